This is an optimization exercise on Yosys and OpenROAD, whose aim is a short achievable clock period, few clock cycles and low power, not a production implementation.
Only simulation tests tie the RTL to the original design; equivalence was not proved.
Runs are listed by start time; runs that overlapped did not see each other's results, and the first one shown may already differ from the original design.
The series may have gaps, and a smaller design here may also do less where the tests do not look.
Power and IR drop assume default switching activity.

==> flow/config.mk <==
export PLATFORM = sky130hd
export DESIGN_NAME = mips_multi_cycle
export DESIGN_NICKNAME = mips_multi_cycle
export VERILOG_FILES = /design/flow/design.v
export SDC_FILE = /design/flow/constraint.sdc
export NUM_CORES = 4
export LEC_CHECK = 0
export CAP_MARGIN = 20
export CORE_MARGIN = 2
export CORE_UTILIZATION = 40
export PLACE_DENSITY = 0.6
export SLEW_MARGIN = 20
==> flow/constraint.sdc <==
create_clock -name core_clock -period 7.5 [get_ports {clk}]
set_input_delay 1.5000 -clock core_clock [delete_from_list [all_inputs] [get_ports {clk}]]
set_output_delay 1.5000 -clock core_clock [all_outputs]
set_load 0.01 [all_outputs]
==> flow/design.v <==
module reg_file (clk, rst, we, wa, wd, ra1, ra2, rd1, rd2);
  input clk, rst, we;
  input [4:0] wa, ra1, ra2;
  input [31:0] wd;
  output [31:0] rd1, rd2;
  wire [32*32-1:0] q;
  reg  [31:1] v;
  wire [31:0] val = {v, 1'b0};
  assign q[31:0] = 32'd0;
  genvar g;
  generate
    for (g = 1; g < 32; g = g + 1) begin : R
      reg [31:0] d;
      always @(posedge clk)
        if (we && wa == g) d <= wd;
      assign q[g*32 +: 32] = d;
    end
  endgenerate
  always @(posedge clk) begin
    if (rst) v <= 31'd0;
    else if (we && wa != 5'd0) v[wa] <= 1'b1;
  end
  assign rd1 = q[ra1*32 +: 32] & {32{val[ra1]}};
  assign rd2 = q[ra2*32 +: 32] & {32{val[ra2]}};
endmodule
module mips_multi_cycle (rst, clk, memwrite, memread, adr, inst, writedata);
  input rst, clk;
  output [31:0] adr, writedata;
  input [31:0] inst;
  output memread, memwrite;
  reg        xv;                  
  reg [11:0] pcn;                 
  reg [31:0] A;                   
  reg [31:0] B;                   
  reg [12:0] imm;                 
  reg        x_sub, x_and, x_or, x_slt;
  reg        x_lw, x_sw, x_beq, x_j, x_jal, x_jr, x_we;
  reg [4:0]  x_wa;
  wire [32:0] s  = {1'b0, A} + {1'b0, B ^ {32{x_sub}}} + {32'd0, x_sub};
  wire [31:0] y  = x_and ? (A & B) :
                   x_or  ? (A | B) :
                   x_slt ? {31'd0, ~s[32]} : s[31:0];
  wire [31:0] wd = x_lw ? inst : (x_jal ? {18'd0, pcn, 2'b00} : y);
  wire        we = xv & x_we;
  wire [12:0] ea  = A[12:0] + imm;                
  wire        eq  = (A == B);
  wire [10:0] tgt = x_jr ? A[12:2] :
                    x_j ? imm[10:0] :
                    (x_beq & eq) ? (pcn[10:0] + imm[10:0]) : pcn[10:0];
  wire [10:0] fa  = xv ? tgt : pcn[10:0];         
  wire        fetch = ~(xv & (x_lw | x_sw));
  wire [5:0] op = inst[31:26];
  wire [4:0] rs = inst[25:21];
  wire [4:0] rt = inst[20:16];
  wire [4:0] rd = inst[15:11];
  wire [5:0] fn = inst[5:0];
  wire is_r    = (op == 6'h00);
  wire is_addi = (op == 6'h09);
  wire is_slti = (op == 6'h0A);
  wire is_lw   = (op == 6'h23);
  wire is_sw   = (op == 6'h2B);
  wire is_beq  = (op == 6'h04);
  wire is_j    = (op == 6'h02);
  wire is_jal  = (op == 6'h03);
  wire is_jr   = (op == 6'h06);
  wire f_add = (fn == 6'h20);
  wire f_sub = (fn == 6'h23);
  wire f_or  = (fn == 6'h25);
  wire f_slt = (fn == 6'h2A);
  wire use_imm = is_addi | is_slti;
  wire [4:0] nwa = is_r ? rd : (is_jal ? 5'd31 : rt);
  wire nwe = (is_r | is_addi | is_slti | is_jal | is_lw) & (nwa != 5'd0);
  wire [31:0] rd1, rd2;
  reg_file RF(.clk(clk), .rst(rst), .we(we), .wa(x_wa), .wd(wd),
              .ra1(rs), .ra2(rt), .rd1(rd1), .rd2(rd2));
  wire [31:0] na = (we & (x_wa == rs)) ? wd : rd1;
  wire [31:0] nb = use_imm ? {{16{inst[15]}}, inst[15:0]} :
                   (we & (x_wa == rt)) ? wd : rd2;
  always @(posedge clk) begin
    if (fetch) begin
      A     <= na;
      B     <= nb;
      imm   <= inst[12:0];
      x_sub <= (is_r & (f_sub | f_slt)) | is_slti;
      x_and <= is_r & ~(f_add | f_sub | f_or | f_slt);
      x_or  <= is_r & f_or;
      x_slt <= (is_r & f_slt) | is_slti;
      x_lw  <= is_lw;
      x_sw  <= is_sw;
      x_beq <= is_beq;
      x_j   <= is_j | is_jal;
      x_jal <= is_jal;
      x_jr  <= is_jr;
      x_we  <= nwe;
      x_wa  <= nwa;
    end
    if (rst) begin
      xv  <= 1'b0;
      pcn <= 12'd0;
    end else if (fetch) begin
      xv  <= 1'b1;
      pcn <= {1'b0, fa} + 12'd1;
    end else begin
      xv  <= 1'b0;
    end
  end
  assign memwrite  = xv & x_sw;
  assign memread   = ~memwrite;
  assign adr       = {19'd0, fetch ? fa : ea[12:2], 2'b00};
  assign writedata = B;
endmodule
==> flow/run.sh <==
#!/bin/bash
# synth_recipe.tcl (not shown) runs the flow's synth.tcl, then flattens the netlist and writes it again
# the make line also repeats each setting of config.mk as NAME=value (left out here)
make -C /OpenROAD-flow-scripts/flow DESIGN_CONFIG=/design/flow/config.mk WORK_HOME=/design/flow/orfs CLKGATE_MAP_FILE= SYNTH_SCRIPT=/design/flow/synth_recipe.tcl finish
==> results of run 1 <==
[registers in the layout (all words and copies together), names as in the netlist]
| register | count |
|---|---|
| x_wa | 5 |
| x_we | 1 |
| x_j | 1 |
| x_lw | 1 |
| x_and | 1 |
| x_jal | 1 |
| RF.R.d | 992 |
| B | 32 |
| x_or | 1 |
| pcn | 12 |
| x_beq | 1 |
| x_sw | 1 |
| x_sub | 1 |
| x_jr | 1 |
| A | 32 |
| imm | 13 |
| RF.v | 31 |
| xv | 1 |
| x_slt | 1 |
[synthesized netlist by cell type (9+ instances only)]
library cell / count / area share, %
sky130_fd_sc_hd__dfxtp_1: 44 / 1.5
sky130_fd_sc_hd__o211ai_1: 19 / 0.24
sky130_fd_sc_hd__xnor2_1: 34 / 0.51
sky130_fd_sc_hd__o21a_1: 24 / 0.31
sky130_fd_sc_hd__mux2i_1: 78 / 1.3
sky130_fd_sc_hd__a21oi_1: 164 / 1.4
sky130_fd_sc_hd__o2bb2ai_1: 11 / 0.16
sky130_fd_sc_hd__nor3b_1: 12 / 0.15
sky130_fd_sc_hd__nand2b_1: 25 / 0.27
sky130_fd_sc_hd__a22o_1: 45 / 0.67
sky130_fd_sc_hd__o21bai_1: 10 / 0.13
sky130_fd_sc_hd__edfxtp_1: 1085 / 56
sky130_fd_sc_hd__buf_2: 46 / 0.39
sky130_fd_sc_hd__or2_2: 9 / 0.096
sky130_fd_sc_hd__inv_1: 125 / 0.80
sky130_fd_sc_hd__o21ai_0: 88 / 0.75
sky130_fd_sc_hd__clkbuf_1: 158 / 1.0
sky130_fd_sc_hd__buf_4: 24 / 0.31
sky130_fd_sc_hd__nand2_1: 112 / 0.72
sky130_fd_sc_hd__a31oi_1: 20 / 0.21
sky130_fd_sc_hd__o22ai_1: 34 / 0.36
sky130_fd_sc_hd__mux4_2: 594 / 23
sky130_fd_sc_hd__o31ai_1: 13 / 0.17
sky130_fd_sc_hd__nand4_1: 19 / 0.20
sky130_fd_sc_hd__a21o_1: 24 / 0.31
sky130_fd_sc_hd__mux2_2: 64 / 1.2
sky130_fd_sc_hd__nor2_1: 171 / 1.1
sky130_fd_sc_hd__a211oi_1: 11 / 0.14
sky130_fd_sc_hd__nor3_1: 30 / 0.26
sky130_fd_sc_hd__nor2b_1: 19 / 0.20
sky130_fd_sc_hd__ha_1: 129 / 2.8
sky130_fd_sc_hd__nor4_1: 19 / 0.20
sky130_fd_sc_hd__nand3_1: 31 / 0.26
sky130_fd_sc_hd__a221oi_1: 10 / 0.15
sky130_fd_sc_hd__a22oi_1: 9 / 0.12
sky130_fd_sc_hd__and3_1: 13 / 0.14
sky130_fd_sc_hd__xor2_1: 52 / 0.78
sky130_fd_sc_hd__buf_1: 39 / 0.25
sky130_fd_sc_hd__or3_1: 10 / 0.11
[cell type report]
class | count | share of cell area [%]
Antenna cell | 5 | 0.0190
Clock inverter | 79 | 1.42
Timing Repair Buffer | 167 | 2.39
Sequential cell | 1129 | 50.9
Multi-Input combinational cell | 2031 | 36.2
Tap cell | 1917 | 3.65
Inverter | 127 | 0.729
Clock buffer | 142 | 4.69
[worst paths after layout]
check	slack (ps)	depth (start not counted)	to	startpoint
setup / recovery	1180	11	adr[11]	A[2]$_DFFE_PN_
hold / removal	490	2	RF.v[15]$_SDFFE_PP0P_	RF.v[15]$_SDFFE_PP0P_
setup reg to reg	2250	11	RF.R[20].d[24]$_DFFE_PP_	x_sub$_DFFE_PN_
hold reg to reg	490	2	RF.v[15]$_SDFFE_PP0P_	RF.v[15]$_SDFFE_PP0P_
[routing by layer]
metal  global-route usage (%)  wire (um)
met5                        0         40
met3                     5.21      17400
met1                     33.5      73800
met2                     39.7      88900
met4                     10.3       7940
[cell families (layout without fill, tap and decap cells)]
logic type / after synthesis / after routing / share of synthesized area (%)
and+or+nand+nor: 507 / 507 / 4.25
buffers and inverters: 395 / 515 / 2.80
xor gates and xnor gates: 86 / 86 / 1.29
adders and majority gates: 131 / 131 / 2.83
muxes: 737 / 737 / 25.4
DFF: 1129 / 1129 / 57.2
AOI/OAI and AO/OA: 549 / 549 / 6.24
other: 1 / 26 / 0.00640
[report_power, final]
group	total [mW]	switching (mW)	internal (mW)
Combinational	2.90	1.95	0.942
Clock	6.14	2.55	3.58
Sequential	7.87	0.136	7.73
Total	16.9	4.64	12.3
[metrics by stage]
step | hold slack [ps] | utilization (%) | instance area [sq um] | setup WS (ps)
after floorplan | 447 | - | 58600 | 1540
final | 486 | 45.2 | 65800 | 1180
after detailed placement | 473 | 42.4 | 61700 | 2030
after global placement | 461 | 42.4 | 61700 | 1740
after global routing | 517 | 45.2 | 65700 | 969
after CTS | 489 | 45.1 | 65700 | 1220
[critical path: cells and delay by family, from the launching register on]
kind                     cells  cell delay [ps]
AO/OA/AOI/OAI                1              180
adder cells (fa/ha/maj)      1              360
buffers and inverters        2              580
flip-flops                   1              450
AND/OR/NAND/NOR              7             2470
[placed cells by master (no fill, tap or decap), drive strengths merged, types with 22 or more instances in the layout]
cell,synthesis,routed
a21o,24,24
a21oi,165,165
a22o,45,45
buf,110,99
clkbuf,158,142
clkdlybuf4s50,0,68
clkinv,2,52
dfxtp,44,44
edfxtp,1085,1085
ha,129,129
inv,125,130
mux2,64,64
mux2i,79,79
mux4,594,594
nand2,112,112
nand2b,25,25
nand3,31,31
nor2,171,171
nor3,32,32
nor4,22,22
o21a,24,24
o21ai,91,91
o22ai,34,34
xnor2,34,34
xor2,52,52
==> summary.md, run 1 <==
Cell seen most often among critical-path stages: sky130_fd_sc_hd__nand2_1. The routed wire length is 188,000 um, and the floorplan die height is 387 um. At the worst endpoint, the required time is 6000 ps. The tools report the first-pass GRT wire length as 266,000 um.

The post-cts repair resize count is 0, and the delay of the slowest cell on the worst path is 840 ps. Setup repair after global routing left no endpoint under its margin. The share of cells above drive strength 1 was 27.5%; the number of distinct library cells after synthesis was 90. The number of nets with antenna violations after detailed routing came out at 0. For the pin with the worst max-slew slack, the measured transition is 1230 ps. The core footprint is 146,000 sq um. Along the worst path, the maximum fanout reaches 11. The clock passes through at most 3 buffers. Setup total negative slack on the finished layout was measured at 0 ps. The number of synthesized flops with an enable pin is 1,085. Walking the worst path, the cells encountered are inv_1 -> ha_1 -> nor4_1 -> nand4_1 -> nor3_2 -> nand2_1 -> or4_1 -> nand2_1 -> nor2_1 -> a21o_1 -> clkdlybuf4s50_1.

In the routed design, unresolved DRC markers number 0. Registers take 33,500 sq um. CTS buffer count: 117. Entering global routing, the biggest net connects 98 pins. Of the synthesized area, sequential elements account for 57.2%. Derived from the worst setup path, the maximum achievable clock frequency is 0.158 GHz. The combined global-route utilization of all metal layers was 25.0%. In the final routed layout, each cell accounts on average for 33.6 um. During synthesis, Yosys emitted a total of 2 warnings.

The congestion estimate from routability-driven global placement came to 0.965. STA classifies the critical path startpoint as a register. In this run the mean area of a mapped cell was 16.6 sq um. The clock skew after layout is 42.9 ps. The max-cap check violation count was 0. For this design, the sink count on the clock tree is 1,129. For this design, the slowest cell found on the critical path is sky130_fd_sc_hd__nor3_2. Among all flip-flop cells after synthesis, the most frequent one is sky130_fd_sc_hd__edfxtp_1. The violation count after the first detailed-route iteration is 4,358.

Once the floorplan was initialized, standard cells occupied 40.2% of the core. The first detailed-routing pass took 7 iterations. The run gives 12,500 as the number of fill cells in the layout. The final layout contains 3,738 nets. The setup path with the least slack is of type register to output pin. Setup violations remaining at the end of the flow were counted as 0. STA puts the critical path data arrival time at 4820 ps.

TritonCTS built the clock tree. The total standard cell area after synthesis was 58,500 sq um; the area overhead of the layout relative to synthesis was 12.3%. The async set-or-reset flop fraction in the synthesized netlist works out to 0%.

Number of port buffers: 78. The worst min-delay path class is register to register. The logs give 5,370 for the cell count after placement and 36,000 for the number of vias after detailed routing.

The post-cts hold buffer count is 0. The later pin in the worst-skew pair is clocked with a latency of 780 ps. The multi-input combinational cells in the finished layout cover a total of 23,800 sq um. The flow ran to the end and the layout has no timing, DRC or antenna violations. For this run the aggregate overflow at the end of global routing stands at 0. Leaving out filler cells and counting taps, the final layout contains 5,597.

The cell count after synthesis came out at 3,535. After floorplanning, the core was divided into 140 placement rows. IR analysis of the VDD net gives a maximum drop of 0.000202 V. The worst path in the final design needs a cycle of 6320 ps, including I/O delays and setup.

Initial antenna violation count: 6. Final count of pins violating max slew: 0. The tools report the clock root buffer as sky130_fd_sc_hd__clkbuf_16.

The clock edge transition at the registers on the reported setup and hold paths is 60 ps. For this design the ratio of total power to cell area is 257 nW/um^2. The die is 387 um wide.

Post-synthesis sequential element count: 1,129. The critical path endpoint category was an output pin. Once the clock tree was built, the setup fixing pass inserted 0 buffers. After layout, the design draws a total of 16.9 mW. The top-level I/O count was 100. The via count of the first global-routing pass was 35,400. The die outline area came out at 149,000 sq um. Share of the clock period used by the worst path after layout: 84.2%.

The average vias per placed instance was 6.42; the total count of hold-check failures in the final report was 0. The run gives 110,000 um as the detailed-placement wirelength estimate. Measured against its own limit, the worst slew margin works out to 17.5%. The tools report the leakage power figure as 21.9 nW.

The number of H-tree levels was 3.
Testbench counts, summed over its fixed seeds: cycles 64,912.
==> run 2: changes to the inputs <==
==> flow/design.v (replaced) <==
module reg_file (clk, rst, we, wa, wd, ra1, ra2, rd1, rd2);
  input clk, rst, we;
  input [4:0] wa, ra1, ra2;
  input [31:0] wd;
  output [31:0] rd1, rd2;
  wire [32*32-1:0] q;
  reg  [31:1] v;
  wire [31:0] val = {v, 1'b0};
  assign q[31:0] = 32'd0;
  genvar g;
  generate
    for (g = 1; g < 32; g = g + 1) begin : R
      reg [31:0] d;
      always @(posedge clk)
        if (we && wa == g) d <= wd;
      assign q[g*32 +: 32] = d;
    end
  endgenerate
  always @(posedge clk) begin
    if (rst) v <= 31'd0;
    else if (we && wa != 5'd0) v[wa] <= 1'b1;
  end
  assign rd1 = q[ra1*32 +: 32] & {32{val[ra1]}};
  assign rd2 = q[ra2*32 +: 32] & {32{val[ra2]}};
endmodule
module mips_multi_cycle (rst, clk, memwrite, memread, adr, inst, writedata);
  input rst, clk;
  output [31:0] adr, writedata;
  input [31:0] inst;
  output memread, memwrite;
  reg [10:0] adr_r;               
  reg        mc;                  
  reg        mw;                  
  reg [10:0] pcs;                 
  reg        xv;                  
  reg        x_lw;                
  reg [31:0] A;                   
  reg [31:0] B;                   
  reg        x_sub, x_and, x_or, x_slt;
  reg [4:0]  x_wa;                
  wire [32:0] s  = {1'b0, A} + {1'b0, B ^ {32{x_sub}}} + {32'd0, x_sub};
  wire [31:0] y  = x_and ? (A & B) :
                   x_or  ? (A | B) :
                   x_slt ? {31'd0, ~s[32]} : s[31:0];
  wire        we = xv | (mc & x_lw);
  wire [31:0] wd = mc ? inst : y;
  wire [5:0] op = inst[31:26];
  wire [4:0] rs = inst[25:21];
  wire [4:0] rt = inst[20:16];
  wire [4:0] rd = inst[15:11];
  wire [5:0] fn = inst[5:0];
  wire [15:0] imm = inst[15:0];
  wire is_r    = (op == 6'h00);
  wire is_addi = (op == 6'h09);
  wire is_slti = (op == 6'h0A);
  wire is_lw   = (op == 6'h23);
  wire is_sw   = (op == 6'h2B);
  wire is_beq  = (op == 6'h04);
  wire is_j    = (op == 6'h02);
  wire is_jal  = (op == 6'h03);
  wire is_jr   = (op == 6'h06);
  wire f_add = (fn == 6'h20);
  wire f_sub = (fn == 6'h23);
  wire f_or  = (fn == 6'h25);
  wire f_slt = (fn == 6'h2A);
  wire use_imm = is_addi | is_slti;
  wire [4:0] nwa = is_r ? rd : (is_jal ? 5'd31 : rt);
  wire alu_we = (is_r | is_addi | is_slti | is_jal) & (nwa != 5'd0);
  wire [31:0] rv1, rv2;
  reg_file RF(.clk(clk), .rst(rst), .we(we), .wa(x_wa), .wd(wd),
              .ra1(rs), .ra2(rt), .rd1(rv1), .rd2(rv2));
  wire hz_rs = xv & (x_wa == rs);
  wire hz_rt = xv & (x_wa == rt);
  wire [31:0] a = hz_rs ? y : rv1;
  wire [31:0] b = hz_rt ? y : rv2;
  wire [11:0] pc4 = {1'b0, adr_r} + 12'd1;
  wire [12:0] ea  = a[12:0] + imm[12:0];
  wire        eq  = (a == b);
  wire [10:0] nfa = (is_lw | is_sw) ? ea[12:2] :
                    is_jr ? a[12:2] :
                    (is_j | is_jal) ? inst[10:0] :
                    (is_beq & eq) ? (pc4[10:0] + imm[10:0]) : pc4[10:0];
  wire [31:0] na = is_jal ? 32'd0 : a;
  wire [31:0] nb = use_imm ? {{16{imm[15]}}, imm} :
                   is_jal  ? {18'd0, pc4, 2'b00} : b;
  wire go = ~mc;                  
  always @(posedge clk) begin
    if (go) begin
      A     <= na;
      B     <= nb;
      x_sub <= (is_r & (f_sub | f_slt)) | is_slti;
      x_and <= is_r & ~(f_add | f_sub | f_or | f_slt);
      x_or  <= is_r & f_or;
      x_slt <= (is_r & f_slt) | is_slti;
      x_wa  <= nwa;
      x_lw  <= is_lw & (rt != 5'd0);
      pcs   <= pc4[10:0];
    end
    if (rst) begin
      adr_r <= 11'd0;
      mc    <= 1'b0;
      mw    <= 1'b0;
      xv    <= 1'b0;
    end else if (mc) begin
      adr_r <= pcs;
      mc    <= 1'b0;
      mw    <= 1'b0;
      xv    <= 1'b0;
    end else begin
      adr_r <= nfa;
      mc    <= go & (is_lw | is_sw);
      mw    <= go & is_sw;
      xv    <= go & alu_we;
    end
  end
  assign memwrite  = mw;
  assign memread   = ~mw;
  assign adr       = {19'd0, adr_r, 2'b00};
  assign writedata = B;
endmodule
--- a/flow/config.mk
+++ b/flow/config.mk
@@ -9,4 +9,5 @@
 export CORE_MARGIN = 2
 export CORE_UTILIZATION = 40
 export PLACE_DENSITY = 0.6
+export SETUP_SLACK_MARGIN = 3
 export SLEW_MARGIN = 20
==> run 2 against run 1 <==
Net effect:
- sequential power is 7.0% lower
- clock skew is 3.5 ps lower
- fmax is 23% higher
- synthesized cell count is 12% higher
- first-iteration DRC count is 25% higher
- combinational power is 18% lower
- utilization is 1.6 points higher
- hold slack better by 14 ps
- via count is 13% higher
- total power is 9.3% lower
- critical path depth is 6 higher
==> summary.md, run 2 <==
The clock skew after layout came out at 39.4 ps (-3.46 ps). For the total global routing overflow, the log shows 0 (unchanged). For the worst path arrival time, the log shows 5790 ps (+970 ps). The maximum fanout count along the critical path is 32 (+21).

For the detailed-placement wirelength estimate, the log shows 129,000 um (+17%). The run finished with no timing, DRC or antenna violations. The relative slew slack is 26.7% (+9.1 points). The register containing the most flip-flops in the final layout was RF.R.d. The logs give 6 (-1) for the length of the first detailed-routing pass in iterations and 22.9 nW (+4.8%) for the leakage power figure. Path depth of the worst reg2reg path: 18 (+7). The worst register-to-register path ends at adr_r[6]$_SDFF_PP0_. Setup repair after global routing could not meet its margin everywhere. The critical path starts at inst[18].

The run gives 7 (+1) as the initial antenna violation count. The global routing usage on met1 was 36.6% (+3.0 points); the share of cells above drive strength 1 was 28.2% (+0.70 points). The post-route total power is 15.3 mW (-9.3%), and the pin count of the biggest net entering global routing is 61 (-38%). The most common cell after layout, fill and taps aside is sky130_fd_sc_hd__edfxtp_1. Met2 routing resource usage after global routing: 44.0% (+4.3 points).

For the number of warnings reported in the yosys synthesis log, the log shows 2 (unchanged). The cell sitting at the root of the clock tree is a sky130_fd_sc_hd__clkbuf_16. The share of the clock period used by the worst path after layout is 68.4% (-16 points), and the async set-or-reset flop fraction in the synthesized netlist is 0% (unchanged). Worst min-delay path class: register to register. The register-to-register setup slack is 2480 ps (+230 ps). Counting instances in the post-synthesis netlist gives the leading cell types as sky130_fd_sc_hd__edfxtp_1 (1,077), sky130_fd_sc_hd__mux4_2 (457), sky130_fd_sc_hd__nor2_1 (287). The tools report the synthesized instance count as 3,951 (+12%). The clock period minus worst slack was 5130 ps (-1190 ps); the violation count after the first detailed-route iteration was 5,427 (+25%). The logs give 1,122 (-0.62%) for the number of sinks driven by the clock tree and 40,800 (+13%) for the number of vias after detailed routing. The run gives 0.928 (-3.9%) as the final RePlAce weighted congestion. The number of synthesized flops with an enable pin works out to 1,077 (-0.74%).

The kind of critical path was primary input to register. The actual transition at the worst max-transition pin was 1100 ps (-138 ps). The average cell area after synthesis came out at 14.9 sq um (-10%). The run gives 4,211 (+13%) as the number of nets in the layout.

Endpoint of the worst hold path: RF.v[12]$_SDFFE_PP0P_. The post-cts hold buffer count was 0 (unchanged). The worst slack on hold paths is 500 ps (+13.9 ps). The run gives 0 (unchanged) as the residual DRC count. Initial core utilization: 40.4% (+0.14 points). sky130_fd_sc_hd__edfxtp_1 takes more of the synthesized area than any other cell. The worst hold path depth was 2 (unchanged); the average vias per placed instance was 6.66 (+3.7%). TritonCTS built the clock tree.

The tools report the number of core rows as 140 (unchanged). The worst setup path is captured at a register. The worst register-to-register path begins at x_sub$_DFFE_PN_.

The clock edge transition at the registers on the reported setup and hold paths was 70 ps (about the same); the later-pin clock latency in the skew report was 750 ps (-30 ps). The run gives 27.6% (+2.6 points) as the combined global-route utilization of all metal layers. The run gives 100 (unchanged) as the top-level I/O count. The number of port buffers is 78 (unchanged), and the final routed wire length divided by cell count is 34.8 um (+3.6%). The routed wire length is 213,000 um (+13%).

The global routing stage identified its most utilized layer as met2. The die outline area was 150,000 sq um (+0.58%). The first-pass GRT wire length was 298,000 um (+12%). The area growth from synthesis to layout is 15.8%. The number of buffers between clock root and the deepest sink came out at 3 (unchanged). The most common cell in the synthesized netlist is sky130_fd_sc_hd__edfxtp_1. The total standard cell area after synthesis was 58,900 sq um (+0.59%).

The number of setup violations in the final report was 0 (unchanged). The run gives 0 (unchanged) as the final count of pins violating max slew. The via count of the first global-routing pass came out at 39,200 (+11%).

The number of nets with antenna violations after detailed routing came out at 0 (unchanged). By area the synthesized netlist is led by sky130_fd_sc_hd__edfxtp_1 (55%), sky130_fd_sc_hd__mux4_2 (17%), sky130_fd_sc_hd__mux2i_1 (2.7%). The total power divided by cell area works out to 225 nW/um^2 (-13%).

Data required time at the worst endpoint: 8160 ps (+2160 ps). Post-synthesis sequential area ratio: 56.4% (-0.71 points). For the final core utilization, the log shows 46.7% (+1.6 points). For the cell count after placement, the log shows 5,840 (+8.8%). The tools report the final instance count without filler cells as 6,125 (+9.4%). The setup TNS is 0 ps (unchanged), and the post-synthesis sequential element count is 1,122 (-0.62%). For the max-cap check violation count, the log shows 0 (unchanged).

The largest registers in the layout are RF.R.d (992), A (32), B (32). The number of fill cells in the layout came out at 12,500 (-0.21%). The core footprint is 146,000 sq um (+0.24%). In the layout the commonest cells are sky130_fd_sc_hd__edfxtp_1 (1,077), sky130_fd_sc_hd__mux4_2 (457), sky130_fd_sc_hd__nor2_1 (263), sky130_fd_sc_hd__nand2_1 (221), sky130_fd_sc_hd__a21oi_1 (177). The met3 global-route usage was 5.67% (+0.46 points). The timing-limited maximum frequency is 0.195 GHz (+23%), and the total count of hold-check failures in the final report is 0 (unchanged).

The maximum resistive drop on vdd came out at 0.000166 V (-18%). Floorplan die height: 388 um (+0.29%). For the number of H-tree levels, the log shows 3 (unchanged). The startpoint of the most critical hold path was RF.v[12]$_SDFFE_PP0P_.

The number of distinct library cells after synthesis is 99 (+10%). The run gives 111 (-5.1%) as the CTS buffer count. Among all flip-flop cells after synthesis, the most frequent one is sky130_fd_sc_hd__edfxtp_1.

The area share of the largest cell type after synthesis was 54.9% (-0.73 points). Number of flip-flops under the largest register name: 992 (unchanged). The width of the die came out at 388 um (+0.29%). The worst setup path is launched from a primary input.
run 2: stage by stage:
stage                     area, sq um  setup WS [ps]
final                           68200           2370
after global routing            68200           2360
after CTS                       67500           2550
after detailed placement        62400            938
after global placement          62300            810
after floorplan                 59600           2490
run 2: cells by family after synthesis:
| kind of cell | after synthesis | share of synthesized area, % |
|---|---|---|
| buf+inv | 338 | 3.09 |
| mux | 708 | 21.9 |
| flops | 1122 | 56.4 |
| compound gates | 770 | 8.85 |
| xor+xnor | 106 | 1.58 |
| other cells | 1 | 0.00637 |
| fa+ha+maj | 67 | 1.45 |
| simple gates | 839 | 6.65 |
run 2: area by class of cell:
type                    count  area [sq um]  area share, %
flip-flops and latches   1122         33200           48.7
multi-input cells        2511         25200           36.9
repair buffers            317          3580           5.26
clock buffers             134          2910           4.26
well taps                1917          2400           3.52
clock inverters            74           694           1.02
inverters                  47           188          0.275
diodes                      3          7.51         0.0110
run 2: metal layers:
layer / vias to the layer above / wire [um]
met1: 21100 / 79100
met4: 6 / 11200
met5: - / 29
met2: 2757 / 99100
met3: 547 / 23700
li1: 16400 / -
run 2: worst max-delay path, stage by stage:
cell,delay [ps]
sky130_fd_sc_hd__buf_12,250
sky130_fd_sc_hd__buf_6,320
sky130_fd_sc_hd__nand2b_1,240
sky130_fd_sc_hd__o221ai_1,310
sky130_fd_sc_hd__a21oi_1,100
sky130_fd_sc_hd__a311oi_2,380
sky130_fd_sc_hd__buf_4,170
sky130_fd_sc_hd__o211ai_1,290
sky130_fd_sc_hd__o21ba_2,350
sky130_fd_sc_hd__o21ai_0,70
sky130_fd_sc_hd__o211a_1,170
sky130_fd_sc_hd__nor4_1,290
sky130_fd_sc_hd__buf_4,210
sky130_fd_sc_hd__and4_4,280
sky130_fd_sc_hd__a211oi_1,90
sky130_fd_sc_hd__or4_1,510
sky130_fd_sc_hd__a311oi_2,220
run 2: worst max-delay path by stage:
stage | endpoint | slack [ps] | cells after the start
detailed placement | adr_r[6]$_SDFF_PP0_ | 940 | 15
global route | adr_r[6]$_SDFF_PP0_ | 2360 | 17
CTS | adr_r[6]$_SDFF_PP0_ | 2550 | 18
floorplan | adr_r[6]$_SDFF_PP0_ | 2490 | 17
global placement | adr_r[6]$_SDFF_PP0_ | 810 | 12
finish | adr_r[6]$_SDFF_PP0_ | 2370 | 17
run 2: what timing repair did:
action / 4_1_cts / 5_1_grt
buffers inserted: 33 / 23
setup endpoints to repair: 224 / 11
resized for setup: 188 / 68
pin swaps: 24 / 34
gates cloned: 11 / 6
run 2: where the power goes:
part	leakage (nW)	internal, mW	switching [mW]
Clock	1.76	3.14	2.50
Combinational	10.7	0.843	1.54
Sequential	10.4	7.25	0.0683
Total	22.9	11.2	4.10
Testbench counts for the RTL of run 2, summed over its fixed seeds: cycles 64,912.
==> run 3: changes to the inputs <==
--- a/flow/design.v
+++ b/flow/design.v
@@ -1,3 +1,30 @@
+module pfx_add #(parameter N = 32, parameter L = 5) (a, b, ci, s, co);
+  input  [N-1:0] a, b;
+  input          ci;
+  output [N-1:0] s;
+  output         co;
+  wire [N-1:0] g [0:L];
+  wire [N-1:0] p [0:L];
+  wire [N-1:0] x = a ^ b;
+  assign g[0] = (a & b) | {{(N-1){1'b0}}, x[0] & ci};
+  assign p[0] = x;
+  genvar k, i;
+  generate
+    for (k = 0; k < L; k = k + 1) begin : lvl
+      for (i = 0; i < N; i = i + 1) begin : col
+        if (i >= (1 << k)) begin : op
+          assign g[k+1][i] = g[k][i] | (p[k][i] & g[k][i - (1 << k)]);
+          assign p[k+1][i] = p[k][i] & p[k][i - (1 << k)];
+        end else begin : pass
+          assign g[k+1][i] = g[k][i];
+          assign p[k+1][i] = p[k][i];
+        end
+      end
+    end
+  endgenerate
+  assign s  = x ^ {g[L][N-2:0], ci};
+  assign co = g[L][N-1];
+endmodule
 module reg_file (clk, rst, we, wa, wd, ra1, ra2, rd1, rd2);
   input clk, rst, we;
   input [4:0] wa, ra1, ra2;
@@ -28,20 +55,25 @@
   output [31:0] adr, writedata;
   input [31:0] inst;
   output memread, memwrite;
-  reg [10:0] adr_r;               
+  reg [10:0] seq_r;               
+  reg [10:0] tgt_r;               
+  reg [10:0] ea_r;                
+  reg        s_seq, s_tgt, s_ea;
   reg        mc;                  
   reg        mw;                  
-  reg [10:0] pcs;                 
+  wire [10:0] cur = ({11{s_seq}} & seq_r) | ({11{s_tgt}} & tgt_r) | ({11{s_ea}} & ea_r);
   reg        xv;                  
   reg        x_lw;                
   reg [31:0] A;                   
   reg [31:0] B;                   
   reg        x_sub, x_and, x_or, x_slt;
   reg [4:0]  x_wa;                
-  wire [32:0] s  = {1'b0, A} + {1'b0, B ^ {32{x_sub}}} + {32'd0, x_sub};
+  wire [31:0] s;
+  wire        co;
+  pfx_add #(32, 5) ADD(.a(A), .b(B), .ci(x_sub), .s(s), .co(co));
   wire [31:0] y  = x_and ? (A & B) :
                    x_or  ? (A | B) :
-                   x_slt ? {31'd0, ~s[32]} : s[31:0];
+                   x_slt ? {31'd0, ~co} : s;
   wire        we = xv | (mc & x_lw);
   wire [31:0] wd = mc ? inst : y;
   wire [5:0] op = inst[31:26];
@@ -73,48 +105,59 @@
   wire hz_rt = xv & (x_wa == rt);
   wire [31:0] a = hz_rs ? y : rv1;
   wire [31:0] b = hz_rt ? y : rv2;
-  wire [11:0] pc4 = {1'b0, adr_r} + 12'd1;
-  wire [12:0] ea  = a[12:0] + imm[12:0];
+  wire [11:0] pc4 = {1'b0, cur} + 12'd1;
+  wire [12:0] ea;
+  wire [10:0] btgt;
+  pfx_add #(13, 4) EA(.a(a[12:0]), .b(imm[12:0] & {13{~is_jr}}), .ci(1'b0), .s(ea), .co());
+  pfx_add #(11, 4) BT(.a(pc4[10:0]), .b(imm[10:0]), .ci(1'b0), .s(btgt), .co());
   wire        eq  = (a == b);
-  wire [10:0] nfa = (is_lw | is_sw) ? ea[12:2] :
-                    is_jr ? a[12:2] :
-                    (is_j | is_jal) ? inst[10:0] :
-                    (is_beq & eq) ? (pc4[10:0] + imm[10:0]) : pc4[10:0];
+  wire        n_ea  = is_lw | is_sw | is_jr;
+  wire        n_tgt = is_j | is_jal | (is_beq & eq);
   wire [31:0] na = is_jal ? 32'd0 : a;
   wire [31:0] nb = use_imm ? {{16{imm[15]}}, imm} :
                    is_jal  ? {18'd0, pc4, 2'b00} : b;
+  wire        nsub = (is_r & (f_sub | f_slt)) | is_slti;
   wire go = ~mc;                  
   always @(posedge clk) begin
     if (go) begin
       A     <= na;
-      B     <= nb;
-      x_sub <= (is_r & (f_sub | f_slt)) | is_slti;
+      B     <= nb ^ {32{nsub}};
+      x_sub <= nsub;
       x_and <= is_r & ~(f_add | f_sub | f_or | f_slt);
       x_or  <= is_r & f_or;
       x_slt <= (is_r & f_slt) | is_slti;
       x_wa  <= nwa;
       x_lw  <= is_lw & (rt != 5'd0);
-      pcs   <= pc4[10:0];
+      tgt_r <= (is_j | is_jal) ? inst[10:0] : btgt;
+      ea_r  <= ea[12:2];
     end
     if (rst) begin
-      adr_r <= 11'd0;
+      seq_r <= 11'd0;
+      s_seq <= 1'b1;
+      s_tgt <= 1'b0;
+      s_ea  <= 1'b0;
       mc    <= 1'b0;
       mw    <= 1'b0;
       xv    <= 1'b0;
     end else if (mc) begin
-      adr_r <= pcs;
+      s_seq <= 1'b1;
+      s_tgt <= 1'b0;
+      s_ea  <= 1'b0;
       mc    <= 1'b0;
       mw    <= 1'b0;
       xv    <= 1'b0;
     end else begin
-      adr_r <= nfa;
-      mc    <= go & (is_lw | is_sw);
-      mw    <= go & is_sw;
-      xv    <= go & alu_we;
+      seq_r <= pc4[10:0];
+      s_seq <= ~(n_ea | n_tgt);
+      s_tgt <= n_tgt;
+      s_ea  <= n_ea;
+      mc    <= is_lw | is_sw;
+      mw    <= is_sw;
+      xv    <= alu_we;
     end
   end
   assign memwrite  = mw;
   assign memread   = ~mw;
-  assign adr       = {19'd0, adr_r, 2'b00};
-  assign writedata = B;
+  assign adr       = {19'd0, cur, 2'b00};
+  assign writedata = B;             
 endmodule
--- a/flow/config.mk
+++ b/flow/config.mk
@@ -9,5 +9,5 @@
 export CORE_MARGIN = 2
 export CORE_UTILIZATION = 40
 export PLACE_DENSITY = 0.6
-export SETUP_SLACK_MARGIN = 3
+export SETUP_SLACK_MARGIN = 4
 export SLEW_MARGIN = 20
==> run 3 against run 2 <==
Net effect:
- highest routed layer unchanged
- fmax up 14%
- critical endpoint is now ea_r[10]$_DFFE_PN_
- first-iteration DRC count up 8.6%
- clock power up 8.9%
- critical path depth down 3
- sequential cell count up 14
- register-to-register slack better by 590 ps
- design area up 6.2%
- still clean
- sequential share of layout area down 2.3 points
- clock skew up 3.0 ps
- area after synthesis up 0.87%
==> summary.md, run 3 <==
Summed over all instances, the cell type with the most area after synthesis is sky130_fd_sc_hd__edfxtp_1. The run gives 1,136 (+1.2%) as the number of sinks driven by the clock tree. The cell sitting at the root of the clock tree is a sky130_fd_sc_hd__clkbuf_16. The xor and xnor area share after synthesis was 1.53% (-0.043 points); the synthesized instance count was 3,953 (+0.051%).

The die outline area is 152,000 sq um (+0.86%). The later-pin clock latency in the skew report is 770 ps (+20 ps). The post-synthesis sequential element count came out at 1,136 (+1.2%). The first-pass GRT wire length is 304,000 um (+2.1%), and the actual transition at the worst max-transition pin is 1160 ps (+65.0 ps). The average cell area after synthesis is 15.0 sq um (+0.82%). Worst setup slack before clock tree synthesis: 1090 ps (+148 ps).

In the layout the commonest cells are sky130_fd_sc_hd__edfxtp_1 (1,088), sky130_fd_sc_hd__mux4_2 (461), sky130_fd_sc_hd__buf_4 (250), sky130_fd_sc_hd__nand2_1 (193), sky130_fd_sc_hd__nor2_1 (188). The run gives 0 (unchanged) as the total global routing overflow. The clock edge transition at the registers on the reported setup and hold paths is 60 ps (about the same), and the data required time at the worst endpoint is 8000 ps (-160 ps). The tools report the critical path endpoint category as a register. The total standard cell area after synthesis is 59,400 sq um (+0.87%).

For the number of core rows, the log shows 141 (+0.71%). The initial core utilization is 40.2% (-0.13 points), and the leakage power figure is 24.9 nW (+8.7%). Sorting the synthesized cells by how often they occur yields sky130_fd_sc_hd__edfxtp_1 (1,088), sky130_fd_sc_hd__mux4_2 (461), sky130_fd_sc_hd__nor2_1 (243).

The run gives 4,403 (+4.6%) as the number of nets in the layout. The run gives 16.7% (+1.2 points) as the share of power burned in combinational logic. The share of cells above drive strength 1 is 34.8% (+6.6 points), and the number of port buffers is 78 (unchanged). The floorplan die height was 389 um (+0.43%); the residual DRC count was 0 (unchanged). The logs give 45.4% (-2.3 points) for the power share of the sequential group and 22.6% (-4.1 points) for the relative slew slack. In the post-synthesis netlist, the biggest area contributors are sky130_fd_sc_hd__edfxtp_1 (55%), sky130_fd_sc_hd__mux4_2 (17%), sky130_fd_sc_hd__mux2i_1 (2.2%).

Most used flip-flop cell after synthesis: sky130_fd_sc_hd__edfxtp_1. The kind of launch point of the worst setup path is a primary input. The detailed-placement wirelength estimate is 125,000 um (-3.1%). The kind of critical path was primary input to register.

The tools report the final RePlAce weighted congestion as 0.924 (-0.38%). The area overhead of the layout relative to synthesis is 21.9%, and the share of synthesized cell area in full adder, half adder and majority cells is 2.19% (+0.74 points). The routed wire length was 224,000 um (+4.9%); the CTS buffer count was 115 (+3.6%).

By area, the combinational part of the netlist is dominated by multiplexers. The flow ran to the end and the layout has no timing, DRC or antenna violations. The combined global-route utilization of all metal layers was 28.4% (+0.77 points); the post-cts hold buffer count was 0 (unchanged). The average vias per placed instance was 6.64 (-0.32%); the clock period minus worst slack was 4490 ps (-640 ps).

Switching share of power: 26.3% (-0.50 points). Area share of the largest cell type after synthesis: 55.0% (+0.082 points). The run gives 0 (unchanged) as the final count of pins violating max slew.

The share of the clock period used by the worst path after layout was 59.9% (-8.5 points). The number of nets with antenna violations after detailed routing was 0 (unchanged). TritonCTS built the clock tree. The post-route total power was 16.2 mW (+5.9%).

The register with the most flip-flops in the final layout is RF.R.d. Max-cap check violation count: 0 (unchanged). The number of synthesized flops with an enable pin is 1,088 (+1.0%).

The run gives 100 (unchanged) as the top-level I/O count. Diode insertion count for antenna repair: 0 (-3). The final standard cell area without fillers was 72,400 sq um (+6.2%); the width of the die was 389 um (+0.43%). The initial antenna violation count is 6 (-1), and the clock power share is 37.9% (+1.1 points).

The number of buffers between clock root and the deepest sink was 3 (unchanged). The violation count after the first detailed-route iteration came out at 5,892 (+8.6%). The largest registers in the layout are RF.R.d (992), A (32), B (32).

The cell-internal power came out at 12.0 mW (+6.6%). The post-synthesis sequential area ratio is 56.6% (+0.17 points), and the post-synthesis mux area share is 21.6% (-0.38 points). The number of flip-flops under the largest register name is 992 (unchanged), and the setup TNS is 0 ps (unchanged).

The total power divided by cell area is 224 nW/um^2 (-0.28%). The pin count of the biggest net entering global routing is 82 (+34%). The total count of hold-check failures in the final report was 0 (unchanged). The number of vias after detailed routing came out at 41,800 (+2.4%). The worst min-delay path class is register to register.

The final instance count without filler cells was 6,291 (+2.7%); the post-synthesis share of cell area spent on and, or, nand and nor gates was 6.03% (-0.62 points). The logs give 39,400 (+0.44%) for the via count of the first global-routing pass and 89 (-10%) for the number of distinct library cells after synthesis. The maximum resistive drop on vdd is 0.000182 V (+9.8%).

The switching component of the power came out at 4.26 mW (+3.9%). The async set-or-reset flop fraction in the synthesized netlist was 0% (unchanged); the core footprint was 148,000 sq um (+1.2%). The tools report the number of warnings reported in the yosys synthesis log as 5 (+3).

Clock skew after layout: 42.5 ps (+3.04 ps). The worst setup margin came out at 3010 ps (+640 ps). The tools report the cell count after placement as 5,832 (-0.14%).

The tools report the number of H-tree levels as 3 (unchanged). The maximum fanout count along the critical path was 19 (-41%). In the post-synthesis netlist, the cell with the most instances is sky130_fd_sc_hd__edfxtp_1. Worst path arrival time: 4990 ps (-800 ps). The logs give 0.223 GHz (+14%) for the timing-limited maximum frequency and 62,900 sq um (+0.73%) for the placed instance area.

The library cell used most frequently in the layout, excluding fill and tap cells, is sky130_fd_sc_hd__edfxtp_1. The tools report the length of the first detailed-routing pass in iterations as 8 (+2). The run gives 0 (unchanged) as the number of setup violations in the final report. The final routed wire length divided by cell count works out to 35.6 um (+2.2%). Setup repair after global routing could not meet its margin everywhere. The post-synthesis compound-gate area fraction came out at 8.64% (-0.22 points).
[run 3: metal layers]
| metal | up-vias | track usage [%] | share of wire (%) |
|---|---|---|---|
| li1 | 16700 | - | - |
| met1 | 21500 | 36.2 | 36 |
| met2 | 2923 | 45.6 | 46 |
| met3 | 664 | 6.69 | 12 |
| met4 | 8 | 13.8 | 6.4 |
| met5 | - | 0 | 0.027 |
[run 3: critical path: stages]
cell,delay [ps]
sky130_fd_sc_hd__buf_16,160
sky130_fd_sc_hd__buf_4,330
sky130_fd_sc_hd__mux2_2,370
sky130_fd_sc_hd__a22oi_1,240
sky130_fd_sc_hd__o21ai_0,210
sky130_fd_sc_hd__a221oi_4,480
sky130_fd_sc_hd__o22ai_2,180
sky130_fd_sc_hd__ha_1,430
sky130_fd_sc_hd__inv_1,120
sky130_fd_sc_hd__o21ai_2,200
sky130_fd_sc_hd__and3_4,220
sky130_fd_sc_hd__a31oi_1,110
sky130_fd_sc_hd__a211o_1,280
sky130_fd_sc_hd__xnor2_1,130
[run 3: worst paths after layout]
check	end	start	slack [ps]	depth (start not counted)
hold reg to reg	seq_r[10]$_SDFFE_PP0N_	seq_r[10]$_SDFFE_PP0N_	460	2
setup / recovery	ea_r[10]$_DFFE_PN_	inst[22]	3010	14
hold / removal	seq_r[10]$_SDFFE_PP0N_	seq_r[10]$_SDFFE_PP0N_	460	2
setup reg to reg	ea_r[7]$_DFFE_PN_	x_or$_DFFE_PN_	3070	13
[run 3: what timing repair did]
| action | in CTS | in global routing |
|---|---|---|
| resized for setup | 353 | 266 |
| gates cloned | 31 | 20 |
| pin swaps | 69 | 102 |
| endpoints found under the setup margin | 913 | 797 |
| setup buffers | 101 | 95 |
[run 3: cell type report]
| cell class | instances | area, sq um |
|---|---|---|
| repair inverters | 1 | 5.00 |
| fillers | 12300 | 75300 |
| multi-input cells | 2441 | 26500 |
| repair buffers | 459 | 5390 |
| inverters | 113 | 453 |
| clock buffers | 131 | 2960 |
| flip-flops and latches | 1136 | 33600 |
| well taps | 1930 | 2410 |
| clock inverters | 80 | 973 |
[run 3: power by group through the flow]
stage,Combinational [mW],Clock (mW),Sequential [mW]
floorplan,1.34,0,7.50
global placement,2.00,0,7.52
detailed placement,2.02,0,7.52
CTS,2.37,6.17,7.38
global route,2.82,6.41,7.38
finish,2.71,6.14,7.38
[run 3: per-stage QoR]
stage | hold WS, ps | util [%]
final | 462 | 49.0
after floorplan | 440 | -
after CTS | 462 | 47.4
after detailed placement | 452 | 42.6
after global routing | 483 | 49.0
after global placement | 450 | 42.5
[run 3: kinds of logic (layout without fill, tap and decap cells)]
family                     after synthesis  after routing
muxes                                  688            692
other                                    1             21
DFF                                   1136           1136
and+or+nand+nor                        756            759
buffers and inverters                  413            784
adders and majority gates              102            102
xor gates and xnor gates               104            104
AOI/OAI and AO/OA                      753            763
Testbench counts for the RTL of run 3, summed over its fixed seeds: cycles 64,912.
==> run 4: changes to the inputs <==
==> flow/design.v (replaced) <==
module pfx_add #(parameter N = 32, parameter L = 5) (a, b, ci, s, co);
  input  [N-1:0] a, b;
  input          ci;
  output [N-1:0] s;
  output         co;
  wire [N-1:0] g [0:L];
  wire [N-1:0] p [0:L];
  wire [N-1:0] x = a ^ b;
  assign g[0] = (a & b) | {{(N-1){1'b0}}, x[0] & ci};
  assign p[0] = x;
  genvar k, i;
  generate
    for (k = 0; k < L; k = k + 1) begin : lvl
      for (i = 0; i < N; i = i + 1) begin : col
        if (i >= (1 << k)) begin : op
          assign g[k+1][i] = g[k][i] | (p[k][i] & g[k][i - (1 << k)]);
          assign p[k+1][i] = p[k][i] & p[k][i - (1 << k)];
        end else begin : pass
          assign g[k+1][i] = g[k][i];
          assign p[k+1][i] = p[k][i];
        end
      end
    end
  endgenerate
  assign s  = x ^ {g[L][N-2:0], ci};
  assign co = g[L][N-1];
endmodule
module reg_file (clk, rst, we, wa, wd, ra1, ra2, k1, k2, rd1, rd2);
  input clk, rst, we;
  input [4:0] wa, ra1, ra2;
  input k1, k2;
  input [31:0] wd;
  output [31:0] rd1, rd2;
  reg [31:0] rd1, rd2;
  wire [32*32-1:0] q;
  assign q[31:0] = 32'd0;
  genvar g;
  generate
    for (g = 1; g < 32; g = g + 1) begin : R
      reg [31:0] d;
      always @(posedge clk)
        if (rst) d <= 32'd0;
        else if (we && wa == g) d <= wd;
      assign q[g*32 +: 32] = d;
    end
  endgenerate
  integer i;
  always @(*) begin
    rd1 = 32'd0;
    rd2 = 32'd0;
    for (i = 1; i < 32; i = i + 1) begin
      rd1 = rd1 | (q[i*32 +: 32] & {32{ra1 == i && !k1}});
      rd2 = rd2 | (q[i*32 +: 32] & {32{ra2 == i && !k2}});
    end
  end
endmodule
module mips_multi_cycle (rst, clk, memwrite, memread, adr, inst, writedata);
  input rst, clk;
  output [31:0] adr, writedata;
  input [31:0] inst;
  output memread, memwrite;
  reg [31:0] A;                   
  reg [31:0] B;                   
  reg        x_sub, x_and, x_or, x_slt;
  reg [4:0]  x_wa;                
  reg [7:0]  eqp;                 
  reg [10:0] ea_hi;               
  reg [3:0]  ea_lo;               
  reg        ea_c;                
  reg [10:0] br_off;              
  reg [10:0] j_tgt;               
  reg        xv;                  
  reg        s_lw;                
  reg        s_mem;               
  reg        mw;                  
  reg        s_ea;                
  reg        s_j;                 
  reg        s_beq;               
  reg        s_seq;               
  reg [11:0] pcn;                 
  wire [31:0] s;
  wire        co;
  pfx_add #(32, 5) ADD(.a(A), .b(B), .ci(x_sub), .s(s), .co(co));
  wire [31:0] y  = x_and ? (A & B) :
                   x_or  ? (A | B) :
                   x_slt ? {31'd0, ~co} : s;
  wire        we = xv | s_lw;
  wire [31:0] wd = s_mem ? inst : y;
  wire [6:0] ea_h0, ea_h1;
  pfx_add #(7, 3) EA0(.a(A[12:6]), .b(ea_hi[10:4]), .ci(1'b0), .s(ea_h0), .co());
  pfx_add #(7, 3) EA1(.a(A[12:6]), .b(ea_hi[10:4]), .ci(1'b1), .s(ea_h1), .co());
  wire [10:0] ea = {ea_c ? ea_h1 : ea_h0, ea_lo};
  wire [10:0] btgt;
  pfx_add #(11, 4) BT(.a(pcn[10:0]), .b(br_off), .ci(1'b0), .s(btgt), .co());
  wire        eq = &eqp;
  wire        tk = s_beq & eq;
  wire [10:0] cur = ({11{s_ea}} & ea) | ({11{s_j}} & j_tgt) | ({11{tk}} & btgt) |
                    ({11{s_seq | (s_beq & ~eq)}} & pcn[10:0]);
  wire [5:0] op = inst[31:26];
  wire [4:0] rs = inst[25:21];
  wire [4:0] rt = inst[20:16];
  wire [4:0] rd = inst[15:11];
  wire [5:0] fn = inst[5:0];
  wire [15:0] imm = inst[15:0];
  wire is_r    = (op == 6'h00);
  wire is_addi = (op == 6'h09);
  wire is_slti = (op == 6'h0A);
  wire is_lw   = (op == 6'h23);
  wire is_sw   = (op == 6'h2B);
  wire is_beq  = (op == 6'h04);
  wire is_j    = (op == 6'h02);
  wire is_jal  = (op == 6'h03);
  wire is_jr   = (op == 6'h06);
  wire f_add = (fn == 6'h20);
  wire f_sub = (fn == 6'h23);
  wire f_or  = (fn == 6'h25);
  wire f_slt = (fn == 6'h2A);
  wire use_imm = is_addi | is_slti;
  wire [4:0] nwa = is_r ? rd : (is_jal ? 5'd31 : rt);
  wire alu_we = (is_r | is_addi | is_slti | is_jal) & (nwa != 5'd0);
  wire hz_rs = xv & (x_wa == rs);
  wire hz_rt = xv & (x_wa == rt);
  wire [31:0] rv1, rv2;
  reg_file RF(.clk(clk), .rst(rst), .we(we), .wa(x_wa), .wd(wd),
              .ra1(rs), .ra2(rt), .k1(hz_rs), .k2(hz_rt), .rd1(rv1), .rd2(rv2));
  wire [31:0] a = rv1 | (y & {32{hz_rs}});
  wire [31:0] b = rv2 | (y & {32{hz_rt}});
  wire [31:0] d = a ^ b;
  wire [7:0]  neqp;
  genvar gi;
  generate
    for (gi = 0; gi < 8; gi = gi + 1) begin : EQ
      assign neqp[gi] = ~|d[gi*4 +: 4];
    end
  endgenerate
  wire [12:0] off = imm[12:0] & {13{~is_jr}};
  wire [6:0]  lo = {1'b0, a[5:0]} + {1'b0, off[5:0]};
  wire [11:0] pc4 = {1'b0, cur} + 12'd1;
  wire [31:0] nb = use_imm ? {{16{imm[15]}}, imm} :
                   is_jal  ? {18'd0, pc4, 2'b00} : b;
  wire        nsub = (is_r & (f_sub | f_slt)) | is_slti;
  always @(posedge clk) begin
    A      <= is_jal ? 32'd0 : a;
    B      <= nb ^ {32{nsub}};
    x_sub  <= nsub;
    x_and  <= is_r & ~(f_add | f_sub | f_or | f_slt);
    x_or   <= is_r & f_or;
    x_slt  <= (is_r & f_slt) | is_slti;
    x_wa   <= nwa;
    eqp    <= neqp;
    ea_hi  <= off[12:2];
    ea_lo  <= lo[5:2];
    ea_c   <= lo[6];
    br_off <= imm[10:0];
    j_tgt  <= inst[10:0];
    if (rst) begin
      pcn   <= 12'd0;
      xv    <= 1'b0;
      s_lw  <= 1'b0;
      s_mem <= 1'b0;
      mw    <= 1'b0;
      s_ea  <= 1'b0;
      s_j   <= 1'b0;
      s_beq <= 1'b0;
      s_seq <= 1'b1;
    end else if (s_mem) begin
      xv    <= 1'b0;
      s_lw  <= 1'b0;
      s_mem <= 1'b0;
      mw    <= 1'b0;
      s_ea  <= 1'b0;
      s_j   <= 1'b0;
      s_beq <= 1'b0;
      s_seq <= 1'b1;
    end else begin
      pcn   <= pc4;
      xv    <= alu_we;
      s_lw  <= is_lw & (rt != 5'd0);
      s_mem <= is_lw | is_sw;
      mw    <= is_sw;
      s_ea  <= is_lw | is_sw | is_jr;
      s_j   <= is_j | is_jal;
      s_beq <= is_beq;
      s_seq <= ~(is_lw | is_sw | is_jr | is_j | is_jal | is_beq);
    end
  end
  assign memwrite  = mw;
  assign memread   = ~mw;
  assign adr       = {19'd0, cur, 2'b00};
  assign writedata = B;             
endmodule
--- a/flow/config.mk
+++ b/flow/config.mk
@@ -7,7 +7,9 @@
 export LEC_CHECK = 0
 export CAP_MARGIN = 20
 export CORE_MARGIN = 2
-export CORE_UTILIZATION = 40
-export PLACE_DENSITY = 0.6
+export CORE_UTILIZATION = 60
+export CTS_CLUSTER_DIAMETER = 100
+export CTS_CLUSTER_SIZE = 24
+export PLACE_DENSITY = 0.75
 export SETUP_SLACK_MARGIN = 4
 export SLEW_MARGIN = 20
==> run 4 against run 3 <==
Net effect:
- the run now fails in global routing
- synthesized cell count rose by 71%
- area after synthesis fell by 7.2%
==> summary.md, run 4 <==
Placed instance area: 58,500 sq um (-7.0%). Number of sinks driven by the clock tree: 1,115 (-1.8%). The number of core rows was 111 (-21%). The async set-or-reset flop fraction in the synthesized netlist is 0% (unchanged).

For the combined global-route utilization of all metal layers, the log shows 79.2%. The synthesized instance count was 6,770 (+71%). The post-synthesis sequential area ratio is 40.5% (-16 points), and the average cell area after synthesis is 8.14 sq um (-46%). The tool reported: "[ERROR GRT-0232] Routing congestion too high. Check the congestion heatmap in the GUI". The number of buffers between clock root and the deepest sink is 3 (unchanged). It got as far as global routing and failed there. The pin count of the biggest net entering global routing was 204; the detailed-placement wirelength estimate was 193,000 um (+54%).

The area share of the largest cell type after synthesis was 40.5% (-14 points). The post-synthesis sequential element count came out at 1,115 (-1.8%). Yosys attributes the largest share of cell area to sky130_fd_sc_hd__dfxtp_1 (41%), sky130_fd_sc_hd__a211oi_1 (9.2%), sky130_fd_sc_hd__nor2_1 (7.7%). The number of warnings reported in the yosys synthesis log is 5 (unchanged), and the floorplan die height is 307 um (-21%). The run gives 90 (+1.1%) as the number of distinct library cells after synthesis. Among all cell types in the netlist, the one instantiated most often is sky130_fd_sc_hd__nor2_1. After synthesis, the most frequently instantiated cells are sky130_fd_sc_hd__nor2_1 (1,133), sky130_fd_sc_hd__dfxtp_1 (1,115), sky130_fd_sc_hd__a211oi_1 (673).

Final RePlAce weighted congestion: 1.20 (+29%). The most used flip-flop cell after synthesis is sky130_fd_sc_hd__dfxtp_1. The tools report the top-level I/O count as 100 (unchanged).

The number of synthesized flops with an enable pin came out at 0 (-100%). The number of H-tree levels is 2 (-1). The initial core utilization was 60.3% (+20 points); the total standard cell area after synthesis was 55,100 sq um (-7.2%). The top cell type by total area after synthesis is sky130_fd_sc_hd__dfxtp_1. The run stopped with a tool error.

The total global routing overflow is 8, and the width of the die is 307 um (-21%). The CTS buffer count is 53 (-54%). The cell sitting at the root of the clock tree is a sky130_fd_sc_hd__clkbuf_16. Number of port buffers: 78 (unchanged).
## run 4: changes by cell type after synthesis, sizes merged, moves of 112 or more
cell and delta:
a211oi +650, nand2 +372, a21oi +212, mux4 -463
a22o +112, a221oi +126, nand4 +116, a22oi +390
nor2 +890, clkbuf +422, edfxtp -1088, dfxtp +1067
## run 4: power by group through the flow
stage / combinational, mW / clock, mW / sequential, mW
after floorplan: 0.468 / 0 / 6.10
after global placement: 0.789 / 0 / 6.12
after detailed placement: 0.796 / 0 / 6.12
after CTS: 1.14 / 3.30 / 5.98
## run 4: kinds of logic after synthesis
| logic type | Yosys count | share of synthesized area [%] |
|---|---|---|
| flip-flops | 1115 | 40.5 |
| XOR/XNOR | 116 | 1.84 |
| multiplexers | 94 | 1.77 |
| other | 1 | 0.00681 |
| AO/OA/AOI/OAI | 2266 | 30.0 |
| adder cells (fa/ha/maj) | 89 | 2.06 |
| buffers and inverters | 808 | 5.83 |
| AND/OR/NAND/NOR | 2281 | 18.0 |
## run 4: per-stage QoR
stage	hold slack (ps)	utilization (%)	instances	power, mW	worst slack [ps]
after floorplan	441	-	6790	6.57	3020
after global placement	456	63.9	7596	6.91	979
after detailed placement	458	64.0	7601	6.91	1030
after CTS	475	76.5	8138	10.4	3070
## run 4: what timing repair did
item | 4_1_cts
cloned | 60
gates resized for setup | 1230
hold buffers | 0
pin swaps | 471
endpoints found under the setup margin | 896
buffers inserted | 415
## run 4: layer usage
layer | global-route usage, % | overflow
met5 | 52.4 | 0
met4 | 74.4 | 3
met3 | 67.4 | 0
met2 | 90.0 | 4
met1 | 81.9 | 1
## run 4: how the worst min path moves through the flow
stage,from,endpoint,slack (ps),depth (start not counted)
floorplan,RF.R[29].d[25]$_SDFFE_PP0P_,RF.R[29].d[25]$_SDFFE_PP0P_,440,2
global placement,RF.R[9].d[18]$_SDFFE_PP0P_,RF.R[9].d[18]$_SDFFE_PP0P_,460,2
detailed placement,RF.R[29].d[25]$_SDFFE_PP0P_,RF.R[29].d[25]$_SDFFE_PP0P_,460,2
CTS,RF.R[29].d[25]$_SDFFE_PP0P_,RF.R[29].d[25]$_SDFFE_PP0P_,470,2
Testbench counts for the RTL of run 4, summed over its fixed seeds: cycles 64,912.
==> run 5: changes to the inputs <==
--- a/flow/design.v
+++ b/flow/design.v
@@ -31,7 +31,6 @@
   input k1, k2;
   input [31:0] wd;
   output [31:0] rd1, rd2;
-  reg [31:0] rd1, rd2;
   wire [32*32-1:0] q;
   assign q[31:0] = 32'd0;
   genvar g;
@@ -44,15 +43,8 @@
       assign q[g*32 +: 32] = d;
     end
   endgenerate
-  integer i;
-  always @(*) begin
-    rd1 = 32'd0;
-    rd2 = 32'd0;
-    for (i = 1; i < 32; i = i + 1) begin
-      rd1 = rd1 | (q[i*32 +: 32] & {32{ra1 == i && !k1}});
-      rd2 = rd2 | (q[i*32 +: 32] & {32{ra2 == i && !k2}});
-    end
-  end
+  assign rd1 = k1 ? 32'd0 : q[ra1*32 +: 32];
+  assign rd2 = k2 ? 32'd0 : q[ra2*32 +: 32];
 endmodule
 module mips_multi_cycle (rst, clk, memwrite, memread, adr, inst, writedata);
   input rst, clk;
@@ -61,13 +53,13 @@
   output memread, memwrite;
   reg [31:0] A;                   
   reg [31:0] B;                   
-  reg        x_sub, x_and, x_or, x_slt;
+  reg        x_sub, x_and, x_or, x_slt, x_link;
   reg [4:0]  x_wa;                
   reg [7:0]  eqp;                 
   reg [10:0] ea_hi;               
-  reg [3:0]  ea_lo;               
+  reg [6:0]  ea_lo;               
   reg        ea_c;                
-  reg [10:0] br_off;              
+  reg [10:0] btgt;                
   reg [10:0] j_tgt;               
   reg        xv;                  
   reg        s_lw;                
@@ -81,17 +73,16 @@
   wire [31:0] s;
   wire        co;
   pfx_add #(32, 5) ADD(.a(A), .b(B), .ci(x_sub), .s(s), .co(co));
-  wire [31:0] y  = x_and ? (A & B) :
-                   x_or  ? (A | B) :
-                   x_slt ? {31'd0, ~co} : s;
+  wire [31:0] y  = x_and  ? (A & B) :
+                   x_or   ? (A | B) :
+                   x_slt  ? {31'd0, ~co} :
+                   x_link ? {18'd0, pcn, 2'b00} : s;
   wire        we = xv | s_lw;
   wire [31:0] wd = s_mem ? inst : y;
-  wire [6:0] ea_h0, ea_h1;
-  pfx_add #(7, 3) EA0(.a(A[12:6]), .b(ea_hi[10:4]), .ci(1'b0), .s(ea_h0), .co());
-  pfx_add #(7, 3) EA1(.a(A[12:6]), .b(ea_hi[10:4]), .ci(1'b1), .s(ea_h1), .co());
+  wire [3:0] ea_h0, ea_h1;
+  pfx_add #(4, 2) EA0(.a(A[12:9]), .b(ea_hi[10:7]), .ci(1'b0), .s(ea_h0), .co());
+  pfx_add #(4, 2) EA1(.a(A[12:9]), .b(ea_hi[10:7]), .ci(1'b1), .s(ea_h1), .co());
   wire [10:0] ea = {ea_c ? ea_h1 : ea_h0, ea_lo};
-  wire [10:0] btgt;
-  pfx_add #(11, 4) BT(.a(pcn[10:0]), .b(br_off), .ci(1'b0), .s(btgt), .co());
   wire        eq = &eqp;
   wire        tk = s_beq & eq;
   wire [10:0] cur = ({11{s_ea}} & ea) | ({11{s_j}} & j_tgt) | ({11{tk}} & btgt) |
@@ -134,10 +125,11 @@
     end
   endgenerate
   wire [12:0] off = imm[12:0] & {13{~is_jr}};
-  wire [6:0]  lo = {1'b0, a[5:0]} + {1'b0, off[5:0]};
+  wire [9:0]  lo = {1'b0, a[8:0]} + {1'b0, off[8:0]};
   wire [11:0] pc4 = {1'b0, cur} + 12'd1;
-  wire [31:0] nb = use_imm ? {{16{imm[15]}}, imm} :
-                   is_jal  ? {18'd0, pc4, 2'b00} : b;
+  wire [10:0] nbt;
+  pfx_add #(11, 4) BT(.a(cur), .b(imm[10:0]), .ci(1'b1), .s(nbt), .co());
+  wire [31:0] nb = use_imm ? {{16{imm[15]}}, imm} : b;
   wire        nsub = (is_r & (f_sub | f_slt)) | is_slti;
   always @(posedge clk) begin
     A      <= is_jal ? 32'd0 : a;
@@ -146,12 +138,13 @@
     x_and  <= is_r & ~(f_add | f_sub | f_or | f_slt);
     x_or   <= is_r & f_or;
     x_slt  <= (is_r & f_slt) | is_slti;
+    x_link <= is_jal;
     x_wa   <= nwa;
     eqp    <= neqp;
     ea_hi  <= off[12:2];
-    ea_lo  <= lo[5:2];
-    ea_c   <= lo[6];
-    br_off <= imm[10:0];
+    ea_lo  <= lo[8:2];
+    ea_c   <= lo[9];
+    btgt   <= nbt;
     j_tgt  <= inst[10:0];
     if (rst) begin
       pcn   <= 12'd0;
--- a/flow/config.mk
+++ b/flow/config.mk
@@ -7,9 +7,9 @@
 export LEC_CHECK = 0
 export CAP_MARGIN = 20
 export CORE_MARGIN = 2
-export CORE_UTILIZATION = 60
+export CORE_UTILIZATION = 40
 export CTS_CLUSTER_DIAMETER = 100
 export CTS_CLUSTER_SIZE = 24
-export PLACE_DENSITY = 0.75
+export PLACE_DENSITY = 0.6
 export SETUP_SLACK_MARGIN = 4
 export SLEW_MARGIN = 20
==> run 5 against run 4 <==
Net effect:
- the layout now fails its checks (capacitance limit, slew limit)
- synthesized cell count shrank 6.3%
- area after synthesis is 9.0% higher
==> summary.md, run 5 <==
The placed instance area was 62,000 sq um (+6.0%). The number of synthesized flops with an enable pin is 0 (unchanged). Setup repair after global routing could not meet its margin everywhere.

The final routed wire length divided by cell count came out at 28.8 um. The clock edge transition at the registers on the reported setup and hold paths works out to 100 ps. Later-pin clock latency in the skew report: 760 ps. Die outline area: 153,000 sq um.

The area share of the largest cell type after synthesis came out at 37.6% (-2.9 points). The worst-path cell with the longest stage delay was sky130_fd_sc_hd__fa_1. Cells with a size suffix above 1 make up 28.3% of the layout. By startpoint and endpoint, the worst setup path is classified as register to output pin. Yosys attributes the largest share of cell area to sky130_fd_sc_hd__dfxtp_1 (38%), sky130_fd_sc_hd__mux4_2 (16%), sky130_fd_sc_hd__a211oi_1 (10%).

Maximum resistive drop on vdd: 0.000213 V. The run finished, with violations left. After detailed routing, the total wire length is 237,000 um.

The synthesized instance count was 6,341 (-6.3%). Width of the die: 392 um (+28%). Counting instances in the post-synthesis netlist gives the leading cell types as sky130_fd_sc_hd__nor2_1 (1,180), sky130_fd_sc_hd__dfxtp_1 (1,128), sky130_fd_sc_hd__a211oi_1 (829). The worst setup path is captured at an output pin. Across the routed clock network, the largest skew measured is 39.7 ps. The switching share of power is 31.0%. The tools report the length of the first detailed-routing pass in iterations as 9. In the final layout, flip-flops and latches occupy 22,600 sq um. The final count of pins violating max slew came out at 43. The total area inside the core boundary comes to 149,000 sq um. The first-pass GRT wire length was 332,000 um; the total power divided by cell area was 171 nW/um^2. The number of nets in the layout is 6,333.

At the pin with the least slew margin, the transition time is 1610 ps. The initial antenna violation count was 4; the average vias per placed instance was 6.42. For the worst setup path, the data arrival time is 2620 ps.

In the post-route analysis, the smallest setup slack over all paths is 3380 ps. The leakage power figure came out at 23.6 nW. Leaving out fill and tap cells, the most frequent cell in the layout is sky130_fd_sc_hd__dfxtp_1.

Clock root buffer: sky130_fd_sc_hd__clkbuf_16. Post-synthesis sequential element count: 1,128 (+1.2%). The detailed router put a total of 93,700 um of wire on met1.

The tools report the combined global-route utilization of all metal layers as 28.8%. The count of nets left with antenna violations once routing finished came out at 0. The register containing the most flip-flops in the final layout is RF.R.d. Total met2 wirelength after detailed routing: 103,000 um.

The run gives 7,899 (+3.9%) as the cell count after placement. The worst min-delay path class was register to register. The via count of the first global-routing pass is 48,500, and the max-cap check violation count is 4. Once layout is done, the placed cells without fillers occupy 71,200 sq um. TritonCTS built the clock tree. The tools report the number of distinct library cells after synthesis as 79 (-12%). Uppermost metal layer occupied by signal nets: met5. The layout checks failed on capacitance limit, slew limit. The floorplan die height is 392 um (+28%), and the number of buffers between clock root and the deepest sink is 3 (unchanged).

Derived from the worst setup path, the maximum achievable clock frequency is 0.243 GHz. The total overflow left after global routing is 0. Entering global routing, the biggest net connects 198 pins. sky130_fd_sc_hd__nor2_1 is the most common cell in the netlist. The logs give 6000 ps for the data required time at the worst endpoint and 0 ps for the setup TNS.

The average cell area after synthesis came out at 9.47 sq um (+16%). The run gives 12.2 mW as the post-route total power. The total length of routed met3 wires was 26,900 um. The switching component of the power is 3.78 mW, and the maximum fanout count along the critical path is 3. Summing all multi-input logic gate instances after layout gives 38,200 sq um. Async set-or-reset flop fraction in the synthesized netlist: 0% (unchanged). The final instance count without filler cells is 8,238.

The top-level I/O count is 100 (unchanged), and the number of setup violations in the final report is 0. The number of port buffers is 78 (unchanged), and the worst setup slack before clock tree synthesis is 1920 ps (+886 ps). Registers are responsible for 50.2% of the overall power.

CTS buffer count: 56 (+5.7%). The run gives 13,700 as the number of fill cells in the layout. The tools report the total standard cell area after synthesis as 60,100 sq um (+9.0%). Of the total power, combinational logic draws 20.0%.

Initial core utilization: 40.2% (-20 points). Headroom to the max-slew limit came out at -7.75%. The cell-internal power is 8.41 mW. Per report_power, the clock group accounts for 29.7% of the total. For this block, the initial DRC count from the detailed router was 6,864. The register with the most flip-flops in the layout has 992 of them. The tools report the number of warnings reported in the yosys synthesis log as 5 (unchanged). The number of sinks driven by the clock tree is 1,128 (+1.2%). The worst setup path is launched from a register. The clock period minus worst slack works out to 4120 ps. Of all cell types, the one taking the most synthesized area is sky130_fd_sc_hd__dfxtp_1. Dividing the final minimum period by the clock period gives 54.9%. The post-synthesis sequential area ratio came out at 37.6% (-2.9 points).

The logs give 142 (+28%) for the number of core rows and 132,000 um (-32%) for the detailed-placement wirelength estimate. Among all flip-flop cells after synthesis, the most frequent one is sky130_fd_sc_hd__dfxtp_1. In the layout the commonest cells are sky130_fd_sc_hd__dfxtp_1 (1,100), sky130_fd_sc_hd__nor2_1 (1,075), sky130_fd_sc_hd__a211oi_1 (575), sky130_fd_sc_hd__mux4_2 (439), sky130_fd_sc_hd__nand2_1 (350). The number of H-tree levels was 2 (unchanged). The critical path goes through inv_4 -> ha_4 -> mux2i_4 -> fa_1 -> a222oi_1 -> nand2_1 -> buf_2. The logs give 0.954 (-20%) for the final RePlAce weighted congestion and 0 for the total count of hold-check failures in the final report.

The largest registers in the layout are RF.R.d (992), A (32), B (32). The residual DRC count came out at 0. The routed layout has 52,900 vias. The delay of the slowest cell on the worst path works out to 480 ps. Compared with the post-synthesis result, the final layout area differs by 18.6%.
==> run 5: path summary, 6_finish.rpt <==
check                               endpoint  slack, ps  cells past startpoint                  startpoint
hold / removal    RF.R[4].d[17]$_SDFFE_PP0P_        470                      2  RF.R[4].d[17]$_SDFFE_PP0P_
setup / recovery                     adr[10]       3380                      7             A[9]$_SDFF_PP0_
hold reg to reg   RF.R[4].d[17]$_SDFFE_PP0P_        470                      2  RF.R[4].d[17]$_SDFFE_PP0P_
setup reg to reg            btgt[10]$_DFF_P_       3460                     29             A[9]$_SDFF_PP0_
==> run 5: area by class of cell <==
class / instances / share of cell area (%)
Sequential cell: 1128 / 31.8
Clock inverter: 11 / 0.234
Inverter: 109 / 0.597
Antenna cell: 3 / 0.0105
Multi-Input combinational cell: 4451 / 53.6
Clock buffer: 58 / 2.02
Timing Repair Buffer: 462 / 8.23
Tap cell: 2016 / 3.54
==> run 5: logic make-up after synthesis <==
| family | after synthesis | share of synthesized area (%) |
|---|---|---|
| buffers and inverters | 795 | 5.81 |
| AO/OA/AOI/OAI | 1648 | 18.9 |
| flip-flops | 1128 | 37.6 |
| other | 1 | 0.00624 |
| multiplexers | 705 | 21.3 |
| XOR/XNOR | 116 | 1.69 |
| AND/OR/NAND/NOR | 1857 | 12.7 |
| adder cells (fa/ha/maj) | 91 | 1.95 |
==> run 5: through the flow <==
stage	utilization, %	hold WS [ps]
5_1_grt	47.7	491
3_5_place_dp	41.5	458
3_3_place_gp	41.5	450
2_1_floorplan	-	442
4_1_cts	44.9	475
6_report	47.7	475
==> run 5: routing by layer <==
| layer | GRT usage [%] | up-vias |
|---|---|---|
| met2 | 44.0 | 3070 |
| met4 | 12.9 | 4 |
| met3 | 6.49 | 708 |
| met5 | 0 | - |
| li1 | - | 23000 |
| met1 | 38.9 | 26100 |
==> run 5: worst max-delay path: cells and delay by family (launching register included) <==
| kind | cells | cell delay (ps) |
|---|---|---|
| buffers and inverters | 2 | 210 |
| and+or+nand+nor | 1 | 150 |
| DFF | 1 | 400 |
| adders and majority gates | 2 | 630 |
| muxes | 1 | 160 |
| AOI/OAI and AO/OA | 1 | 330 |
==> run 5: repair_timing <==
item,4_1_cts,5_1_grt
cloned,36,34
pin swaps,78,246
resized for setup,460,645
setup endpoints to repair,773,680
setup buffers,118,77
hold buffers,0,0
==> run 5: power groups by stage <==
stage	combinational [mW]	sequential, mW	clock (mW)
floorplan	1.10	6.23	0
global placement	1.61	6.26	0
detailed placement	1.62	6.26	0
CTS	1.97	6.12	3.63
global route	2.51	6.13	3.83
finish	2.44	6.12	3.63
Testbench counts for the RTL of run 5, summed over its fixed seeds: cycles 64,912.
==> run 6: changes to the inputs <==
--- a/flow/config.mk
+++ b/flow/config.mk
@@ -13,3 +13,4 @@
 export PLACE_DENSITY = 0.6
 export SETUP_SLACK_MARGIN = 4
 export SLEW_MARGIN = 20
+export TNS_END_PERCENT = 5
==> run 6 against run 5 <==
Net effect:
- now clean on timing, DRC and antenna
- area after synthesis unchanged
- design area down 6.6%
- setup slack worse by 33 ps
- via count down 3.2%
- sequential cell count unchanged
- global-route usage down 0.51 points
==> summary.md, run 6 <==
The final routed wire length divided by cell count works out to 27.9 um (-3.1%). The max-cap check violation count came out at 0 (-4). The flow ran to the end and the layout has no timing, DRC or antenna violations. The run gives 6000 ps (about the same) as the data required time at the worst endpoint. The number of vias after detailed routing was 51,200 (-3.2%).

The worst hold path belongs to the class register to register. The number of sinks driven by the clock tree was 1,128 (unchanged); the final count of pins violating max slew was 0 (-100%). The detailed-placement wirelength estimate came out at 132,000 um (+0.27%).

The kind of critical path is register to output pin. The via count of the first global-routing pass was 47,500 (-2.1%). Post-synthesis compound-gate area fraction: 18.9% (unchanged).

The initial antenna violation count was 4 (unchanged). The width of the die came out at 392 um (unchanged). The clock period minus worst slack is 4150 ps (+33.1 ps).

The logs give 0 (unchanged) for the total global routing overflow and 149,000 sq um (unchanged) for the core footprint. The share of cells above drive strength 1 is 19.6% (-8.6 points). The switching share of power came out at 30.1% (-0.97 points).

The tools report the clock root buffer as sky130_fd_sc_hd__clkbuf_16. The logs give 327,000 um (-1.5%) for the first-pass GRT wire length and 8.15 mW (-3.1%) for the cell-internal power. The tools report the number of nets in the layout as 6,201 (-2.1%). The synthesized instance count was 6,341 (unchanged); the share of power burned in combinational logic was 16.8% (-3.2 points).

The die outline area was 153,000 sq um (unchanged); the post-synthesis share of cell area spent on and, or, nand and nor gates was 12.7% (unchanged). Area share of the largest cell type after synthesis: 37.6% (unchanged). In the post-synthesis netlist, the biggest area contributors are sky130_fd_sc_hd__dfxtp_1 (38%), sky130_fd_sc_hd__mux4_2 (16%), sky130_fd_sc_hd__a211oi_1 (10%). The violation count after the first detailed-route iteration is 6,525 (-4.9%), and the number of H-tree levels is 2 (unchanged).

The clock power share was 30.6% (+0.9 points); the number of core rows was 142 (unchanged). For the length of the first detailed-routing pass in iterations, the log shows 7 (-2). STA classifies the critical path startpoint as a register. For the combined global-route utilization of all metal layers, the log shows 28.3% (-0.51 points).

The residual DRC count was 0 (unchanged). The largest registers in the layout are RF.R.d (992), A (32), B (32). The post-synthesis mux area share works out to 21.3% (unchanged). For the clock skew after layout, the log shows 33.0 ps (-6.72 ps). Number of flip-flops under the largest register name: 992 (unchanged). Maximum resistive drop on vdd: 0.000188 V (-12%). The logs give 0.970 (+1.8%) for the final RePlAce weighted congestion and 60,100 sq um (unchanged) for the total standard cell area after synthesis.

Compared with the post-synthesis result, the final layout area differs by 10.7%. The post-synthesis sequential area ratio came out at 37.6% (unchanged). The run gives 52.6% (+2.4 points) as the power share of the sequential group. The initial core utilization came out at 40.2% (unchanged). For the top-level I/O count, the log shows 100 (unchanged). The critical path goes through inv_4 -> ha_4 -> mux2i_4 -> fa_2 -> a222oi_1 -> nand2_1 -> buf_2. The async set-or-reset flop fraction in the synthesized netlist is 0% (unchanged). The slowest stage of the critical path is the sky130_fd_sc_hd__fa_2 cell. The worst path arrival time is 2650 ps (+30 ps). The number of buffers between clock root and the deepest sink was 3 (unchanged). By count the netlist is led by sky130_fd_sc_hd__nor2_1 (1,180), sky130_fd_sc_hd__dfxtp_1 (1,128), sky130_fd_sc_hd__a211oi_1 (829). The number of port buffers came out at 78 (unchanged). The number of warnings reported in the yosys synthesis log was 5 (unchanged).

The number of distinct library cells after synthesis was 79 (unchanged). In the post-synthesis netlist, the cell with the most instances is sky130_fd_sc_hd__nor2_1. The tools report the total count of hold-check failures in the final report as 0 (unchanged).

The run gives 0 (unchanged) as the number of setup violations in the final report. The number of fill cells in the layout came out at 14,100 (+3.1%). Summed over all instances, the cell type with the most area after synthesis is sky130_fd_sc_hd__dfxtp_1. TritonCTS built the clock tree. For the worst setup margin, the log shows 3350 ps (-33.1 ps). The later-pin clock latency in the skew report came out at 730 ps (-30 ps). The tools report the worst slack on hold paths as 472 ps (-2.88 ps). The xor and xnor area share after synthesis works out to 1.69% (unchanged). The number of nets with antenna violations after detailed routing came out at 0 (unchanged). The top cell types in the final layout, fill and taps aside, are sky130_fd_sc_hd__nor2_1 (1,127), sky130_fd_sc_hd__dfxtp_1 (1,099), sky130_fd_sc_hd__a211oi_1 (786), sky130_fd_sc_hd__mux4_2 (438), sky130_fd_sc_hd__nand2_1 (382). The delay of the slowest cell on the worst path was 470 ps (about the same). Share of synthesized cell area in full adder, half adder and majority cells: 1.95% (unchanged).

The register with the most flip-flops in the final layout is RF.R.d. For the relative slew slack, the log shows 16.2% (+24 points). The switching component of the power was 3.50 mW (-7.5%).

Dominant combinational cell family by area after synthesis: multiplexers. The run gives 0 ps (unchanged) as the setup TNS. The pin count of the biggest net entering global routing is 232 (+17%).

The worst setup path is captured at an output pin. The post-cts hold buffer count came out at 0 (unchanged). The routed wire length came out at 226,000 um (-4.6%). For the CTS buffer count, the log shows 54 (-3.6%). Setup repair after global routing could not meet its margin everywhere.

The floorplan die height is 392 um (unchanged). The post-synthesis sequential element count was 1,128 (unchanged); the worst setup slack before clock tree synthesis was 1960 ps (+45.6 ps). The clock edge transition at the registers on the reported setup and hold paths is 100 ps (about the same).

The actual transition at the worst max-transition pin was 1260 ps (-357 ps); the post-route total power was 11.7 mW (-4.5%). Leaving out fill and tap cells, the most frequent cell in the layout is sky130_fd_sc_hd__nor2_1. The share of the clock period used by the worst path after layout came out at 55.4% (+0.44 points). The average vias per placed instance was 6.32 (-1.6%). The number of synthesized flops with an enable pin came out at 0 (unchanged). The average cell area after synthesis is 9.47 sq um (unchanged), and the total power divided by cell area is 175 nW/um^2 (+2.3%). The most used flip-flop cell after synthesis was sky130_fd_sc_hd__dfxtp_1. The timing-limited maximum frequency was 0.241 GHz (-0.80%); the leakage power figure was 21.8 nW (-7.6%).

The maximum fanout count along the critical path was 3 (unchanged).
## run 6: cell counts after synthesis
Identical to the previous run, type by type.
## run 6: critical path, delay by kind of cell, from the launching register on
| kind | cells | cell delay [ps] |
|---|---|---|
| buffers and inverters | 2 | 220 |
| adders and majority gates | 2 | 620 |
| muxes | 1 | 170 |
| AOI/OAI and AO/OA | 1 | 360 |
| and+or+nand+nor | 1 | 140 |
| DFF | 1 | 410 |
## run 6: path summary, 6_finish.rpt
| check | start | endpoint | slack [ps] | cells past startpoint |
|---|---|---|---|---|
| setup / recovery | A[9]$_SDFF_PP0_ | adr[10] | 3350 | 7 |
| hold / removal | RF.R[26].d[17]$_SDFFE_PP0P_ | RF.R[26].d[17]$_SDFFE_PP0P_ | 470 | 2 |
| setup reg to reg | A[0]$_SDFF_PP0_ | eqp[7]$_DFF_P_ | 3420 | 13 |
| hold reg to reg | RF.R[26].d[17]$_SDFFE_PP0P_ | RF.R[26].d[17]$_SDFFE_PP0P_ | 470 | 2 |
## run 6: per-layer routing
layer / share of wire (%) / vias up / GRT usage, %
li1: - / 22700 / -
met3: 10 / 546 / 5.31
met2: 44 / 2772 / 44.0
met5: 0.016 / - / 0
met4: 4.5 / 6 / 11.2
met1: 41 / 25200 / 38.8
## run 6: layout make-up
| type | instances | area, sq um | share of cell area (%) |
|---|---|---|---|
| tap | 2016 | 2520 | 3.79 |
| clock buffer | 59 | 1440 | 2.17 |
| inverter | 109 | 419 | 0.630 |
| antenna | 4 | 10.0 | 0.0150 |
| timing repair buffer | 337 | 3690 | 5.54 |
| sequential | 1128 | 22600 | 34.0 |
| clock inverter | 7 | 106 | 0.160 |
| multi-input combinational | 4446 | 35700 | 53.7 |
## run 6: what timing repair did
action,CTS,global route
buffers inserted,66,48
resized for setup,206,203
pin swaps,84,52
setup endpoints to repair,767,810
cloned,13,11
## run 6: cell families (layout without fill, tap and decap cells)
logic type | Yosys count | in the layout
buffers and inverters | 795 | 512
other | 1 | 25
AOI/OAI and AO/OA | 1648 | 1649
xor gates and xnor gates | 116 | 116
DFF | 1128 | 1128
adders and majority gates | 91 | 91
muxes | 705 | 708
and+or+nand+nor | 1857 | 1861
## run 6: per-stage QoR
step                std cells  area, sq um  util (%)
CTS                      8041        65000      43.5
global placement         7894        61900      41.4
detailed placement       7896        62000      41.5
global route             8102        66500      44.5
floorplan                6361        60300         -
finish                   8106        66500      44.5
## run 6: power by group through the flow
stage | logic (mW) | clock network, mW | registers (mW)
after CTS | 1.76 | 3.59 | 6.12
after floorplan | 1.08 | 0 | 6.23
final | 1.96 | 3.56 | 6.13
after global routing | 2.03 | 3.79 | 6.13
after global placement | 1.61 | 0 | 6.26
after detailed placement | 1.62 | 0 | 6.26
==> run 7: changes to the inputs <==
--- a/flow/config.mk
+++ b/flow/config.mk
@@ -11,6 +11,6 @@
 export CTS_CLUSTER_DIAMETER = 100
 export CTS_CLUSTER_SIZE = 24
 export PLACE_DENSITY = 0.6
-export SETUP_SLACK_MARGIN = 4
+export SETUP_SLACK_MARGIN = 3
 export SLEW_MARGIN = 20
 export TNS_END_PERCENT = 5
==> run 7 against run 6 <==
Net effect:
- global-route usage down 1.3 points
- wire length down 6.2%
- clock power down 4%
- utilization down 1.9 points
- still clean on timing, DRC and antenna
==> summary.md, run 7 <==
The run finished with no timing, DRC or antenna violations. The run gives 5,941 (-9.0%) as the violation count after the first detailed-route iteration. The clock period minus worst slack was 4600 ps (+452 ps); the pin count of the biggest net entering global routing was 207 (-11%). The number of setup violations in the final report is 0 (unchanged). The most common cell after layout, fill and taps aside was sky130_fd_sc_hd__nor2_1. The worst path arrival time came out at 3100 ps (+450 ps).

The run gives 7,896 (unchanged) as the cell count after placement. The run gives 0 (unchanged) as the final count of pins violating max slew. The final routed wire length divided by cell count works out to 26.6 um (-4.6%). The startpoint of the most critical hold path was RF.R[24].d[17]$_SDFFE_PP0P_. The leakage power figure is 20.7 nW (-5.3%). Most frequent cell after synthesis: sky130_fd_sc_hd__nor2_1. The actual transition at the worst max-transition pin is 1180 ps (-72.9 ps). TritonCTS built the clock tree. The tools report the residual DRC count as 0 (unchanged). The initial core utilization is 40.2% (unchanged), and the width of the die is 392 um (unchanged). The number of synthesized flops with an enable pin is 0 (unchanged), and the length of the first detailed-routing pass in iterations is 6 (-1). The average cell area after synthesis was 9.47 sq um (unchanged); the area overhead of the layout relative to synthesis was 5.96%. The diode insertion count for antenna repair is 0 (-4), and the number of flip-flops under the largest register name is 992 (unchanged). The post-synthesis sequential area ratio came out at 37.6% (unchanged). The post-synthesis sequential element count is 1,128 (unchanged). By count the netlist is led by sky130_fd_sc_hd__nor2_1 (1,180), sky130_fd_sc_hd__dfxtp_1 (1,128), sky130_fd_sc_hd__a211oi_1 (829).

The area share of the largest cell type after synthesis works out to 37.6% (unchanged). Launching instance or port of the critical path: eqp[6]$_DFF_P_. The register-to-register setup slack is 3100 ps (-320 ps). The share of the clock period used by the worst path after layout works out to 61.4% (+6.0 points). The tools report the core footprint as 149,000 sq um (unchanged). The tools report the die outline area as 153,000 sq um (unchanged). The logs give 79 (unchanged) for the number of distinct library cells after synthesis and 0 (unchanged) for the total global routing overflow. The later-pin clock latency in the skew report came out at 710 ps (-20 ps). In the layout the commonest cells are sky130_fd_sc_hd__nor2_1 (1,146), sky130_fd_sc_hd__dfxtp_1 (1,127), sky130_fd_sc_hd__a211oi_1 (826), sky130_fd_sc_hd__mux4_2 (438), sky130_fd_sc_hd__nand2_1 (384). For the combined area of the multi-input logic cells, the log shows 34,600 sq um (-3.1%). The run gives 27.0% (-1.3 points) as the combined global-route utilization of all metal layers. The worst register-to-register path begins at B[0]$_DFF_P_.

The number of nets with antenna violations after detailed routing is 0 (unchanged), and the number of H-tree levels is 2 (unchanged). The via count of the first global-routing pass is 47,100 (-0.93%), and the post-cts hold buffer count is 0 (unchanged). The run gives 6,341 (unchanged) as the synthesized instance count. The routed wire length was 212,000 um (-6.2%); the setup TNS was 0 ps (unchanged).

The tree is rooted in a sky130_fd_sc_hd__clkbuf_16. The logs give 100 (unchanged) for the top-level I/O count and 0 (unchanged) for the max-cap check violation count. The maximum resistive drop on vdd came out at 0.000180 V (-4.0%).

Sorting the synthesized cells by area gives the leading types as sky130_fd_sc_hd__dfxtp_1 (38%), sky130_fd_sc_hd__mux4_2 (16%), sky130_fd_sc_hd__a211oi_1 (10%). The kind of critical path was register to output pin. For the CTS buffer count, the log shows 54 (unchanged).

The tools report the number of fill cells in the layout as 14,500 (+2.6%). The run gives 6000 ps (about the same) as the data required time at the worst endpoint. The number of port buffers came out at 78 (unchanged). The floorplan die height came out at 392 um (unchanged).

The tools report the total count of hold-check failures in the final report as 0 (unchanged). The kind of launch point of the worst setup path is a register. The logs give 314,000 um (-3.9%) for the first-pass GRT wire length and 3 (unchanged) for the number of buffers between clock root and the deepest sink. The tools report the number of vias after detailed routing as 49,600 (-3.2%). The detailed-placement wirelength estimate is 131,000 um (-0.50%).

Setup repair after global routing could not meet its margin everywhere. The run gives 29.4 ps (-3.57 ps) as the clock skew after layout. The register area is 22,600 sq um (-0.21%). The average vias per placed instance was 6.22 (-1.5%); the timing-limited maximum frequency was 0.217 GHz (-9.8%).

The number of sinks driven by the clock tree was 1,128 (unchanged); the number of warnings reported in the yosys synthesis log was 5 (unchanged). The tools report the critical path endpoint category as an output pin. The async set-or-reset flop fraction in the synthesized netlist works out to 0% (unchanged). The number of nets in the layout was 6,068 (-2.1%). In this run the worst hold path is classified as register to register. The initial antenna violation count came out at 5 (+1).

The largest registers in the layout are RF.R.d (992), A (32), B (32). The total power divided by cell area was 176 nW/um^2 (+0.46%); the final RePlAce weighted congestion was 0.959 (-1.2%). The run gives 142 (unchanged) as the number of core rows. The biggest area contributor in the post-synthesis netlist is sky130_fd_sc_hd__dfxtp_1. The run gives 60,100 sq um (unchanged) as the total standard cell area after synthesis. RF.R.d holds more flip-flops than any other register.

The relative slew slack is 20.9% (+4.7 points), and the clock edge transition at the registers on the reported setup and hold paths is 100 ps (about the same). The most used flip-flop cell after synthesis is sky130_fd_sc_hd__dfxtp_1. The maximum fanout count along the critical path works out to 11 (+8).

For the final instance count without filler cells, the log shows 7,966 (-1.7%). The share of cells above drive strength 1 works out to 14.5% (-5.2 points).
==> run 7: cell counts after synthesis <==
No cell type changed its count.
==> run 7: worst paths after layout <==
kind / to / depth (start not counted)
max reg2reg: B[28]$_DFF_P_ / 12
max: adr[12] / 6
min reg2reg: RF.R[24].d[17]$_SDFFE_PP0P_ / 2
min: RF.R[24].d[17]$_SDFFE_PP0P_ / 2
==> run 7: where the power goes <==
group          total (mW)  switching [mW]  internal (mW)
clock                3.40            2.06           1.34
combinational        1.68            1.18          0.499
sequential           6.12          0.0676           6.05
==> run 7: what timing repair did <==
item,4_1_cts,5_1_grt
resized for setup,4,22
cloned,0,2
hold endpoints to repair,0,0
buffers inserted,1,1
pin swaps,1,1
endpoints found under the setup margin,50,301
==> run 7: layout make-up <==
| type | count | area share [%] |
|---|---|---|
| inverters | 109 | 0.645 |
| clock buffers | 58 | 2.20 |
| multi-input cells | 4438 | 54.4 |
| well taps | 2016 | 3.96 |
| clock inverters | 5 | 0.0904 |
| repair buffers | 212 | 3.25 |
| flip-flops and latches | 1128 | 35.5 |
==> run 7: kinds of logic (layout without fill, tap and decap cells) <==
group / Yosys count / count (layout) / share of synthesized area, %
AND/OR/NAND/NOR: 1857 / 1857 / 12.7
AO/OA/AOI/OAI: 1648 / 1648 / 18.9
flip-flops: 1128 / 1128 / 37.6
buffers and inverters: 795 / 384 / 5.81
multiplexers: 705 / 705 / 21.3
XOR/XNOR: 116 / 116 / 1.69
adder cells (fa/ha/maj): 91 / 91 / 1.95
other: 1 / 21 / 0.00624
==> run 7: routing by layer <==
layer | vias up | wire length (um) | GRT usage [%]
li1 | 22300 | - | -
met5 | - | 23 | 0
met2 | 2356 | 95400 | 42.4
met4 | 4 | 7700 | 8.90
met1 | 24500 | 89300 | 37.7
met3 | 379 | 19700 | 4.36
==> run 7: worst max-delay path, stage by stage, from the launching register on <==
cell	delay (ps)
sky130_fd_sc_hd__dfxtp_1	340
sky130_fd_sc_hd__nand4_1	300
sky130_fd_sc_hd__o21ai_0	280
sky130_fd_sc_hd__nand2b_1	330
sky130_fd_sc_hd__a222oi_1	410
sky130_fd_sc_hd__nand2_1	190
sky130_fd_sc_hd__clkdlybuf4s50_1	530
==> run 7: per-stage QoR <==
step	cell area (sq um)	hold WS (ps)	total power [mW]	setup WS [ps]	util, %
finish	63600	475	11.2	2900	42.6
global route	63600	493	11.6	2720	42.6
CTS	63400	475	11.2	2820	42.5
detailed placement	61900	459	7.87	1860	41.5
global placement	61900	451	7.85	1900	41.4
floorplan	60300	442	7.31	2760	-
==> run 8: changes to the inputs <==
--- a/flow/config.mk
+++ b/flow/config.mk
@@ -11,6 +11,6 @@
 export CTS_CLUSTER_DIAMETER = 100
 export CTS_CLUSTER_SIZE = 24
 export PLACE_DENSITY = 0.6
-export SETUP_SLACK_MARGIN = 3
+export SETUP_SLACK_MARGIN = 5
 export SLEW_MARGIN = 20
 export TNS_END_PERCENT = 5
==> run 8 against run 7 <==
Net effect:
- highest routed layer unchanged
- final cell count rose by 3.3%
- setup slack improved by 490 ps
- utilization rose by 3.5 points
- critical endpoint is now adr[10]
- synthesized cell count did not move
- clock-buffer cell count did not move
- still clean
- die area did not move
- hold slack got worse by 1.7 ps
==> summary.md, run 8 <==
The flow ran to the end and the layout has no timing, DRC or antenna violations. The tools report the met2 routing resource usage after global routing as 45.1% (+2.7 points). The total global routing overflow is 0 (unchanged), and the number of nets with antenna violations after detailed routing is 0 (unchanged).

TritonCTS built the clock tree. Total standard cell area after synthesis: 60,100 sq um (unchanged). The max-cap check violation count was 0 (unchanged); the via count of the first global-routing pass was 48,900 (+3.9%). The total power divided by cell area is 171 nW/um^2 (-2.7%).

The worst setup path is captured at an output pin. The width of the die was 392 um (unchanged); the post-synthesis sequential element count was 1,128 (unchanged). The async set-or-reset flop fraction in the synthesized netlist came out at 0% (unchanged). Kind of launch point of the worst setup path: a register. For the die outline area, the log shows 153,000 sq um (unchanged).

In the layout the commonest cells are sky130_fd_sc_hd__nor2_1 (1,124), sky130_fd_sc_hd__dfxtp_1 (1,099), sky130_fd_sc_hd__a211oi_1 (784), sky130_fd_sc_hd__mux4_2 (438), sky130_fd_sc_hd__nand2_1 (380). Walking the worst path, the cells encountered are inv_4 -> ha_4 -> mux2i_4 -> fa_1 -> a222oi_1 -> nand2_1 -> buf_2. The logs give 39.1% (+1.4 points) for the global routing usage on met1 and 142 (unchanged) for the number of core rows. The top cell type by total area after synthesis was sky130_fd_sc_hd__dfxtp_1. The floorplan die height was 392 um (unchanged); the combined global-route utilization of all metal layers was 29.4% (+2.4 points). For the number of sinks driven by the clock tree, the log shows 1,128 (unchanged).

The number of port buffers was 78 (unchanged). CTS buffer count: 55 (+1.9%). The tools report the number of setup violations in the final report as 0 (unchanged). The average vias per placed instance came out at 6.41 (+3.0%). The number of buffers between clock root and the deepest sink was 3 (unchanged); the number of synthesized flops with an enable pin was 0 (unchanged). The global routing stage identified its most utilized layer as met2.

The worst path arrival time is 2610 ps (-490 ps), and the first-pass GRT wire length is 337,000 um (+7.2%). The final RePlAce weighted congestion was 0.970 (+1.2%). The area share of the largest cell type after synthesis works out to 37.6% (unchanged).

The clock period minus worst slack is 4110 ps (-493 ps). The worst min-delay path class was register to register. The logs give 0.243 GHz (+12%) for the timing-limited maximum frequency and 6 (unchanged) for the length of the first detailed-routing pass in iterations. Setup repair after global routing could not meet its margin everywhere. The run gives 5.21% (-16 points) as the relative slew slack. The commonest cells after synthesis are sky130_fd_sc_hd__nor2_1 (1,180), sky130_fd_sc_hd__dfxtp_1 (1,128), sky130_fd_sc_hd__a211oi_1 (829).

The library cell used most frequently in the layout, excluding fill and tap cells, is sky130_fd_sc_hd__nor2_1. The most common cell in the synthesized netlist is sky130_fd_sc_hd__nor2_1. The setup TNS is 0 ps (unchanged), and the average cell area after synthesis is 9.47 sq um (unchanged). The most used flip-flop cell after synthesis is sky130_fd_sc_hd__dfxtp_1. The number of flip-flops under the largest register name is 992 (unchanged), and the number of H-tree levels is 2 (unchanged). For the detailed-placement wirelength estimate, the log shows 135,000 um (+2.8%). The run gives 6,341 (unchanged) as the synthesized instance count.

Number of nets in the layout: 6,328 (+4.3%). Final count of pins violating max slew: 0 (unchanged). For the pin count of the biggest net entering global routing, the log shows 208 (+0.48%). For the data required time at the worst endpoint, the log shows 6000 ps (about the same).

The tools report the initial antenna violation count as 6 (+1). The tree is rooted in a sky130_fd_sc_hd__clkbuf_16. Number of vias after detailed routing: 52,700 (+6.4%).

The total count of hold-check failures in the final report was 0 (unchanged). Post-synthesis sequential area ratio: 37.6% (unchanged). Number of distinct library cells after synthesis: 79 (unchanged). The largest registers in the layout are RF.R.d (992), A (32), B (32).

The register containing the most flip-flops in the final layout was RF.R.d. Final standard cell area without fillers: 68,900 sq um (+8.3%). The share of the clock period used by the worst path after layout is 54.8% (-6.6 points), and the placed instance area is 62,100 sq um (+0.29%). The residual DRC count is 0 (unchanged), and the final instance count without filler cells is 8,226 (+3.3%). The maximum resistive drop on vdd is 0.000198 V (+10%), and the clock skew after layout is 54.1 ps (+24.7 ps).

By startpoint and endpoint, the worst setup path is classified as register to output pin. The cell family contributing the most delay on the critical path is adder cells. The run gives 23.0 nW (+11%) as the leakage power figure. The actual transition at the worst max-transition pin was 1420 ps (+236 ps); the core footprint was 149,000 sq um (unchanged). The number of warnings reported in the yosys synthesis log is 5 (unchanged), and the sum of buffers and inverters on the critical path is 2 (+1). The final routed wire length divided by cell count was 29.1 um (+9.3%); the diode insertion count for antenna repair was 0 (unchanged). The cell count after placement is 7,894 (-0.025%), and the met3 global-route usage is 7.68% (+3.3 points). The tools report the initial core utilization as 40.2% (unchanged).

The violation count after the first detailed-route iteration was 7,096 (+19%); the area overhead of the layout relative to synthesis was 14.8%. The run gives 750 ps (+40 ps) as the later-pin clock latency in the skew report. The slowest stage of the critical path is the sky130_fd_sc_hd__fa_1 cell.

The delay of the slowest cell on the worst path is 470 ps (-60 ps), and the routed wire length is 239,000 um (+13%). The top-level I/O count was 100 (unchanged). Ranked by total cell area, the synthesized netlist is headed by sky130_fd_sc_hd__dfxtp_1 (38%), sky130_fd_sc_hd__mux4_2 (16%), sky130_fd_sc_hd__a211oi_1 (10%).

Clock edge transition at the registers on the reported setup and hold paths: 100 ps (about the same). The share of cells above drive strength 1 is 22.7% (+8.2 points). The maximum fanout count along the critical path works out to 3 (-8).
[run 8: cell counts after synthesis]
No cell type changed its count.
[run 8: power breakdown]
group          internal (mW)  switching, mW
clock                   1.38           2.14
combinational          0.753           1.41
sequential              6.05         0.0716
total                   8.19           3.61
[run 8: what timing repair did]
action / 4_1_cts / 5_1_grt
setup endpoints to repair: 1158 / 1149
setup buffers: 106 / 100
pin swaps: 123 / 79
resized for setup: 352 / 217
hold buffers: 0 / 0
cloned: 31 / 26
[run 8: metrics by stage]
| step | power, mW | util, % | setup WS (ps) | hold slack (ps) |
|---|---|---|---|---|
| after floorplan | 7.35 | - | 2760 | 442 |
| after global placement | 7.89 | 41.6 | 1760 | 451 |
| after detailed placement | 7.89 | 41.6 | 1770 | 459 |
| after CTS | 11.5 | 44.5 | 3400 | 473 |
| after global routing | 12.1 | 46.1 | 3390 | 498 |
| final | 11.8 | 46.1 | 3390 | 474 |
[run 8: cell families (layout without fill, tap and decap cells)]
family                   after synthesis  after routing  synth area share (%)
AO/OA/AOI/OAI                       1648           1649                  18.9
XOR/XNOR                             116            116                  1.69
adder cells (fa/ha/maj)               91             91                  1.95
buffers and inverters                795            633                  5.81
flip-flops                          1128           1128                  37.6
multiplexers                         705            709                  21.3
other                                  1             21               0.00624
AND/OR/NAND/NOR                     1857           1863                  12.7
[run 8: cell type report]
class	count	area [sq um]
fill	13900	80500
multi-input combinational	4449	36200
sequential	1128	22600
timing repair buffer	459	5580
tap	2016	2520
clock buffer	58	1430
inverter	109	432
clock inverter	6	83.8
timing repair inverter	1	7.51
[run 8: worst reg2reg max path, stage by stage (launching register included)]
cell,delay [ps]
sky130_fd_sc_hd__dfxtp_1,660
sky130_fd_sc_hd__nor2_1,230
sky130_fd_sc_hd__nor2_1,300
sky130_fd_sc_hd__nand3_1,510
sky130_fd_sc_hd__nor2_4,1090
sky130_fd_sc_hd__buf_4,660
sky130_fd_sc_hd__nor2_1,120
sky130_fd_sc_hd__a211oi_1,240
[run 8: per-layer routing]
layer | wire, um | share of wire (%)
met1 | 92600 | 39
met2 | 104000 | 43
met3 | 29800 | 12
met4 | 12800 | 5.3
met5 | 18 | 0.0075
[run 8: worst paths after layout]
path	slack (ps)	to	cells after the start	from
worst min-delay path	470	RF.R[10].d[17]$_SDFFE_PP0P_	2	RF.R[10].d[17]$_SDFFE_PP0P_
worst max-delay path	3390	adr[10]	7	A[9]$_SDFF_PP0_
worst min register to register	470	RF.R[10].d[17]$_SDFFE_PP0P_	2	RF.R[10].d[17]$_SDFFE_PP0P_
worst max register to register	3590	RF.R[25].d[31]$_SDFFE_PP0P_	7	xv$_SDFF_PP0_
==> run 9: changes to the inputs <==
--- a/flow/config.mk
+++ b/flow/config.mk
@@ -7,10 +7,10 @@
 export LEC_CHECK = 0
 export CAP_MARGIN = 20
 export CORE_MARGIN = 2
-export CORE_UTILIZATION = 40
+export CORE_UTILIZATION = 50
 export CTS_CLUSTER_DIAMETER = 100
 export CTS_CLUSTER_SIZE = 24
-export PLACE_DENSITY = 0.6
+export PLACE_DENSITY = 0.65
 export SETUP_SLACK_MARGIN = 5
 export SLEW_MARGIN = 20
 export TNS_END_PERCENT = 5
==> run 9 against run 8 <==
Net effect:
- area after synthesis unchanged
- sequential share of layout area shrank 0.091 points
- sequential cell count did not move
- hold slack lost 1.0 ps
- first-iteration DRC count up 12%
- design area up 0.27%
- final cell count decreased by 4.3%
- synthesized cell count did not move
- critical path type unchanged
- largest cell class unchanged
- largest power group unchanged
==> summary.md, run 9 <==
The flow ran to the end and the layout has no timing, DRC or antenna violations. The number of warnings reported in the yosys synthesis log is 5 (unchanged), and the number of core rows is 127 (-11%). The area share of the largest cell type after synthesis is 37.6% (unchanged). The number of H-tree levels was 2 (unchanged); the number of port buffers was 78 (unchanged). From synthesis to final layout, the design area changed by 15.1%.

The run gives 2690 ps (+80 ps) as the worst path arrival time. The number of nets in the layout was 6,376 (+0.76%); the timing-limited maximum frequency was 0.239 GHz (-1.8%). The worst slack on hold paths is 472 ps (-1.03 ps), and the pin count of the biggest net entering global routing is 202 (-2.9%). The number of nets with antenna violations after detailed routing came out at 0 (unchanged).

The width of the die is 351 um (-10%), and the setup TNS is 0 ps (unchanged). Yosys attributes the largest share of cell area to sky130_fd_sc_hd__dfxtp_1 (38%), sky130_fd_sc_hd__mux4_2 (16%), sky130_fd_sc_hd__a211oi_1 (10%). The logs give 123,000 sq um (-20%) for the die outline area and 53,300 (+1.0%) for the number of vias after detailed routing. Average vias per placed instance: 6.77 (+5.6%).

The maximum fanout count along the critical path came out at 3 (unchanged). The run gives 327,000 um (-3.0%) as the first-pass GRT wire length. The async set-or-reset flop fraction in the synthesized netlist works out to 0% (unchanged).

The average cell area after synthesis was 9.47 sq um (unchanged). The largest registers in the layout are RF.R.d (992), A (32), B (32). By count the netlist is led by sky130_fd_sc_hd__nor2_1 (1,180), sky130_fd_sc_hd__dfxtp_1 (1,128), sky130_fd_sc_hd__a211oi_1 (829).

In the post-synthesis netlist, the cell with the most instances is sky130_fd_sc_hd__nor2_1. The share of cells above drive strength 1 was 23.5% (+0.82 points); the initial antenna violation count was 3 (-3). The clock edge transition at the registers on the reported setup and hold paths is 110 ps (about the same), and the leakage power figure is 23.3 nW (+1.4%).

The number of sinks driven by the clock tree was 1,128 (unchanged); the data required time at the worst endpoint was 6000 ps (about the same). The tools report the placed instance area as 61,600 sq um (-0.92%). The startpoint identified for the worst hold timing path is RF.R[12].d[17]$_SDFFE_PP0P_.

The path class of the tightest hold or removal check is register to register. The final count of pins violating max slew came out at 0 (unchanged). The logs give 3 (unchanged) for the number of buffers between clock root and the deepest sink and 7,871 (-4.3%) for the final instance count without filler cells. The share of the clock period used by the worst path after layout was 55.8% (+1.0 points); the total standard cell area after synthesis was 60,100 sq um (unchanged). The violation count after the first detailed-route iteration was 7,966 (+12%). The later-pin clock latency in the skew report was 740 ps (about the same); the residual DRC count was 0 (unchanged). The delay of the slowest cell on the worst path was 440 ps (-30 ps); the relative slew slack was 20.8% (+16 points). The critical path goes through inv_4 -> ha_4 -> mux2i_4 -> fa_1 -> a222oi_1 -> nand2_1 -> buf_2. The total met2 wirelength after detailed routing was 101,000 um (-3.4%); the floorplan die height was 351 um (-10%). The via count of the first global-routing pass came out at 48,200 (-1.5%).

The initial core utilization is 50.3% (+10 points), and the worst setup margin is 3310 ps (-75.6 ps). For the total global routing overflow, the log shows 0 (unchanged). The run gives 0.000179 V (-9.8%) as the maximum resistive drop on vdd. The number of distinct library cells after synthesis came out at 79 (unchanged). The number of synthesized flops with an enable pin is 0 (unchanged).

The final RePlAce weighted congestion came out at 0.943 (-2.8%). The actual transition at the worst max-transition pin is 1190 ps (-235 ps), and the number of flip-flops under the largest register name is 992 (unchanged). The most used flip-flop cell after synthesis was sky130_fd_sc_hd__dfxtp_1.

The run gives 69,100 sq um (+0.27%) as the final standard cell area without fillers. Clock tree synthesis selected as its root buffer the cell sky130_fd_sc_hd__clkbuf_16. The post-synthesis sequential element count works out to 1,128 (unchanged). For the number of fill cells in the layout, the log shows 10,200 (-27%).

TritonCTS built the clock tree. The run gives 119,000 sq um (-20%) as the core footprint. In the layout the commonest cells are sky130_fd_sc_hd__nor2_1 (1,122), sky130_fd_sc_hd__dfxtp_1 (1,097), sky130_fd_sc_hd__a211oi_1 (789), sky130_fd_sc_hd__mux4_2 (439), sky130_fd_sc_hd__nand2_1 (380). The cell count after placement is 7,491 (-5.1%), and the number of setup violations in the final report is 0 (unchanged).

The length of the first detailed-routing pass in iterations was 8 (+2). Setup repair after global routing could not meet its margin everywhere. The synthesized instance count was 6,341 (unchanged); the clock skew after layout was 37.9 ps (-16.2 ps).

The register containing the most flip-flops in the final layout is RF.R.d. The worst hold path depth was 2 (unchanged). The uppermost metal layer occupied by signal nets is met5.

The top-level I/O count is 100 (unchanged), and the routed wire length is 233,000 um (-2.7%). Among all stages on the critical path, the largest delay is contributed by sky130_fd_sc_hd__fa_1. For the detailed-placement wirelength estimate, the log shows 128,000 um (-5.3%). The tools report the post-route total power as 11.7 mW (-1.1%).

The kind of critical path was register to output pin. In this run the critical register-to-register path is launched from A[0]$_SDFF_PP0_. The tools report the total length of routed met3 wires as 29,600 um (-0.63%).

Path depth of the worst reg2reg path: 14 (+7). The launching instance or port of the critical path was A[9]$_SDFF_PP0_. Total count of hold-check failures in the final report: 0 (unchanged). The total power divided by cell area was 169 nW/um^2 (-1.4%). The worst setup path is launched from a register. The post-synthesis sequential area ratio is 37.6% (unchanged), and the worst setup slack before clock tree synthesis is 1870 ps (+93.2 ps). The final core utilization is 57.8% (+12 points), and the CTS buffer count is 54 (-1.8%).

The final routed wire length divided by cell count is 29.6 um (+1.6%). The tools report the critical path endpoint category as an output pin. sky130_fd_sc_hd__dfxtp_1 takes more of the synthesized area than any other cell. The total routed wire length on the met1 layer came out at 87,900 um (-5.1%). The most common cell after layout, fill and taps aside is sky130_fd_sc_hd__nor2_1. The clock period minus worst slack works out to 4190 ps (+75.6 ps). For the max-cap check violation count, the log shows 0 (unchanged).

For the combined global-route utilization of all metal layers, the log shows 35.7% (+6.2 points).
[run 9: cell counts after synthesis]
Identical to the previous run, type by type.
[run 9: path summary, 6_finish.rpt]
kind | to | slack (ps)
max | adr[10] | 3310
min | RF.R[12].d[17]$_SDFFE_PP0P_ | 470
max reg2reg | RF.R[4].d[18]$_SDFFE_PP0P_ | 3680
min reg2reg | RF.R[12].d[17]$_SDFFE_PP0P_ | 470
[run 9: final cells by class]
cell class / count / area [sq um] / share of cell area [%]
Antenna cell: 1 / 2.50 / 0.00362
Timing Repair Buffer: 515 / 6260 / 9.05
Multi-Input combinational cell: 4443 / 36300 / 52.6
Clock inverter: 7 / 86.3 / 0.125
Inverter: 109 / 423 / 0.612
Tap cell: 1612 / 2020 / 2.92
Clock buffer: 56 / 1360 / 1.97
Sequential cell: 1128 / 22600 / 32.8
[run 9: cell families (layout without fill, tap and decap cells)]
group	Yosys count	in the layout	synth area share [%]
and+or+nand+nor	1857	1858	12.7
AOI/OAI and AO/OA	1648	1649	18.9
DFF	1128	1128	37.6
buffers and inverters	795	687	5.81
muxes	705	708	21.3
xor gates and xnor gates	116	116	1.69
adders and majority gates	91	91	1.95
other	1	22	0.00624
[run 9: worst max-delay path, delay by kind of cell (launching register included)]
family,cells,cell delay [ps]
fa+ha+maj,2,600
flops,1,420
compound gates,1,380
buf+inv,2,230
mux,1,150
simple gates,1,150
[run 9: timing repair]
action                                   CTS  global route
gates cloned                              39            21
resized for setup                        351           311
hold buffers                               0             0
endpoints found under the setup margin  1156          1153
pin swaps                                112           108
buffers inserted                          98           158
[run 9: power by group]
part	total (mW)	internal [mW]	switching [mW]
clock	3.42	1.32	2.10
sequential	6.12	6.05	0.0664
combinational	2.14	0.766	1.37
total	11.7	8.14	3.54
[run 9: per-layer routing]
metal  vias up  global-route usage, %
li1      23100                      -
met1     25800                   47.9
met2      3585                   54.1
met3       801                   7.81
met4         4                   18.4
met5         -                      0
==> run 10: changes to the inputs <==
--- a/flow/config.mk
+++ b/flow/config.mk
@@ -7,10 +7,10 @@
 export LEC_CHECK = 0
 export CAP_MARGIN = 20
 export CORE_MARGIN = 2
-export CORE_UTILIZATION = 50
+export CORE_UTILIZATION = 40
 export CTS_CLUSTER_DIAMETER = 100
-export CTS_CLUSTER_SIZE = 24
-export PLACE_DENSITY = 0.65
+export CTS_CLUSTER_SIZE = 20
+export PLACE_DENSITY = 0.6
 export SETUP_SLACK_MARGIN = 5
 export SLEW_MARGIN = 20
 export TNS_END_PERCENT = 5
==> run 10 against run 9 <==
Net effect:
- still clean
- sequential cell count unchanged
- clock-buffer cell count up 14
- utilization down 11 points
- synthesized cell count unchanged
- final cell count up 4.5%
- total power up 5.3%
- area after synthesis unchanged
- largest power group unchanged
==> summary.md, run 10 <==
The number of port buffers was 78 (unchanged). The number of synthesized flops with an enable pin was 0 (unchanged); the combined global-route utilization of all metal layers was 29.6% (-6.0 points). The path depth of the worst reg2reg path came out at 7 (-7). The routed wire length came out at 241,000 um (+3.5%). The clock edge transition at the registers on the reported setup and hold paths came out at 90 ps (-20 ps). The commonest cells after synthesis are sky130_fd_sc_hd__nor2_1 (1,180), sky130_fd_sc_hd__dfxtp_1 (1,128), sky130_fd_sc_hd__a211oi_1 (829). The run gives 0 (unchanged) as the number of setup violations in the final report. The width of the die is 392 um (+12%), and the post-synthesis sequential element count is 1,128 (unchanged). The tools report the pin count of the biggest net entering global routing as 208 (+3.0%). More flip-flops sit in one register than any other, and that register is RF.R.d. The number of flip-flops under the largest register name came out at 992 (unchanged). The actual transition at the worst max-transition pin was 1450 ps (+269 ps); the core footprint was 149,000 sq um (+25%). TritonCTS built the clock tree.

The tools report the detailed-placement wirelength estimate as 135,000 um (+5.6%). The CTS buffer count was 67 (+24%); the number of sinks driven by the clock tree was 1,128 (unchanged). The tools report the critical path endpoint category as an output pin.

The largest total area in the synthesized netlist belongs to sky130_fd_sc_hd__dfxtp_1. The flow ran to the end and the layout has no timing, DRC or antenna violations. CTS placed an instance of sky130_fd_sc_hd__clkbuf_16 at the clock tree root. The total power divided by cell area came out at 177 nW/um^2 (+5.1%). The share of cells above drive strength 1 is 22.4% (-1.1 points), and the total global routing overflow is 0 (unchanged).

The area share of the largest cell type after synthesis was 37.6% (unchanged); the number of fill cells in the layout was 13,900 (+37%). The worst hold path depth is 2 (unchanged), and the average cell area after synthesis is 9.47 sq um (unchanged). The run gives 52,900 (-0.71%) as the number of vias after detailed routing.

The library cells used most frequently in the layout, excluding fill and tap cells, are sky130_fd_sc_hd__nor2_1 (1,129), sky130_fd_sc_hd__dfxtp_1 (1,100), sky130_fd_sc_hd__a211oi_1 (785), sky130_fd_sc_hd__mux4_2 (438), sky130_fd_sc_hd__nand2_1 (375). The clock skew after layout is 50.0 ps (+12.1 ps), and the data required time at the worst endpoint is 6000 ps (about the same). The tools report the number of nets in the layout as 6,319 (-0.89%). The timing-limited maximum frequency is 0.245 GHz (+2.6%). The run gives 153,000 sq um (+25%) as the die outline area. For the synthesized instance count, the log shows 6,341 (unchanged). For the number of nets with antenna violations after detailed routing, the log shows 0 (unchanged). The worst slack on hold paths is 473 ps (+0.441 ps). The delay of the slowest cell on the worst path was 480 ps (+40 ps); the final count of pins violating max slew was 0 (unchanged). The max-cap check violation count is 0 (unchanged).

The worst path arrival time was 2580 ps (-110 ps); the total count of hold-check failures in the final report was 0 (unchanged). The post-synthesis sequential area ratio is 37.6% (unchanged), and the violation count after the first detailed-route iteration is 6,939 (-13%). The tightest min-delay check is of the register to register type. The kind of launch point of the worst setup path was a register. The average vias per placed instance works out to 6.43 (-5.0%). Final routed wire length divided by cell count: 29.3 um (-0.90%). The length of the first detailed-routing pass in iterations came out at 9 (+1).

The run gives 8,224 (+4.5%) as the final instance count without filler cells. Leaving out fill and tap cells, the most frequent cell in the layout is sky130_fd_sc_hd__nor2_1. The share of the clock period used by the worst path after layout works out to 54.4% (-1.4 points). The total standard cell area after synthesis came out at 60,100 sq um (unchanged). Most used flip-flop cell after synthesis: sky130_fd_sc_hd__dfxtp_1.

The run gives 720 ps (-20 ps) as the later-pin clock latency in the skew report. The number of buffers between clock root and the deepest sink came out at 3 (unchanged). Setup repair after global routing could not meet its margin everywhere.

Number of distinct library cells after synthesis: 79 (unchanged). The tools report the first-pass GRT wire length as 338,000 um (+3.5%). The area overhead of the layout relative to synthesis was 15.3%; the relative slew slack was 2.92% (-18 points). The largest registers in the layout are RF.R.d (992), A (32), B (32). For the leakage power figure, the log shows 23.1 nW (-0.60%). Most frequent cell after synthesis: sky130_fd_sc_hd__nor2_1. The tools report the final RePlAce weighted congestion as 0.970 (+2.9%). The residual DRC count came out at 0 (unchanged).

The logs give 3 (+1) for the number of H-tree levels and 0.000147 V (-18%) for the maximum resistive drop on vdd. The tools report the cell count after placement as 7,894 (+5.4%). The number of warnings reported in the yosys synthesis log is 5 (unchanged), and the floorplan die height is 392 um (+12%). The top-level I/O count came out at 100 (unchanged).

For the number of core rows, the log shows 142 (+12%). The run gives 40.2% (-10 points) as the initial core utilization. Sorting the synthesized cells by area gives the leading types as sky130_fd_sc_hd__dfxtp_1 (38%), sky130_fd_sc_hd__mux4_2 (16%), sky130_fd_sc_hd__a211oi_1 (10%). The setup TNS was 0 ps (unchanged).

The tools report the post-cts hold buffer count as 0 (unchanged). The largest individual stage delay along the critical path comes from the cell sky130_fd_sc_hd__fa_2. The kind of critical path was register to output pin. Async set-or-reset flop fraction in the synthesized netlist: 0% (unchanged).

The clock period minus worst slack is 4080 ps (-104 ps). The signal on the critical path passes through inv_4 -> ha_4 -> mux2i_4 -> fa_2 -> a222oi_1 -> nand2_1 -> buf_2. The initial antenna violation count is 6 (+3), and the via count of the first global-routing pass is 49,200 (+2.2%). The maximum fanout count along the critical path was 3 (unchanged).
==> run 10: cell counts after synthesis <==
No cell type changed its count.
==> run 10: kinds of logic (layout without fill, tap and decap cells) <==
| family | after synthesis | after routing | share of synthesized area [%] |
|---|---|---|---|
| AND/OR/NAND/NOR | 1857 | 1865 | 12.7 |
| AO/OA/AOI/OAI | 1648 | 1649 | 18.9 |
| flip-flops | 1128 | 1128 | 37.6 |
| buffers and inverters | 795 | 624 | 5.81 |
| multiplexers | 705 | 709 | 21.3 |
| XOR/XNOR | 116 | 116 | 1.69 |
| adder cells (fa/ha/maj) | 91 | 91 | 1.95 |
| other | 1 | 26 | 0.00624 |
==> run 10: repair_timing <==
| action | in CTS | in global routing |
|---|---|---|
| gates cloned | 32 | 28 |
| pin swaps | 117 | 75 |
| setup buffers | 95 | 88 |
| resized for setup | 341 | 229 |
| endpoints found under the setup margin | 1158 | 1152 |
==> run 10: worst paths after layout <==
| kind | startpoint | endpoint | slack, ps |
|---|---|---|---|
| setup / recovery | A[9]$_SDFF_PP0_ | adr[10] | 3420 |
| hold / removal | RF.R[22].d[17]$_SDFFE_PP0P_ | RF.R[22].d[17]$_SDFFE_PP0P_ | 470 |
| setup reg to reg | xv$_SDFF_PP0_ | RF.R[25].d[31]$_SDFFE_PP0P_ | 3550 |
| hold reg to reg | RF.R[22].d[17]$_SDFFE_PP0P_ | RF.R[22].d[17]$_SDFFE_PP0P_ | 470 |
==> run 10: layout make-up <==
cell class	count	area, sq um	share of cell area [%]
tap	2016	2520	3.64
timing repair buffer	436	5430	7.84
timing repair inverter	1	7.51	0.0108
clock buffer	70	1750	2.53
sequential	1128	22600	32.7
multi-input combinational	4451	36300	52.4
clock inverter	8	145	0.210
inverter	109	429	0.620
antenna	5	12.5	0.0181
==> run 10: report_power, final <==
group | internal [mW] | leakage, nW | total, mW | switching, mW
Sequential | 6.05 | 9.12 | 6.13 | 0.0726
Clock | 1.76 | 0.929 | 3.97 | 2.21
Combinational | 0.774 | 13.1 | 2.19 | 1.42
Total | 8.59 | 23.1 | 12.3 | 3.70
==> run 10: critical path, delay by kind of cell (launching register included) <==
family / cells / cell delay [ps]
compound gates: 1 / 320
fa+ha+maj: 2 / 630
flops: 1 / 390
simple gates: 1 / 160
mux: 1 / 150
buf+inv: 2 / 230
==> run 10: metal layers <==
layer / track usage [%] / part of all wire [%] / up-vias
met3: 7.34 / 12 / 751
met4: 15.0 / 5.6 / 8
met2: 44.8 / 43 / 3269
met5: 0 / 0.035 / -
met1: 39.3 / 39 / 25900
li1: - / - / 23000
==> run 10: metrics by stage <==
stage | worst slack (ps) | util [%] | area (sq um) | power [mW]
finish | 3420 | 46.3 | 69200 | 12.3
global route | 3360 | 46.3 | 69200 | 12.6
CTS | 3420 | 44.7 | 66800 | 12.0
detailed placement | 1770 | 41.6 | 62100 | 7.89
global placement | 1760 | 41.6 | 62100 | 7.89
floorplan | 2760 | - | 60900 | 7.35
==> run 11: changes to the inputs <==
--- a/flow/design.v
+++ b/flow/design.v
@@ -139,13 +139,13 @@
     x_or   <= is_r & f_or;
     x_slt  <= (is_r & f_slt) | is_slti;
     x_link <= is_jal;
-    x_wa   <= nwa;
     eqp    <= neqp;
     ea_hi  <= off[12:2];
     ea_lo  <= lo[8:2];
     ea_c   <= lo[9];
     btgt   <= nbt;
     j_tgt  <= inst[10:0];
+    if (~s_mem & (alu_we | is_lw)) x_wa <= nwa;
     if (rst) begin
       pcn   <= 12'd0;
       xv    <= 1'b0;
--- a/flow/config.mk
+++ b/flow/config.mk
@@ -9,7 +9,7 @@
 export CORE_MARGIN = 2
 export CORE_UTILIZATION = 40
 export CTS_CLUSTER_DIAMETER = 100
-export CTS_CLUSTER_SIZE = 20
+export CTS_CLUSTER_SIZE = 24
 export PLACE_DENSITY = 0.6
 export SETUP_SLACK_MARGIN = 5
 export SLEW_MARGIN = 20
==> run 11 against run 10 <==
Net effect:
- die area shrank 0.33%
- global-route usage decreased by 0.85 points
- clock power decreased by 13%
- combinational power down 13%
- fmax shrank 1.8%
- synthesized cell count decreased by 0.99%
- sequential power is essentially flat
- highest routed layer unchanged
- register-to-register slack worse by 130 ps
- clock-buffer cell count decreased by 12
- via count is 2.9% lower
==> summary.md, run 11 <==
The relative slew slack came out at 6.93% (+4.0 points). The tools report the final count of pins violating max slew as 0 (unchanged). The tools report the die outline area as 153,000 sq um (-0.33%). The endpoint of the worst-slack reg-to-reg timing path was pcn[10]$_SDFFE_PP0N_. The run gives 0 (unchanged) as the number of setup violations in the final report.

The tools report the launch instance of the worst register-to-register path as A[9]$_SDFF_PP0_. The tools report the placed instance area as 61,800 sq um (-0.49%). The signal on the critical path passes through inv_4 -> ha_4 -> mux2i_4 -> fa_2 -> a22o_1 -> a221oi_4 -> inv_2 -> buf_6.

The tools report the worst slack on hold paths as 471 ps (-2.41 ps). In the synthesized netlist the dominant register cell turns out to be sky130_fd_sc_hd__dfxtp_1. The logs give 1810 ps (+42.6 ps) for the worst setup slack before clock tree synthesis and 3 (unchanged) for the number of buffers between clock root and the deepest sink. Number of nets in the layout: 6,196 (-1.9%). Sum of buffers and inverters on the critical path: 3 (+1). The final routed wire length divided by cell count is 28.6 um (-2.3%). The area growth from synthesis to layout is 12.9%. The logs give 740 ps (+20 ps) for the later-pin clock latency in the skew report and 67,600 sq um (-2.4%) for the final standard cell area without fillers. The actual transition at the worst max-transition pin was 1400 ps (-58.6 ps); the final instance count without filler cells was 8,011 (-2.6%). The logs give 6000 ps (about the same) for the data required time at the worst endpoint and 7,750 (-1.8%) for the cell count after placement. Top cell type by total area after synthesis: sky130_fd_sc_hd__dfxtp_1. The run gives 331,000 um (-2.2%) as the first-pass GRT wire length. In the final layout, the registers with the most flip-flops are RF.R.d (992), A (32), B (32).

Setup repair after global routing could not meet its margin everywhere. The clock edge transition at the registers on the reported setup and hold paths is 100 ps (about the same), and the number of H-tree levels is 2 (-1). The async set-or-reset flop fraction in the synthesized netlist was 0% (unchanged); the number of nets with antenna violations after detailed routing was 0 (unchanged).

The commonest cells after synthesis are sky130_fd_sc_hd__dfxtp_1 (1,123), sky130_fd_sc_hd__nor2_1 (982), sky130_fd_sc_hd__a211oi_1 (774). The initial core utilization came out at 40.4% (+0.20 points). The violation count after the first detailed-route iteration is 6,672 (-3.8%). The floorplan die height works out to 391 um (-0.17%).

The worst hold path depth came out at 2 (unchanged). The combined global-route utilization of all metal layers came out at 28.8% (-0.85 points). The tightest min-delay check is of the register to register type.

Yosys attributes the largest share of cell area to sky130_fd_sc_hd__dfxtp_1 (38%), sky130_fd_sc_hd__mux4_2 (17%), sky130_fd_sc_hd__a211oi_1 (9.7%). The clock period minus worst slack came out at 4160 ps (+74.6 ps). The path with the worst hold slack has its endpoint at RF.R[23].d[14]$_SDFFE_PP0P_.

For the number of vias after detailed routing, the log shows 51,400 (-2.9%). The register-to-register setup slack is 3420 ps (-130 ps). Leaving out fill and tap cells, the most frequent cells in the layout are sky130_fd_sc_hd__dfxtp_1 (1,099), sky130_fd_sc_hd__nor2_1 (942), sky130_fd_sc_hd__a211oi_1 (710), sky130_fd_sc_hd__nand2_1 (564), sky130_fd_sc_hd__mux4_2 (457). The library cell used most frequently in the layout, excluding fill and tap cells, is sky130_fd_sc_hd__dfxtp_1. The final core utilization was 45.6% (-0.73 points). The total power divided by cell area works out to 170 nW/um^2 (-4.3%). Top-level I/O count: 100 (unchanged).

By instance count, the leading cell after synthesis is sky130_fd_sc_hd__dfxtp_1. The area share of the largest cell type after synthesis was 37.6% (-0.040 points). TritonCTS built the clock tree.

The average vias per placed instance came out at 6.41 (-0.29%). The post-synthesis sequential element count came out at 1,128 (unchanged). The leakage power figure is 22.3 nW (-3.7%), and the worst path arrival time is 2660 ps (+80 ps).

The worst setup margin came out at 3340 ps (-74.5 ps). More flip-flops sit in one register than any other, and that register is RF.R.d. The tools report the final RePlAce weighted congestion as 0.955 (-1.6%).

The number of synthesized flops with an enable pin works out to 5 (+5). For the timing-limited maximum frequency, the log shows 0.241 GHz (-1.8%). The tools report the number of core rows as 141 (-0.70%). The share of cells above drive strength 1 works out to 21.4% (-0.96 points). The run finished with no timing, DRC or antenna violations. The setup TNS was 0 ps (unchanged); the CTS buffer count was 54 (-19%). The number of port buffers came out at 78 (unchanged). Path depth of the worst reg2reg path: 30 (+23). The residual DRC count was 0 (unchanged); the synthesized instance count was 6,278 (-0.99%).

The cell sitting at the root of the clock tree is a sky130_fd_sc_hd__clkbuf_16. The tools report the total count of hold-check failures in the final report as 0 (unchanged). The largest delay contributor family on the critical path was adder cells. The pin count of the biggest net entering global routing was 215 (+3.4%). For this design, the slowest cell found on the critical path is sky130_fd_sc_hd__fa_2.

The maximum fanout count along the critical path was 3 (unchanged); the detailed-placement wirelength estimate was 137,000 um (+1.1%). The initial antenna violation count is 5 (-1). The total global routing overflow is 0 (unchanged), and the total standard cell area after synthesis is 59,900 sq um (-0.34%). The max-cap check violation count is 0 (unchanged), and the post-route total power is 11.5 mW (-6.6%). The number of warnings reported in the yosys synthesis log came out at 5 (unchanged). The kind of launch point of the worst setup path is a register. The delay of the slowest cell on the worst path is 470 ps (about the same), and the number of distinct library cells after synthesis is 78 (-1.3%). The maximum resistive drop on vdd is 0.000139 V (-5.4%).

Width of the die: 391 um (-0.17%). The routed wire length was 229,000 um (-4.8%); the number of sinks driven by the clock tree was 1,128 (unchanged). The critical path is of the register to output pin type. The post-synthesis sequential area ratio is 37.8% (+0.21 points). For the length of the first detailed-routing pass in iterations, the log shows 6 (-3). Share of the clock period used by the worst path after layout: 55.4% (+0.99 points). The startpoint identified for the worst hold timing path is RF.R[23].d[14]$_SDFFE_PP0P_.

The number of flip-flops under the largest register name works out to 992 (unchanged). The core footprint is 148,000 sq um (-0.82%), and the via count of the first global-routing pass is 48,000 (-2.5%). The average cell area after synthesis was 9.53 sq um (+0.66%). The tools report the clock skew after layout as 65.9 ps (+15.8 ps).

Critical path endpoint category: an output pin.
## run 11: cell types whose count changed after synthesis, sizes merged, moves of 24 or more
cell and change:
nor2 -198, and2 -24, nand2 +197, nand3 -30, clkbuf +25, o21ai -37
buf -30, a211oi -56, a21oi +46
## run 11: cell type report
class                      count  area [sq um]
inverter                     107           410
timing repair buffer         392          4730
tap                         1930          2410
fill                       13900         80600
clock inverter                 7          68.8
sequential                  1128         22700
clock buffer                  58          1400
antenna                        1          2.50
multi-input combinational   4388         35900
## run 11: metal layers
| metal | track usage, % | wire [um] |
|---|---|---|
| met1 | 39.6 | 91800 |
| met2 | 44.8 | 102000 |
| met3 | 5.55 | 25200 |
| met4 | 10.8 | 10400 |
| met5 | 0 | 13 |
## run 11: worst max path at each step
stage,cells past startpoint,endpoint,start
finish,8,adr[10],A[9]$_SDFF_PP0_
floorplan,16,ea_lo[6]$_DFF_P_,inst[21]
CTS,8,adr[10],A[9]$_SDFF_PP0_
global route,18,btgt[10]$_DFF_P_,eqp[4]$_DFF_P_
detailed placement,12,ea_lo[6]$_DFF_P_,inst[21]
global placement,12,ea_lo[6]$_DFF_P_,inst[21]
## run 11: kinds of logic (layout without fill, tap and decap cells)
family,after synthesis,in the layout,share of synthesized area [%]
AO/OA/AOI/OAI,1624,1625,18.7
flip-flops,1128,1128,37.8
adder cells (fa/ha/maj),91,91,1.95
other,1,22,0.00626
AND/OR/NAND/NOR,1813,1816,12.3
XOR/XNOR,118,118,1.73
buffers and inverters,788,564,5.80
multiplexers,715,717,21.7
## run 11: report_power, final
part	internal (mW)	switching, mW	total, mW
Clock	1.34	2.10	3.44
Sequential	6.05	0.0650	6.12
Combinational	0.683	1.23	1.91
Total	8.08	3.39	11.5
## run 11: what timing repair did
| item | CTS | global route |
|---|---|---|
| buffers inserted | 121 | 35 |
| cloned | 29 | 7 |
| resized for setup | 285 | 200 |
| endpoints found under the setup margin | 1166 | 1166 |
| pin swaps | 51 | 63 |
| hold buffers | 0 | 0 |
## run 11: worst min-delay path, cell delays in order (launching register included)
cell	delay [ps]
sky130_fd_sc_hd__dfxtp_1	330
sky130_fd_sc_hd__nand2_1	50
sky130_fd_sc_hd__a21oi_1	50
Testbench counts for the RTL of run 11, summed over its fixed seeds: cycles 64,912.
==> run 12: changes to the inputs <==
--- a/flow/config.mk
+++ b/flow/config.mk
@@ -11,6 +11,6 @@
 export CTS_CLUSTER_DIAMETER = 100
 export CTS_CLUSTER_SIZE = 24
 export PLACE_DENSITY = 0.6
-export SETUP_SLACK_MARGIN = 5
+export SETUP_SLACK_MARGIN = 4
 export SLEW_MARGIN = 20
 export TNS_END_PERCENT = 5
==> run 12 against run 11 <==
Net effect:
- area after synthesis unchanged
- non-clock buffer count is 14 lower
- sequential share of layout area is 0.18 points higher
- clock power grew 1%
- fmax about the same
- total power shrank 0.16%
- design area down 0.69%
- hold slack better by 2.8 ps
==> summary.md, run 12 <==
The later-pin clock latency in the skew report is 740 ps (about the same). The final instance count without filler cells was 7,998 (-0.16%); the timing-limited maximum frequency was 0.241 GHz (about the same). For the clock skew after layout, the log shows 32.8 ps (-33.0 ps). The run gives 16.1% (-0.6 points) as the share of power burned in combinational logic. The run gives 9 (+3) as the length of the first detailed-routing pass in iterations.

Number of synthesized flops with an enable pin: 5 (unchanged). The most used flip-flop cell after synthesis is sky130_fd_sc_hd__dfxtp_1. The post-synthesis sequential element count was 1,128 (unchanged). The run gives 8.07 mW (about the same) as the cell-internal power.

Among all cell types in the netlist, the one instantiated most often is sky130_fd_sc_hd__dfxtp_1. Setup repair after global routing could not meet its margin everywhere. The clock edge transition at the registers on the reported setup and hold paths was 100 ps (about the same).

The tools report the clock root buffer as sky130_fd_sc_hd__clkbuf_16. The total global routing overflow was 0 (unchanged). The run gives 37.8% (unchanged) as the post-synthesis sequential area ratio.

The number of nets in the layout was 6,183 (-0.21%). The relative slew slack is 20.4% (+13 points). The synthesized design spends more area on one cell type than any other, namely sky130_fd_sc_hd__dfxtp_1.

First-pass GRT wire length: 334,000 um (+0.81%). For the post-cts hold buffer count, the log shows 0 (unchanged). Leaving out fill and tap cells, the most frequent cells in the layout are sky130_fd_sc_hd__dfxtp_1 (1,115), sky130_fd_sc_hd__nor2_1 (943), sky130_fd_sc_hd__a211oi_1 (746), sky130_fd_sc_hd__nand2_1 (580), sky130_fd_sc_hd__mux4_2 (457).

Register containing the most flip-flops in the final layout: RF.R.d. The tools report the routed wire length as 231,000 um (+0.54%). Sorting the synthesized cells by how often they occur yields sky130_fd_sc_hd__dfxtp_1 (1,123), sky130_fd_sc_hd__nor2_1 (982), sky130_fd_sc_hd__a211oi_1 (774). The tools report the setup TNS as 0 ps (unchanged). Leaving out fill and tap cells, the most frequent cell in the layout is sky130_fd_sc_hd__dfxtp_1. Average vias per placed instance: 6.39 (-0.36%).

For the core footprint, the log shows 148,000 sq um (unchanged). By area the synthesized netlist is led by sky130_fd_sc_hd__dfxtp_1 (38%), sky130_fd_sc_hd__mux4_2 (17%), sky130_fd_sc_hd__a211oi_1 (9.7%). Number of core rows: 141 (unchanged). The via count of the first global-routing pass was 48,300 (+0.56%); the CTS buffer count was 54 (unchanged). The data required time at the worst endpoint was 6000 ps (about the same). Total count of hold-check failures in the final report: 0 (unchanged).

The switching component of the power is 3.38 mW (-0.32%). The average cell area after synthesis was 9.53 sq um (unchanged). The number of distinct library cells after synthesis came out at 78 (unchanged).

The share of cells above drive strength 1 works out to 19.8% (-1.6 points). The area share of the largest cell type after synthesis was 37.6% (unchanged). The critical path endpoint category was an output pin. The path class of the tightest hold or removal check is register to register. The residual DRC count is 0 (unchanged), and the pin count of the biggest net entering global routing is 207 (-3.7%).

The run finished with no timing, DRC or antenna violations. The clock period minus worst slack works out to 4160 ps (+1.16 ps). The number of buffers between clock root and the deepest sink is 3 (unchanged).

The run gives 59,900 sq um (unchanged) as the total standard cell area after synthesis. For the final count of pins violating max slew, the log shows 0 (unchanged). In the final layout, the registers with the most flip-flops are RF.R.d (992), A (32), B (32). For the cell count after placement, the log shows 7,757 (+0.090%). The number of port buffers was 78 (unchanged). The top-level I/O count came out at 100 (unchanged). For the maximum resistive drop on vdd, the log shows 0.000186 V (+34%).

STA classifies the critical path startpoint as a register. The tools report the number of setup violations in the final report as 0 (unchanged). The async set-or-reset flop fraction in the synthesized netlist is 0% (unchanged), and the area overhead of the layout relative to synthesis is 12.1%. The max-cap check violation count was 0 (unchanged). The actual transition at the worst max-transition pin was 1190 ps (-205 ps); the final routed wire length divided by cell count was 28.8 um (+0.70%). The diode insertion count for antenna repair was 0 (-1).

The switching share of power was 29.5% (-0.049 points); the power share of the sequential group was 53.4% (about the same). The leakage power figure was 22.2 nW (-0.59%); the die outline area was 153,000 sq um (unchanged). TritonCTS built the clock tree.

The tools report the number of sinks driven by the clock tree as 1,128 (unchanged). The number of H-tree levels is 2 (unchanged). The initial antenna violation count is 7 (+2).

The floorplan die height is 391 um (unchanged). The maximum fanout count along the critical path came out at 3 (unchanged). By startpoint and endpoint, the worst setup path is classified as register to output pin.

The run gives 51,100 (-0.52%) as the number of vias after detailed routing. For the synthesized instance count, the log shows 6,278 (unchanged). The detailed-placement wirelength estimate was 135,000 um (-1.3%); the combined global-route utilization of all metal layers was 29.2% (+0.40 points). The violation count after the first detailed-route iteration is 6,469 (-3.0%), and the number of nets with antenna violations after detailed routing is 0 (unchanged).

The number of flip-flops under the largest register name is 992 (unchanged), and the number of warnings reported in the yosys synthesis log is 5 (unchanged). Final RePlAce weighted congestion: 0.952 (-0.32%). The clock power share is 30.5% (+0.5 points), and the initial core utilization is 40.4% (unchanged). The share of the clock period used by the worst path after layout is 55.4% (about the same). The worst path arrival time is 2660 ps (about the same), and the width of the die is 391 um (unchanged). The total power divided by cell area was 171 nW/um^2 (+0.53%).
-- run 12: final cells by class --
class	count	area, sq um
fillers	13900	81100
multi-input cells	4389	35500
flip-flops and latches	1128	22600
repair buffers	378	4650
well taps	1930	2410
clock buffers	56	1360
inverters	107	405
clock inverters	10	144
-- run 12: worst max-delay path, cell delays in order, from the launching register on --
cell	delay (ps)
sky130_fd_sc_hd__dfxtp_4	390
sky130_fd_sc_hd__inv_2	60
sky130_fd_sc_hd__ha_4	160
sky130_fd_sc_hd__mux2i_4	150
sky130_fd_sc_hd__fa_1	440
sky130_fd_sc_hd__a22o_1	230
sky130_fd_sc_hd__a221oi_2	230
sky130_fd_sc_hd__inv_1	130
sky130_fd_sc_hd__buf_2	160
-- run 12: through the flow --
step / util [%] / total power, mW / hold WS [ps] / cell area [sq um] / setup slack, ps
after floorplan: - / 7.21 / 442 / 60000 / 2660
after global placement: 41.6 / 7.72 / 449 / 61700 / 1890
after detailed placement: 41.6 / 7.73 / 457 / 61700 / 1890
after CTS: 44.6 / 11.3 / 472 / 66000 / 3330
after global routing: 45.3 / 11.7 / 490 / 67100 / 3260
final: 45.3 / 11.5 / 473 / 67100 / 3340
-- run 12: cells by family (layout without fill, tap and decap cells) --
family / Yosys count / count (layout) / share of synthesized area [%]
AOI/OAI and AO/OA: 1624 / 1626 / 18.7
xor gates and xnor gates: 118 / 118 / 1.73
adders and majority gates: 91 / 91 / 1.95
buffers and inverters: 788 / 551 / 5.80
DFF: 1128 / 1128 / 37.8
muxes: 715 / 717 / 21.7
other: 1 / 21 / 0.00626
and+or+nand+nor: 1813 / 1816 / 12.3
-- run 12: what timing repair did --
action | 4_1_cts | 5_1_grt
setup endpoints to repair | 814 | 854
pin swaps | 53 | 52
buffers inserted | 89 | 44
resized for setup | 271 | 145
gates cloned | 35 | 6
-- run 12: worst paths after layout --
check | depth (start not counted) | from | slack [ps] | to
worst max-delay path | 8 | A[9]$_SDFF_PP0_ | 3340 | adr[10]
worst min-delay path | 2 | RF.R[31].d[25]$_SDFFE_PP0P_ | 470 | RF.R[31].d[25]$_SDFFE_PP0P_
worst max register to register | 11 | x_sub$_DFF_P_ | 3590 | RF.R[26].d[14]$_SDFFE_PP0P_
worst min register to register | 2 | RF.R[31].d[25]$_SDFFE_PP0P_ | 470 | RF.R[31].d[25]$_SDFFE_PP0P_
-- run 12: power groups by stage --
stage          sequential [mW]  combinational, mW  clock, mW
6_report                  6.12               1.85       3.49
3_3_place_gp              6.25               1.47          0
4_1_cts                   6.11               1.71       3.52
5_1_grt                   6.12               1.90       3.72
2_1_floorplan             6.22              0.982          0
3_5_place_dp              6.25               1.48          0
-- run 12: layer usage --
layer	track usage [%]	share of wire (%)	routed length, um	up-vias
met5	0	0.017	39	-
met4	14.3	5.6	12800	6
met3	6.00	11	24800	603
met2	44.9	44	102000	2977
met1	39.0	39	91100	25000
li1	-	-	-	22500

## what the ideal ports hide
Ports are ideal in the flow. The routed layouts listed here were re-timed in OpenROAD.
Step 1 (the two cells are an assumption about what drives the block):
set clk [get_ports {clk}]
set_driving_cell -lib_cell sky130_fd_sc_hd__clkbuf_16 $clk
set_driving_cell -lib_cell sky130_fd_sc_hd__buf_2 [delete_from_list [all_inputs] $clk]
Step 2, shift: input delay + t, output delay - t, t = (earliest + latest rising clock arrival at the registers) / 2. This alone moves slack from input paths to output paths.
Three values: no drivers, after step 1, after step 2; two values: the first two.
run	t (ns)	slack for setup (ns)	worst setup path at the end	clock arrival spread, ns	worst slew at a driven data input, ns
run 1	0.843	1.181 / 1.094 / 1.936	register to output	0.043 / 0.043	0.14
run 2	0.810	2.371 / 2.212 / 1.402	input to register	0.047 / 0.047	0.40
run 3	0.825	3.010 / 2.594 / 1.769	input to register	0.042 / 0.043	0.62
run 5	0.822	3.380 / 3.255 / 2.433	input to register	0.050 / 0.050	0.46
run 6	0.800	3.347 / 3.201 / 2.401	input to register	0.035 / 0.035	0.45
run 7	0.782	2.896 / 2.811 / 2.155	input to register	0.030 / 0.030	0.33
run 8	0.807	3.389 / 3.257 / 2.449	input to register	0.059 / 0.059	0.47
run 9	0.801	3.313 / 3.239 / 2.440	input to register	0.039 / 0.040	0.48
run 10	0.779	3.418 / 3.186 / 2.407	input to register	0.056 / 0.056	0.51
run 11	0.797	3.343 / 3.133 / 2.336	input to register	0.066 / 0.065	0.42
run 12	0.811	3.342 / 3.085 / 2.273	input to register	0.038 / 0.037	0.57
The setup slack of run 3, which loses most, moves by -0.416 ns with the drivers and by -1.241 ns with both steps.
